This design comes from an exercise in tuning for small area on the open sky130 flow, not from production work.
Function was checked by simulation only, so behaviour that the tests miss may differ from the original.
The runs stand in the order in which they began. Some may have run side by side, so a run need not build on the results above it, and the first need not be the original design.
The series may have gaps, and a smaller design here may also do less where the tests do not look.
Power and IR drop assume default switching activity.

File: design/flow/config.mk
export PLATFORM = sky130hd
export DESIGN_NAME = vga_game_top
export DESIGN_NICKNAME = vga_game_top
export VERILOG_FILES = /design/flow/design.v
export SDC_FILE = /design/flow/constraint.sdc
export NUM_CORES = 4
export LEC_CHECK = 0
export CAP_MARGIN = 20
export CORE_MARGIN = 2
export CORE_UTILIZATION = 40
export SLEW_MARGIN = 20
File: design/flow/constraint.sdc
create_clock -name core_clock -period 20.0 [get_ports {clk}]
set_input_delay 4.0000 -clock core_clock [delete_from_list [all_inputs] [get_ports {clk}]]
set_output_delay 4.0000 -clock core_clock [all_outputs]
set_load 0.01 [all_outputs]
File: design/flow/design.v
module vga_timing(
    input         clk_50m,     
    input         rst_n,       
    output reg    hsync,       
    output reg    vsync,       
    output reg    valid,       
    output reg [10:0] xpos,    
    output reg [10:0] ypos     
);
parameter H_TOTAL = 1115;   
parameter H_SYNC  = 128;    
parameter H_BACK  = 163;    
parameter H_VALID = 800;    
parameter H_FRONT = 24;     
parameter V_TOTAL = 666;    
parameter V_SYNC  = 6;      
parameter V_BACK  = 23;     
parameter V_VALID = 600;    
parameter V_FRONT = 3;      
reg [10:0] h_cnt;
always @(posedge clk_50m or negedge rst_n) begin
    if(!rst_n) h_cnt <= 11'd0;
    else if(h_cnt == H_TOTAL - 1) h_cnt <= 11'd0;
    else h_cnt <= h_cnt + 11'd1;
end
reg [10:0] v_cnt;
always @(posedge clk_50m or negedge rst_n) begin
    if(!rst_n) v_cnt <= 11'd0;
    else if(h_cnt == H_TOTAL - 1) begin
        if(v_cnt == V_TOTAL - 1) v_cnt <= 11'd0;
        else v_cnt <= v_cnt + 11'd1;
    end
end
always @(posedge clk_50m or negedge rst_n) begin
    if(!rst_n) hsync <= 1'b1;
    else if(h_cnt < H_SYNC) hsync <= 1'b0;
    else hsync <= 1'b1;
end
always @(posedge clk_50m or negedge rst_n) begin
    if(!rst_n) vsync <= 1'b1;
    else if(v_cnt < V_SYNC) vsync <= 1'b0;
    else vsync <= 1'b1;
end
always @(posedge clk_50m or negedge rst_n) begin
    if(!rst_n) begin
        valid <= 1'b0;
        xpos  <= 11'd0;
        ypos  <= 11'd0;
    end
    else if((h_cnt >= H_SYNC + H_BACK) && (h_cnt < H_SYNC + H_BACK + H_VALID) 
         && (v_cnt >= V_SYNC + V_BACK) && (v_cnt < V_SYNC + V_BACK + V_VALID)) begin
        valid <= 1'b1;
        xpos  <= h_cnt - (H_SYNC + H_BACK);   
        ypos  <= v_cnt - (V_SYNC + V_BACK);   
    end
    else begin
        valid <= 1'b0;
        xpos  <= 11'd0;
        ypos  <= 11'd0;
    end
end
endmodule
module game_ctrl(
    input         clk_50m,
    input         rst_n,
    input  [10:0] xpos,     
    input  [10:0] ypos,     
    input         valid,    
    input  [1:0]  key,      
    output reg [11:0] rgb,  
    output reg [7:0] score  
);
parameter BOARD_W = 80;     
parameter BOARD_H = 10;     
parameter BOARD_Y = 580;    
parameter BALL_R  = 5;      
parameter POINT_W = 20;     
parameter POINT_H = 20;     
parameter BORDER_W = 5;     
parameter BORDER_MARGIN = 10;  
parameter BIN_LED_SIZE = 12;  
parameter BIN_LED_GAP = 4;   
parameter SCORE_X = 680;    
parameter SCORE_Y = 20;     
parameter SPEED_CNT_MAX = 250;  
reg [10:0] board_x;   
reg [10:0] ball_x, ball_y;
reg [2:0] ball_vx, ball_vy;
reg ball_dir_x, ball_dir_y;
reg [10:0] point_x[0:2], point_y[0:2];
reg [2:0] point_valid;   
reg [19:0] speed_cnt;
wire move_en;
reg [15:0] lfsr;   
wire feedback;
assign feedback = lfsr[15] ^ lfsr[13] ^ lfsr[12] ^ lfsr[10];   
always @(posedge clk_50m or negedge rst_n) begin
    if(!rst_n) lfsr <= 16'hACE1;   
    else lfsr <= {lfsr[14:0], feedback};   
end
always @(posedge clk_50m or negedge rst_n) begin
    if(!rst_n) speed_cnt <= 20'd0;
    else if(speed_cnt == SPEED_CNT_MAX - 1) speed_cnt <= 20'd0;
    else speed_cnt <= speed_cnt + 1'b1;
end
assign move_en = (speed_cnt == SPEED_CNT_MAX - 1);
always @(posedge clk_50m or negedge rst_n) begin
    if(!rst_n) board_x <= (800 - BOARD_W)/2;
    else if(move_en) begin
        case(key)
            2'b01:   
                if(board_x > 4) board_x <= board_x - 4'd4;  
            2'b10:   
                if(board_x < 800 - BOARD_W - 4) board_x <= board_x + 4'd4;
            default: board_x <= board_x;
        endcase
    end
end
always @(posedge clk_50m or negedge rst_n) begin
    if(!rst_n) begin
        ball_x <= 400; ball_y <= 300;
        ball_dir_x <= 1; ball_dir_y <= 1;
        ball_vx <= 2; ball_vy <= 2;
    end
    else if(move_en) begin
        if(ball_dir_x) ball_x <= ball_x + ball_vx;   
        else ball_x <= ball_x - ball_vx;             
        if(ball_dir_y) ball_y <= ball_y + ball_vy;   
        else ball_y <= ball_y - ball_vy;             
        if(ball_x <= BALL_R + ball_vx)
            ball_dir_x <= 1;  
        else if(ball_x >= 800 - BALL_R - ball_vx)
            ball_dir_x <= 0;  
        if(ball_y <= BALL_R + ball_vy)
            ball_dir_y <= 1;  
        if((ball_y + BALL_R >= BOARD_Y) && (ball_y + BALL_R <= BOARD_Y + BOARD_H + ball_vy)
           && (ball_x >= board_x - BALL_R) && (ball_x <= board_x + BOARD_W + BALL_R))
            ball_dir_y <= 0;   
        if(ball_y >= 600 - BALL_R) begin
            ball_x <= 400; ball_y <= 300;
            ball_dir_x <= 1; ball_dir_y <= 1;
        end
    end
end
integer i;
always @(posedge clk_50m or negedge rst_n) begin
    if(!rst_n) begin
        score <= 8'd0;
        point_valid <= 3'b111;
        point_x[0] <= 200; point_y[0] <= 100;
        point_x[1] <= 400; point_y[1] <= 100;
        point_x[2] <= 600; point_y[2] <= 100;
    end
    else begin
        if(move_en && ball_y >= 600 - BALL_R) begin
             score <= 8'd0;
             point_valid <= 3'b111;
             point_x[0] <= 50 + (lfsr[9:0] % 700);   
             point_y[0] <= 50 + (lfsr[5:0] % 350);   
             point_x[1] <= 50 + ((lfsr[15:6] + 200) % 700);
             point_y[1] <= 50 + ((lfsr[11:6] + 20) % 350);
             point_x[2] <= 50 + ((lfsr[7:0] + 400) % 700);
             point_y[2] <= 50 + ((lfsr[13:8] + 40) % 350);
        end
        else if(point_valid == 3'b000) begin
            point_valid <= 3'b111;   
            point_x[0] <= 50 + (lfsr[9:0] % 700);
            point_y[0] <= 50 + (lfsr[5:0] % 350);
            point_x[1] <= 50 + ((lfsr[15:6] + 200) % 700);
            point_y[1] <= 50 + ((lfsr[11:6] + 20) % 350);
            point_x[2] <= 50 + ((lfsr[7:0] + 400) % 700);
            point_y[2] <= 50 + ((lfsr[13:8] + 40) % 350);
        end
        else begin
            for( i=0; i<3; i=i+1) begin
                if(point_valid[i] && (ball_x >= point_x[i] - BALL_R) && (ball_x <= point_x[i] + POINT_W + BALL_R)
                   && (ball_y >= point_y[i] - BALL_R) && (ball_y <= point_y[i] + POINT_H + BALL_R)) begin
                    point_valid[i] <= 1'b0;   
                    score <= score + 8'd1;    
                end
            end
        end
    end
end
wire [7:0] led_on;   
wire [7:0] in_led;   
genvar j;
generate
    for(j=0; j<8; j=j+1) begin : led_gen
        wire [10:0] led_x = SCORE_X + (7-j) * (BIN_LED_SIZE + BIN_LED_GAP);
        wire [10:0] led_y = SCORE_Y;
        assign in_led[j] = (xpos >= led_x) && (xpos < led_x + BIN_LED_SIZE) &&
                          (ypos >= led_y) && (ypos < led_y + BIN_LED_SIZE);
        assign led_on[j] = score[j]; 
    end
endgenerate
wire in_any_led = |in_led;
wire [11:0] led_color = 
    (in_led[0] && led_on[0]) ? 12'hFFF :
    (in_led[1] && led_on[1]) ? 12'hFFF :
    (in_led[2] && led_on[2]) ? 12'hFFF :
    (in_led[3] && led_on[3]) ? 12'hFFF :
    (in_led[4] && led_on[4]) ? 12'hFFF :
    (in_led[5] && led_on[5]) ? 12'hFFF :
    (in_led[6] && led_on[6]) ? 12'hFFF :
    (in_led[7] && led_on[7]) ? 12'hFFF :
    (in_led[0] && !led_on[0]) ? 12'h333 :
    (in_led[1] && !led_on[1]) ? 12'h333 :
    (in_led[2] && !led_on[2]) ? 12'h333 :
    (in_led[3] && !led_on[3]) ? 12'h333 :
    (in_led[4] && !led_on[4]) ? 12'h333 :
    (in_led[5] && !led_on[5]) ? 12'h333 :
    (in_led[6] && !led_on[6]) ? 12'h333 :
    (in_led[7] && !led_on[7]) ? 12'h333 : 12'h000;
always @(posedge clk_50m or negedge rst_n) begin
    if(!rst_n) rgb <= 12'h000;   
    else if(valid) begin
        if((xpos < BORDER_W) ||                            
           (xpos >= 800 - BORDER_W) ||                     
           (ypos < BORDER_W) ||                            
           (ypos >= 600 - BORDER_W))                       
            rgb <= 12'hFFF;   
        else if(in_any_led)
            rgb <= led_color;
        else if((ypos >= BOARD_Y) && (ypos <= BOARD_Y + BOARD_H)
           && (xpos >= board_x) && (xpos <= board_x + BOARD_W))
            rgb <= 12'h00F;
        else if(((xpos > ball_x ? xpos - ball_x : ball_x - xpos)*(xpos > ball_x ? xpos - ball_x : ball_x - xpos) + 
                 (ypos > ball_y ? ypos - ball_y : ball_y - ypos)*(ypos > ball_y ? ypos - ball_y : ball_y - ypos)) <= BALL_R*BALL_R)
            rgb <= 12'hF00;
        else if((point_valid[0] && (xpos >= point_x[0]) && (xpos <= point_x[0]+POINT_W) 
                && (ypos >= point_y[0]) && (ypos <= point_y[0]+POINT_H))
             || (point_valid[1] && (xpos >= point_x[1]) && (xpos <= point_x[1]+POINT_W) 
                && (ypos >= point_y[1]) && (ypos <= point_y[1]+POINT_H))
             || (point_valid[2] && (xpos >= point_x[2]) && (xpos <= point_x[2]+POINT_W) 
                && (ypos >= point_y[2]) && (ypos <= point_y[2]+POINT_H)))
            rgb <= 12'h0F0;
        else rgb <= 12'h000;
    end
    else rgb <= 12'h000;   
end
endmodule
module vga_game_top(
    input         clk,         
    input         rst_n,       
    input         BTNL,        
    input         BTNR,        
    output        VGA_HS,      
    output        VGA_VS,      
    output [3:0]  VGA_R,       
    output [3:0]  VGA_G,       
    output [3:0]  VGA_B,       
    output [7:0]  LED          
);
wire clk_50m = clk;
wire [1:0] key;
assign key = {BTNR, BTNL};  
wire [11:0] rgb;
assign VGA_R = rgb[11:8];
assign VGA_G = rgb[7:4];
assign VGA_B = rgb[3:0];
wire [10:0] xpos, ypos;
wire        valid;
wire [7:0]  score;
assign LED = score;
vga_timing u_vga_timing(
    .clk_50m(clk_50m),
    .rst_n(rst_n),
    .hsync(VGA_HS),
    .vsync(VGA_VS),
    .valid(valid),
    .xpos(xpos),
    .ypos(ypos)
);
game_ctrl u_game_ctrl(
    .clk_50m(clk_50m),
    .rst_n(rst_n),
    .xpos(xpos),
    .ypos(ypos),
    .valid(valid),
    .key(key),
    .rgb(rgb),
    .score(score)
);
endmodule
File: design/flow/run.sh
#!/bin/bash
# synth_recipe.tcl (not shown) runs the flow's synth.tcl, then flattens the netlist and writes it again
# the make line also repeats each setting of config.mk as NAME=value (left out here)
make -C /OpenROAD-flow-scripts/flow DESIGN_CONFIG=/design/flow/config.mk WORK_HOME=/design/flow/orfs CLKGATE_MAP_FILE= SYNTH_SCRIPT=/design/flow/synth_recipe.tcl finish
==> flow_metrics.py, run 1 <==
metrics = {
    "outcome": {
        "status": "finished clean",
    },
    "timing": {
        "clock_skew_ns": 0.0193,
        "period_share": 0.712,
        "setup_viol": 0,
        "post-route-min-period_ns": 14.24,
        "fmax_ghz": 0.0702,
        "fin_tns_setup_ns": 0,
        "tightest_slew_ns": 1.26,
        "hold_viol": 0,
        "max_slew_margin": 0.160,
        "maxSlewViolCount": 0,
        "rsz0062_at_grt": "no",
    },
    "critical_path": {
        "worstSetupStartpointType": "flop",
        "crit_start": "u_game_ctrl.ball_x[9]",
        "path_common_cell": "fa_1",
        "worst_r2r_endpoint": "u_game_ctrl.rgb[5]",
        "worst_r2r_startpoint": "u_game_ctrl.ball_x[9]",
        "critPathMaxStageDelay_ns": 0.93,
        "cp.required_ns": 20.38,
        "reg2reg_depth": 37,
        "crit_fanout": 18,
        "setup.worst_path.end_class": "flop",
        "cp.arrival_ns": 14.62,
        "r2r_slack_ns": 5.76,
        "slowest_stage": "dfrtp_1",
        "worstSetupPathType": "reg -> reg",
    },
    "final_layout": {
        "final_cell_mix": "inv_1 (847), ha_1 (611), fa_1 (559), nand2_1 (292), nor2_1 (274)",
        "drive_gt1_frac": 0.0406,
        "syn_to_final_growth_pct": 6.08,
        "final_nets": 5666,
        "antenna_cells": 0,
        "fillers": 9917,
        "regArea_um2": 4590,
        "multiInputGateArea_um2": 32200,
        "final_common_cell": "inv_1",
    },
    "floorplanning": {
        "die-area_um2": 104000,
        "io_pins": 26,
        "rows": 116,
        "die_h_um": 322,
        "initial_core_util": 0.404,
        "fp.dieW_um": 322,
        "core-area_um2": 100000,
    },
    "synthesis": {
        "synth-edff-count": 0,
        "yosysWarnings": 4,
        "synthCells": 4505,
        "ys_types": 98,
        "async_flop_share": 1.00,
        "synth_ff_type": "dfrtp_1",
        "ys_seq_elements": 181,
        "syn_area_um2": 40500,
        "avgSynthCellArea_um2": 8.98,
        "ys_seq_area_frac": 0.113,
    },
    "detailed_routing": {
        "wl_per_cell_um": 20.1,
        "vias": 31356,
        "drcViolationCount": 0,
        "drt_pre_antenna_iters": 6,
        "drtAntennaViolNets": 0,
        "routed_via_density": 5.40,
        "drt-total-wl_mm": 117,
        "drtIter0Drc": 2418,
    },
    "cts": {
        "hold_buffers": 0,
        "cts_setup_buffers": 0,
        "insertion_delay_ns": 0.51,
        "clk_pin_slew_worst_paths_ns": 0.09,
        "tritoncts": "done",
        "numCtsBuffers": 17,
        "htree_levels": 4,
        "cts_resized": 0,
        "clkSinkCount": 181,
        "root_buffer": "clkbuf_16",
        "ctsLongestPathBuffers": 2,
    },
    "place": {
        "hpwlAfterDp_mm": 97.6,
        "port_buffers": 25,
        "place.gp.congestion": 0.945,
    },
    "worst_hold_path": {
        "worstHoldPathType": "reg -> reg",
        "min_from": "u_game_ctrl.lfsr[0]",
        "min_to": "u_game_ctrl.lfsr[1]",
        "hold_depth": 0,
    },
    "global_route": {
        "overflow": 0,
        "first_global_vias": 31499,
        "grt_start_max_net_pins": 66,
        "grt_pass1_wl_mm": 185,
        "antenna_found_initial": 2,
        "gr-usage-all-layers": 0.231,
    },
    "run": {
        "maxCapViolCount": 0,
    },
}
-- cells in the mapped netlist (29+ instances only) --
cell type,number,area [um^2]
dfrtp_1,136,3400
o21ai_0,173,866
nand3_1,79,395
inv_1,847,3180
clkbuf_1,86,323
ha_1,611,7640
nor2_1,274,1030
nand2b_1,39,244
nor2b_1,38,238
a21o_1,80,601
dfstp_2,45,1180
a21oi_1,226,1130
nand2_1,293,1100
xnor2_1,250,2190
nand4_1,47,294
fa_1,559,11200
o21a_1,44,330
nor3_1,76,380
xor2_1,83,727
mux2i_1,29,290
-- layout make-up --
| cell class | count | area share |
|---|---|---|
| clock inverters | 15 | 0.00487 |
| well taps | 1298 | 0.0378 |
| clock buffers | 17 | 0.00991 |
| repair buffers | 75 | 0.0147 |
| flip-flops and latches | 181 | 0.107 |
| inverters | 867 | 0.0758 |
| multi-input cells | 3350 | 0.750 |
-- worst max-delay path, delay by kind of cell, from the launching register on --
kind | cells | cell delay, ns
AND/OR/NAND/NOR | 7 | 2.16
buffers and inverters | 8 | 1.13
adder cells (fa/ha/maj) | 12 | 6.65
AO/OA/AOI/OAI | 9 | 2.77
multiplexers | 1 | 0.43
flip-flops | 1 | 0.93
-- sequential cells by signal, summed over array words and instances (netlist names), 11 cells and up --
register	cells
u_game_ctrl.lfsr	16
u_game_ctrl.speed_cnt	20
u_vga_timing.v_cnt	11
u_vga_timing.h_cnt	11
u_game_ctrl.point_y	19
u_vga_timing.ypos	11
u_vga_timing.xpos	11
u_game_ctrl.point_x	31
-- per-layer routing --
layer,routed length [um],GRT usage
met1,56300,0.346
met2,47600,0.326
met3,11000,0.0739
met4,1620,0.0390
met5,0,0
-- stage by stage --
step	cell area (um^2)	setup WS (ns)	util	instances	hold WS [ns]
after floorplan	40500	7.70	-	4509	0.353
after global placement	42300	6.05	0.422	5771	0.414
after detailed placement	42300	5.79	0.422	5771	0.414
after CTS	42900	5.75	0.429	5803	0.425
after global routing	42900	4.92	0.429	5803	0.426
final	42900	5.76	0.429	5803	0.423
-- how the worst max path moves through the flow --
stage                                     to  slack (ns)  cells past startpoint
final                     u_game_ctrl.rgb[5]        5.76                     37
after global routing      u_game_ctrl.rgb[5]        4.92                     37
after CTS                 u_game_ctrl.rgb[5]        5.75                     37
after detailed placement  u_game_ctrl.rgb[7]        5.79                     37
after global placement    u_game_ctrl.rgb[7]        6.05                     37
after floorplan           u_game_ctrl.rgb[5]        7.70                     40
-- logic make-up after synthesis --
kind of cell    share of synthesized area
xor+xnor                           0.0729
simple gates                        0.119
fa+ha+maj                           0.465
compound gates                      0.129
flops                               0.113
mux                               0.00828
buf+inv                            0.0921
other cells                     0.0000927
Power of run 1 is not shown: the default activity estimate is doubtful for this run.
==> run 2: changes to the inputs <==
==> design/flow/design.v (replaced) <==
module vga_timing(
    input             clk_50m,
    input             rst_n,
    output            hsync,
    output            vsync,
    output            valid,
    output reg [10:0] xpos,
    output reg [9:0]  ypos
);
wire x_end = xpos[10] & xpos[6] & xpos[4] & xpos[3] & xpos[1];    
wire y_inc = (xpos == 11'd823);                                    
wire y_end = ypos[9] & ypos[7] & ypos[4] & ypos[3] & ypos[0];     
always @(posedge clk_50m or negedge rst_n) begin
    if(!rst_n) xpos <= 11'd823;
    else if(x_end) xpos <= 11'd0;
    else xpos <= xpos + 11'd1;
end
always @(posedge clk_50m or negedge rst_n) begin
    if(!rst_n) ypos <= 10'd636;
    else if(y_inc) begin
        if(y_end) ypos <= 10'd0;
        else ypos <= ypos + 10'd1;
    end
end
assign hsync = !((xpos >= 11'd824) && (xpos <= 11'd951));
assign vsync = !((ypos >= 10'd637) && (ypos <= 10'd642));
assign valid = (xpos < 11'd800) && (ypos < 10'd600);
endmodule
module game_ctrl(
    input             clk_50m,
    input             rst_n,
    input      [10:0] xpos,
    input      [9:0]  ypos,
    input             valid,
    input      [1:0]  key,      
    output reg [2:0]  hi,       
    output reg        lo,       
    output reg [7:0]  score
);
reg [7:0] spd;
wire move_en = spd[7] & spd[6] & spd[5] & spd[4] & spd[3] & spd[0];
always @(posedge clk_50m or negedge rst_n) begin
    if(!rst_n) spd <= 8'd0;
    else if(move_en) spd <= 8'd0;
    else spd <= spd + 8'd1;
end
reg [15:0] lfsr;
wire feedback = lfsr[15] ^ lfsr[13] ^ lfsr[12] ^ lfsr[10];
always @(posedge clk_50m or negedge rst_n) begin
    if(!rst_n) lfsr <= 16'hACE1;
    else lfsr <= {lfsr[14:0], feedback};
end
reg [7:0] bd;
always @(posedge clk_50m or negedge rst_n) begin
    if(!rst_n) bd <= 8'd90;
    else if(move_en) begin
        if(key == 2'b01) begin
            if(bd != 8'd1) bd <= bd - 8'd1;
        end
        else if(key == 2'b10) begin
            if(bd < 8'd179) bd <= bd + 8'd1;
        end
    end
end
reg [8:0] bx, by;
reg dir_x, dir_y;
wire fall  = by[8] & by[5] & by[3] & by[1];               
wire pad_y = (by >= 9'd288) && (by <= 9'd293);
wire [9:0] bd2 = {1'b0, bd, 1'b0};
wire pad_x = (bd != 8'd1) && ({1'b0, bx} >= bd2 - 10'd2) && ({1'b0, bx} <= bd2 + 10'd42);
always @(posedge clk_50m or negedge rst_n) begin
    if(!rst_n) begin
        bx <= 9'd200; by <= 9'd150;
        dir_x <= 1'b1; dir_y <= 1'b1;
    end
    else if(move_en) begin
        if(fall) begin
            bx <= 9'd200; by <= 9'd150;
            dir_x <= 1'b1; dir_y <= 1'b1;
        end
        else begin
            bx <= dir_x ? bx + 9'd1 : bx - 9'd1;
            by <= dir_y ? by + 9'd1 : by - 9'd1;
            if(bx <= 9'd3) dir_x <= 1'b1;
            else if(bx >= 9'd397) dir_x <= 1'b0;
            if(pad_y && pad_x) dir_y <= 1'b0;
            else if(by <= 9'd3) dir_y <= 1'b1;
        end
    end
end
reg        p_init;      
reg [15:0] pl;          
reg [2:0]  pv;          
wire signed [11:0] BX = {2'b00, bx, 1'b0};
wire signed [11:0] BY = {2'b00, by, 1'b0};
wire signed [11:0] L0 = {2'b00, pl[9:0]};
wire signed [11:0] L1 = {2'b00, pl[15:6]};
wire signed [11:0] L2 = {4'b0000, pl[7:0]};
wire signed [11:0] M0 = {6'b000000, pl[5:0]};
wire signed [11:0] M1 = {6'b000000, pl[11:6]};
wire signed [11:0] M2 = {6'b000000, pl[13:8]};
wire ge0 = pl[9:0] >= 10'd700;      
wire lt1 = pl[15:6] < 10'd500;      
wire signed [11:0] ex0 = BX - L0, ex1 = BX - L1, ex2 = BX - L2;
wire signed [11:0] ey0 = BY - M0, ey1 = BY - M1, ey2 = BY - M2;
wire cx0 = p_init ? (bx >= 9'd98 && bx <= 9'd112) :
           ge0 ? (ex0 >= -12'sd655 && ex0 <= -12'sd625) : (ex0 >= 12'sd45 && ex0 <= 12'sd75);
wire cx1 = p_init ? (bx >= 9'd198 && bx <= 9'd212) :
           lt1 ? (ex1 >= 12'sd245 && ex1 <= 12'sd275) : (ex1 >= -12'sd455 && ex1 <= -12'sd425);
wire cx2 = p_init ? (bx >= 9'd298 && bx <= 9'd312) : (ex2 >= 12'sd445 && ex2 <= 12'sd475);
wire cyi = (by >= 9'd48 && by <= 9'd62);
wire cy0 = p_init ? cyi : (ey0 >= 12'sd45 && ey0 <= 12'sd75);
wire cy1 = p_init ? cyi : (ey1 >= 12'sd65 && ey1 <= 12'sd95);
wire cy2 = p_init ? cyi : (ey2 >= 12'sd85 && ey2 <= 12'sd115);
wire [2:0] hit = pv & {cx2 & cy2, cx1 & cy1, cx0 & cy0};
always @(posedge clk_50m or negedge rst_n) begin
    if(!rst_n) begin
        score <= 8'd0;
        pv <= 3'b111;
        p_init <= 1'b1;
    end
    else if((move_en && fall) || pv == 3'b000) begin
        if(move_en && fall) score <= 8'd0;
        pv <= 3'b111;
        p_init <= 1'b0;
    end
    else begin
        pv <= pv & ~hit;
        if(|hit) score <= score + 8'd1;
    end
end
always @(posedge clk_50m) begin
    if((move_en && fall) || pv == 3'b000) pl <= lfsr;
end
wire signed [11:0] X = {2'b00, xpos[9:0]};    
wire signed [11:0] Y = {2'b00, ypos};
wire border = (X < 12'sd5) || (X >= 12'sd795) || (Y < 12'sd5) || (Y >= 12'sd595);
wire [9:0] u = xpos[9:0] - 10'd680;
wire led_area = (Y >= 12'sd20) && (Y < 12'sd32) && (X >= 12'sd680) && (u[3:2] != 2'b11);
wire led_on = score[~u[6:4]];
wire signed [11:0] dbx = X - {2'b00, bd, 2'b00};
wire in_board = (Y >= 12'sd580) && (Y <= 12'sd590) && (dbx >= 12'sd0) && (dbx <= 12'sd80);
wire signed [11:0] ddx = X - BX, ddy = Y - BY;
wire near_x = (ddx >= -12'sd5) && (ddx <= 12'sd5);
wire near_y = (ddy >= -12'sd5) && (ddy <= 12'sd5);
wire [2:0] ax = ddx[11] ? 3'd0 - ddx[2:0] : ddx[2:0];
wire [2:0] ay = ddy[11] ? 3'd0 - ddy[2:0] : ddy[2:0];
wire [5:0] r2 = ax * ax + ay * ay;
wire in_ball = near_x && near_y && (r2 <= 6'd25);
wire signed [11:0] fx0 = X - L0, fx1 = X - L1, fx2 = X - L2;
wire signed [11:0] fy0 = Y - M0, fy1 = Y - M1, fy2 = Y - M2;
wire qx0 = p_init ? (X >= 12'sd200 && X <= 12'sd220) :
           ge0 ? (fx0 >= -12'sd650 && fx0 <= -12'sd630) : (fx0 >= 12'sd50 && fx0 <= 12'sd70);
wire qx1 = p_init ? (X >= 12'sd400 && X <= 12'sd420) :
           lt1 ? (fx1 >= 12'sd250 && fx1 <= 12'sd270) : (fx1 >= -12'sd450 && fx1 <= -12'sd430);
wire qx2 = p_init ? (X >= 12'sd600 && X <= 12'sd620) : (fx2 >= 12'sd450 && fx2 <= 12'sd470);
wire qyi = (Y >= 12'sd100 && Y <= 12'sd120);
wire qy0 = p_init ? qyi : (fy0 >= 12'sd50 && fy0 <= 12'sd70);
wire qy1 = p_init ? qyi : (fy1 >= 12'sd70 && fy1 <= 12'sd90);
wire qy2 = p_init ? qyi : (fy2 >= 12'sd90 && fy2 <= 12'sd110);
wire in_point = |(pv & {qx2 & qy2, qx1 & qy1, qx0 & qy0});
always @(posedge clk_50m or negedge rst_n) begin
    if(!rst_n) begin
        hi <= 3'b000; lo <= 1'b0;
    end
    else if(!valid) begin
        hi <= 3'b000; lo <= 1'b0;
    end
    else if(border) begin
        hi <= 3'b111; lo <= 1'b0;
    end
    else if(led_area) begin
        hi <= led_on ? 3'b111 : 3'b000; lo <= !led_on;
    end
    else if(in_board) begin
        hi <= 3'b001; lo <= 1'b0;
    end
    else if(in_ball) begin
        hi <= 3'b100; lo <= 1'b0;
    end
    else if(in_point) begin
        hi <= 3'b010; lo <= 1'b0;
    end
    else begin
        hi <= 3'b000; lo <= 1'b0;
    end
end
endmodule
module vga_game_top(
    input         clk,         
    input         rst_n,       
    input         BTNL,        
    input         BTNR,        
    output        VGA_HS,      
    output        VGA_VS,      
    output [3:0]  VGA_R,       
    output [3:0]  VGA_G,       
    output [3:0]  VGA_B,       
    output [7:0]  LED          
);
wire [1:0] key = {BTNR, BTNL};  
wire [10:0] xpos;
wire [9:0]  ypos;
wire        valid;
wire [2:0]  hi;    
wire        lo;    
wire [7:0]  score;
assign VGA_R = {hi[2], hi[2], hi[2] | lo, hi[2] | lo};
assign VGA_G = {hi[1], hi[1], hi[1] | lo, hi[1] | lo};
assign VGA_B = {hi[0], hi[0], hi[0] | lo, hi[0] | lo};
assign LED = score;
vga_timing u_vga_timing(
    .clk_50m(clk),
    .rst_n(rst_n),
    .hsync(VGA_HS),
    .vsync(VGA_VS),
    .valid(valid),
    .xpos(xpos),
    .ypos(ypos)
);
game_ctrl u_game_ctrl(
    .clk_50m(clk),
    .rst_n(rst_n),
    .xpos(xpos),
    .ypos(ypos),
    .valid(valid),
    .key(key),
    .hi(hi),
    .lo(lo),
    .score(score)
);
endmodule
==> flow_metrics.py, run 2 <==
metrics = {
    "cts": {
        "cts_resized": 0,
        "clk_pin_slew_worst_paths_ns": 0.09,
        "htree_levels": 3,
        "hold_buffers": 0,
        "numCtsBuffers": 9,
        "root_buffer": "clkbuf_16",
        "tritoncts": "done",
        "clkSinkCount": 105,
        "ctsLongestPathBuffers": 2,
        "insertion_delay_ns": 0.37,
        "cts_setup_buffers": 0,
    },
    "global_route": {
        "gr-usage-all-layers": 0.229,
        "antenna_found_initial": 0,
        "grt_pass1_wl_mm": 56.2,
        "overflow": 0,
        "first_global_vias": 10157,
        "grt_start_max_net_pins": 54,
    },
    "synthesis": {
        "ys_seq_elements": 105,
        "synthXorXnorAreaFrac": 0.0699,
        "synth_ff_type": "dfrtp_1",
        "synth-edff-count": 16,
        "yosysWarnings": 2,
        "synth_fa_ha_area_frac": 0.179,
        "synth_top_cells_by_count": "ha_1 (153), nor2_1 (124), a21oi_1 (102), inv_1 (93), o21ai_0 (88)",
        "synth.most_common_cell": "ha_1",
        "synth-simple-area-share": 0.202,
        "synth-compound-area-share": 0.252,
        "async_flop_share": 0.848,
        "syn_area_um2": 11900,
        "synth_mux_area_frac": 0.0208,
        "synthCells": 1433,
        "yosys.area.top_type_share": 0.161,
        "avgSynthCellArea_um2": 8.31,
        "yosys.area.top_type": "ha_1",
        "ys_types": 86,
        "synthTopCellsByArea": "ha_1 (16%), dfrtp_1 (11%), dfstp_2 (8.4%)",
        "synth_top_family_by_area": "compound AO/OA/AOI/OAI gates",
        "ys_seq_area_frac": 0.231,
    },
    "timing": {
        "finalWorstSetupSlack_ns": 13.45,
        "fin_tns_setup_ns": 0,
        "hold_viol": 0,
        "setup_viol": 0,
        "rsz0062_at_grt": "no",
        "post-route-min-period_ns": 6.55,
        "fmax_ghz": 0.153,
        "clock_skew_ns": 0.0179,
        "tightest_slew_ns": 1.01,
        "max_slew_margin": 0.324,
        "maxSlewViolCount": 0,
        "period_share": 0.328,
    },
    "final_layout": {
        "final_cell_area_um2": 12900,
        "antenna_cells": 0,
        "regArea_um2": 2760,
        "final_cell_mix": "ha_1 (153), nor2_1 (124), a21oi_1 (102), inv_1 (93), o21ai_0 (87)",
        "syn_to_final_growth_pct": 7.92,
        "drive_gt1_frac": 0.0667,
        "final_common_cell": "ha_1",
        "final_nets": 1602,
        "reg_top3": "u_game_ctrl.lfsr x16, u_game_ctrl.pl x16, u_vga_timing.xpos x11",
        "multiInputGateArea_um2": 8640,
        "fillers": 2967,
    },
    "floorplanning": {
        "fp.dieW_um": 177,
        "rows": 63,
        "io_pins": 26,
        "initial_core_util": 0.404,
        "core-area_um2": 29500,
        "die_h_um": 177,
        "die-area_um2": 31200,
    },
    "detailed_routing": {
        "routed_via_density": 6.00,
        "drt-total-wl_mm": 35.2,
        "wl_per_cell_um": 19.3,
        "drcViolationCount": 0,
        "drt_pre_antenna_iters": 6,
        "vias": 10971,
        "drtAntennaViolNets": 0,
        "drtIter0Drc": 805,
    },
    "outcome": {
        "status": "finished clean",
    },
    "place": {
        "hpwlAfterDp_mm": 27.4,
        "place_area_um2": 12500,
        "place_ws_ns": 13.87,
        "place.gp.congestion": 0.953,
        "port_buffers": 25,
    },
    "critical_path": {
        "cp_top_family": "buffers and inverters",
        "crit_chain": "inv_1 -> ha_1 -> inv_1 -> o21ai_0 -> nor2_1 -> a21oi_1 -> clkdlybuf4s50_1",
        "worstSetupPathType": "reg -> out",
        "critPathMaxStageDelay_ns": 0.57,
        "cp.required_ns": 16.00,
        "cp.arrival_ns": 2.55,
        "worstSetupStartpointType": "flop",
        "crit_fanout": 11,
        "critical_path_buf_inv_count": 3,
        "worst_r2r_endpoint": "u_game_ctrl.hi[2]",
        "worst_r2r_startpoint": "u_game_ctrl.bx[1]",
        "path_common_cell": "inv_1",
        "r2r_slack_ns": 14.65,
        "reg2reg_depth": 19,
        "slowest_stage": "clkdlybuf4s50_1",
        "setup.worst_path.end_class": "output pin",
    },
    "worst_hold_path": {
        "min_from": "u_game_ctrl.lfsr[5]",
        "hold_depth": 0,
        "worstHoldPathType": "reg -> reg",
        "min_to": "u_game_ctrl.lfsr[6]",
    },
    "run": {
        "maxCapViolCount": 0,
    },
}
## run 2: worst max-delay path by stage
stage,depth (start not counted),slack [ns],endpoint,startpoint
2_1_floorplan,6,14.53,VGA_HS,u_vga_timing.xpos[3]
3_3_place_gp,7,13.88,VGA_VS,u_vga_timing.ypos[0]
3_5_place_dp,7,13.87,VGA_VS,u_vga_timing.ypos[0]
4_1_cts,7,13.43,VGA_VS,u_vga_timing.ypos[0]
5_1_grt,7,13.30,VGA_VS,u_vga_timing.ypos[0]
6_report,7,13.45,VGA_VS,u_vga_timing.ypos[0]
## run 2: logic make-up after synthesis
kind of cell | Yosys count
xor+xnor | 95
flops | 105
fa+ha+maj | 164
mux | 22
compound gates | 448
buf+inv | 133
simple gates | 466
## run 2: metal layers
metal / vias up / global-route usage / wire [um]
met5: - / 0 / 0
met4: 0 / 0.0861 / 1190
met3: 53 / 0.0269 / 1870
met2: 340 / 0.361 / 15800
met1: 5219 / 0.322 / 16300
li1: 5359 / - / -
## run 2: stage by stage
| step | hold WS (ns) | cells | utilization |
|---|---|---|---|
| 3_5_place_dp | 0.358 | 1813 | 0.424 |
| 5_1_grt | 0.379 | 1829 | 0.436 |
| 4_1_cts | 0.370 | 1829 | 0.436 |
| 2_1_floorplan | 0.349 | 1433 | - |
| 3_3_place_gp | 0.358 | 1813 | 0.424 |
| 6_report | 0.371 | 1829 | 0.436 |
## run 2: cell type report
cell class | count | share of cell area
clock buffers | 9 | 0.0175
clock inverters | 7 | 0.00925
inverters | 94 | 0.0274
multi-input cells | 1195 | 0.672
flip-flops and latches | 105 | 0.214
well taps | 390 | 0.0380
repair buffers | 29 | 0.0216
Power of run 2 is not shown: the default activity estimate is doubtful for this run.
==> run 3: changes to the inputs <==
--- a/design/flow/design.v
+++ b/design/flow/design.v
@@ -66,8 +66,8 @@
 reg dir_x, dir_y;
 wire fall  = by[8] & by[5] & by[3] & by[1];               
 wire pad_y = (by >= 9'd288) && (by <= 9'd293);
-wire [9:0] bd2 = {1'b0, bd, 1'b0};
-wire pad_x = (bd != 8'd1) && ({1'b0, bx} >= bd2 - 10'd2) && ({1'b0, bx} <= bd2 + 10'd42);
+wire [8:0] rb = bx - {bd, 1'b0};
+wire pad_x = (bd != 8'd1) && (rb >= 9'd510 || rb <= 9'd42);
 always @(posedge clk_50m or negedge rst_n) begin
     if(!rst_n) begin
         bx <= 9'd200; by <= 9'd150;
@@ -91,27 +91,26 @@
 reg        p_init;      
 reg [15:0] pl;          
 reg [2:0]  pv;          
-wire signed [11:0] BX = {2'b00, bx, 1'b0};
-wire signed [11:0] BY = {2'b00, by, 1'b0};
-wire signed [11:0] L0 = {2'b00, pl[9:0]};
-wire signed [11:0] L1 = {2'b00, pl[15:6]};
-wire signed [11:0] L2 = {4'b0000, pl[7:0]};
-wire signed [11:0] M0 = {6'b000000, pl[5:0]};
-wire signed [11:0] M1 = {6'b000000, pl[11:6]};
-wire signed [11:0] M2 = {6'b000000, pl[13:8]};
 wire ge0 = pl[9:0] >= 10'd700;      
 wire lt1 = pl[15:6] < 10'd500;      
-wire signed [11:0] ex0 = BX - L0, ex1 = BX - L1, ex2 = BX - L2;
-wire signed [11:0] ey0 = BY - M0, ey1 = BY - M1, ey2 = BY - M2;
+wire [9:0] BX = {bx, 1'b0};
+wire [9:0] ex0 = BX - pl[9:0];
+wire [9:0] ex1 = BX - pl[15:6];
+wire [9:0] ex2 = BX - {2'b00, pl[7:0]};
+wire [7:0] BY = {by[6:0], 1'b0};
+wire by_lo = (by[8:7] == 2'b00);
+wire [7:0] ey0 = BY - {2'b00, pl[5:0]};
+wire [7:0] ey1 = BY - {2'b00, pl[11:6]};
+wire [7:0] ey2 = BY - {2'b00, pl[13:8]};
 wire cx0 = p_init ? (bx >= 9'd98 && bx <= 9'd112) :
-           ge0 ? (ex0 >= -12'sd655 && ex0 <= -12'sd625) : (ex0 >= 12'sd45 && ex0 <= 12'sd75);
+           ge0 ? (ex0 >= 10'd369 && ex0 <= 10'd399) : (ex0 >= 10'd45 && ex0 <= 10'd75);
 wire cx1 = p_init ? (bx >= 9'd198 && bx <= 9'd212) :
-           lt1 ? (ex1 >= 12'sd245 && ex1 <= 12'sd275) : (ex1 >= -12'sd455 && ex1 <= -12'sd425);
-wire cx2 = p_init ? (bx >= 9'd298 && bx <= 9'd312) : (ex2 >= 12'sd445 && ex2 <= 12'sd475);
+           lt1 ? (ex1 >= 10'd245 && ex1 <= 10'd275) : (ex1 >= 10'd569 && ex1 <= 10'd599);
+wire cx2 = p_init ? (bx >= 9'd298 && bx <= 9'd312) : (ex2 >= 10'd445 && ex2 <= 10'd475);
 wire cyi = (by >= 9'd48 && by <= 9'd62);
-wire cy0 = p_init ? cyi : (ey0 >= 12'sd45 && ey0 <= 12'sd75);
-wire cy1 = p_init ? cyi : (ey1 >= 12'sd65 && ey1 <= 12'sd95);
-wire cy2 = p_init ? cyi : (ey2 >= 12'sd85 && ey2 <= 12'sd115);
+wire cy0 = p_init ? cyi : by_lo && (ey0 >= 8'd45 && ey0 <= 8'd75);
+wire cy1 = p_init ? cyi : by_lo && (ey1 >= 8'd65 && ey1 <= 8'd95);
+wire cy2 = p_init ? cyi : by_lo && (ey2 >= 8'd85 && ey2 <= 8'd115);
 wire [2:0] hit = pv & {cx2 & cy2, cx1 & cy1, cx0 & cy0};
 always @(posedge clk_50m or negedge rst_n) begin
     if(!rst_n) begin
@@ -132,32 +131,50 @@
 always @(posedge clk_50m) begin
     if((move_en && fall) || pv == 3'b000) pl <= lfsr;
 end
-wire signed [11:0] X = {2'b00, xpos[9:0]};    
-wire signed [11:0] Y = {2'b00, ypos};
-wire border = (X < 12'sd5) || (X >= 12'sd795) || (Y < 12'sd5) || (Y >= 12'sd595);
-wire [9:0] u = xpos[9:0] - 10'd680;
-wire led_area = (Y >= 12'sd20) && (Y < 12'sd32) && (X >= 12'sd680) && (u[3:2] != 2'b11);
+wire [9:0] X = xpos[9:0];
+wire [9:0] Y = ypos;
+wire border = (X < 10'd5) || (X >= 10'd795) || (Y < 10'd5) || (Y >= 10'd595);
+wire [9:0] u = X - 10'd680;
+wire led_area = (Y >= 10'd20) && (Y < 10'd32) && (X >= 10'd680) && (u[3:2] != 2'b11);
 wire led_on = score[~u[6:4]];
-wire signed [11:0] dbx = X - {2'b00, bd, 2'b00};
-wire in_board = (Y >= 12'sd580) && (Y <= 12'sd590) && (dbx >= 12'sd0) && (dbx <= 12'sd80);
-wire signed [11:0] ddx = X - BX, ddy = Y - BY;
-wire near_x = (ddx >= -12'sd5) && (ddx <= 12'sd5);
-wire near_y = (ddy >= -12'sd5) && (ddy <= 12'sd5);
-wire [2:0] ax = ddx[11] ? 3'd0 - ddx[2:0] : ddx[2:0];
-wire [2:0] ay = ddy[11] ? 3'd0 - ddy[2:0] : ddy[2:0];
-wire [5:0] r2 = ax * ax + ay * ay;
-wire in_ball = near_x && near_y && (r2 <= 6'd25);
-wire signed [11:0] fx0 = X - L0, fx1 = X - L1, fx2 = X - L2;
-wire signed [11:0] fy0 = Y - M0, fy1 = Y - M1, fy2 = Y - M2;
-wire qx0 = p_init ? (X >= 12'sd200 && X <= 12'sd220) :
-           ge0 ? (fx0 >= -12'sd650 && fx0 <= -12'sd630) : (fx0 >= 12'sd50 && fx0 <= 12'sd70);
-wire qx1 = p_init ? (X >= 12'sd400 && X <= 12'sd420) :
-           lt1 ? (fx1 >= 12'sd250 && fx1 <= 12'sd270) : (fx1 >= -12'sd450 && fx1 <= -12'sd430);
-wire qx2 = p_init ? (X >= 12'sd600 && X <= 12'sd620) : (fx2 >= 12'sd450 && fx2 <= 12'sd470);
-wire qyi = (Y >= 12'sd100 && Y <= 12'sd120);
-wire qy0 = p_init ? qyi : (fy0 >= 12'sd50 && fy0 <= 12'sd70);
-wire qy1 = p_init ? qyi : (fy1 >= 12'sd70 && fy1 <= 12'sd90);
-wire qy2 = p_init ? qyi : (fy2 >= 12'sd90 && fy2 <= 12'sd110);
+wire [7:0] dbx = X[9:2] - bd;
+wire in_board = (Y >= 10'd580) && (Y <= 10'd590) &&
+                ((dbx < 8'd20) || (dbx == 8'd20 && X[1:0] == 2'b00));
+wire [8:0] sx = X[9:1] - bx;       
+wire [8:0] sy = Y[9:1] - by;
+wire near = (sx >= 9'd509 || sx <= 9'd2) && (sy >= 9'd509 || sy <= 9'd2);
+reg round;
+always @(*) begin
+    case({sx[2:0], X[0]})
+        4'b1010: round = 0;                          
+        4'b1011, 4'b0101:                             
+            round = ({sy[2:0], Y[0]} == 4'b0000);
+        4'b1100, 4'b0100:                             
+            round = ({sy[2:0], Y[0]} >= 4'b1101 || {sy[2:0], Y[0]} <= 4'b0011);
+        default:                                      
+            round = ({sy[2:0], Y[0]} >= 4'b1100 || {sy[2:0], Y[0]} <= 4'b0100);
+    endcase
+    if({sy[2:0], Y[0]} == 4'b1010) round = 0;        
+    if({sy[2:0], Y[0]} == 4'b1011 || {sy[2:0], Y[0]} == 4'b0101)    
+        round = ({sx[2:0], X[0]} == 4'b0000);
+end
+wire in_ball = near && round;
+wire [9:0] fx0 = X - pl[9:0];
+wire [9:0] fx1 = X - pl[15:6];
+wire [9:0] fx2 = X - {2'b00, pl[7:0]};
+wire y_lo = (Y[9:8] == 2'b00);
+wire [7:0] fy0 = Y[7:0] - {2'b00, pl[5:0]};
+wire [7:0] fy1 = Y[7:0] - {2'b00, pl[11:6]};
+wire [7:0] fy2 = Y[7:0] - {2'b00, pl[13:8]};
+wire qx0 = p_init ? (X >= 10'd200 && X <= 10'd220) :
+           ge0 ? (fx0 >= 10'd374 && fx0 <= 10'd394) : (fx0 >= 10'd50 && fx0 <= 10'd70);
+wire qx1 = p_init ? (X >= 10'd400 && X <= 10'd420) :
+           lt1 ? (fx1 >= 10'd250 && fx1 <= 10'd270) : (fx1 >= 10'd574 && fx1 <= 10'd594);
+wire qx2 = p_init ? (X >= 10'd600 && X <= 10'd620) : (fx2 >= 10'd450 && fx2 <= 10'd470);
+wire qyi = (Y >= 10'd100 && Y <= 10'd120);
+wire qy0 = p_init ? qyi : y_lo && (fy0 >= 8'd50 && fy0 <= 8'd70);
+wire qy1 = p_init ? qyi : y_lo && (fy1 >= 8'd70 && fy1 <= 8'd90);
+wire qy2 = p_init ? qyi : y_lo && (fy2 >= 8'd90 && fy2 <= 8'd110);
 wire in_point = |(pv & {qx2 & qy2, qx1 & qy1, qx0 & qy0});
 always @(posedge clk_50m or negedge rst_n) begin
     if(!rst_n) begin
==> flow_metrics.py, run 3 <==
metrics = {
    "cts": {
        "numCtsBuffers": 9,
        "clk_pin_slew_worst_paths_ns": 0.07,
        "insertion_delay_ns": 0.37,
        "ctsLongestPathBuffers": 2,
        "clkSinkCount": 105,
        "cts_resized": 0,
        "cts_setup_buffers": 0,
        "tritoncts": "done",
        "htree_levels": 3,
        "root_buffer": "clkbuf_16",
        "hold_buffers": 0,
    },
    "critical_path": {
        "cp_top_family": "buffers and inverters",
        "r2r_slack_ns": 15.85,
        "cp.arrival_ns": 2.74,
        "worstSetupPathDepth": 5,
        "reg2reg_depth": 11,
        "worstSetupStartpointType": "flop",
        "cp-endpoint": "VGA_HS",
        "worst_r2r_startpoint": "u_game_ctrl.pl[1]",
        "crit_start": "u_vga_timing.xpos[2]",
        "setup.worst_path.end_class": "output pin",
        "crit_chain": "inv_1 -> nor3_1 -> a21oi_1 -> o211ai_1 -> clkdlybuf4s50_1",
        "slowest_stage": "dfstp_2",
        "critPathMaxStageDelay_ns": 0.69,
        "cp.required_ns": 16.00,
        "crit_fanout": 11,
        "worstSetupPathType": "reg -> out",
        "worst_r2r_endpoint": "u_game_ctrl.score[4]",
        "critical_path_buf_inv_count": 2,
    },
    "outcome": {
        "status": "finished clean",
    },
    "place": {
        "hpwlAfterDp_mm": 25.6,
        "port_buffers": 25,
        "place.gp.congestion": 0.944,
        "place_ws_ns": 13.67,
    },
    "synthesis": {
        "avgSynthCellArea_um2": 8.33,
        "synth-edff-count": 16,
        "yosysWarnings": 2,
        "ys_seq_elements": 105,
        "ys_seq_area_frac": 0.248,
        "synth-simple-area-share": 0.201,
        "ys_types": 78,
        "synth.most_common_cell": "ha_1",
        "synth_top_family_by_area": "compound AO/OA/AOI/OAI gates",
        "synth_fa_ha_area_frac": 0.161,
        "synth-compound-area-share": 0.227,
        "synth_ff_type": "dfrtp_1",
        "syn_area_um2": 11100,
        "synthXorXnorAreaFrac": 0.0936,
        "synth_mux_area_frac": 0.0196,
        "async_flop_share": 0.848,
        "yosys.area.top_type_share": 0.142,
        "synthCells": 1336,
        "synth_top_cells_by_count": "ha_1 (126), nor2_1 (108), inv_1 (92), o21ai_0 (88), nand2_1 (82)",
        "synthTopCellsByArea": "ha_1 (14%), dfrtp_1 (11%), dfstp_2 (9.0%)",
        "yosys.area.top_type": "ha_1",
    },
    "global_route": {
        "antenna_found_initial": 0,
        "grt_start_max_net_pins": 53,
        "gr-usage-all-layers": 0.236,
        "overflow": 0,
        "grt_pass1_wl_mm": 53.1,
        "first_global_vias": 9456,
    },
    "final_layout": {
        "final_cell_mix": "ha_1 (126), nor2_1 (108), inv_1 (92), o21ai_0 (88), nand2_1 (82)",
        "fin_util": 0.434,
        "fillers": 2723,
        "regArea_um2": 2760,
        "final_common_cell": "ha_1",
        "reg_top3": "u_game_ctrl.lfsr x16, u_game_ctrl.pl x16, u_vga_timing.xpos x11",
        "syn_to_final_growth_pct": 7.52,
        "drive_gt1_frac": 0.0719,
        "multiInputGateArea_um2": 7840,
        "antenna_cells": 0,
        "final_nets": 1472,
    },
    "timing": {
        "period_share": 0.337,
        "fmax_ghz": 0.148,
        "max_slew_margin": 0.238,
        "setup_viol": 0,
        "finalWorstSetupSlack_ns": 13.26,
        "maxSlewViolCount": 0,
        "fin_tns_setup_ns": 0,
        "tightest_slew_ns": 1.11,
        "hold_ws_ns": 0.371,
        "hold_viol": 0,
        "rsz0062_at_grt": "no",
        "clock_skew_ns": 0.0120,
        "post-route-min-period_ns": 6.74,
    },
    "floorplanning": {
        "core-area_um2": 27600,
        "fp.dieW_um": 171,
        "die-area_um2": 29200,
        "initial_core_util": 0.404,
        "rows": 61,
        "io_pins": 26,
        "die_h_um": 171,
    },
    "run": {
        "maxCapViolCount": 0,
    },
    "detailed_routing": {
        "drt_pre_antenna_iters": 5,
        "drcViolationCount": 0,
        "drtAntennaViolNets": 0,
        "wl_per_cell_um": 19.5,
        "routed_via_density": 5.86,
        "vias": 10036,
        "drt-total-wl_mm": 33.4,
        "drtIter0Drc": 943,
    },
    "worst_hold_path": {
        "worstHoldPathType": "reg -> reg",
    },
}
## run 3: changes by cell type in the layout (fill, tap and decap cells not counted), moves of 7 or more
cell	delta
o31ai_1	-13
o21a_1	-25
nand3_1	+11
o41ai_1	+7
xor2_1	+28
a211oi_1	-8
mux2i_1	-9
ha_1	-27
nor2_1	-16
a21oi_1	-22
## run 3: cell families after synthesis
| group | Yosys count |
|---|---|
| AO/OA/AOI/OAI | 378 |
| multiplexers | 18 |
| adder cells (fa/ha/maj) | 137 |
| buffers and inverters | 137 |
| flip-flops | 105 |
| AND/OR/NAND/NOR | 442 |
| XOR/XNOR | 119 |
## run 3: final cells by class
cell class	count	area share
Sequential cell	105	0.230
Timing Repair Buffer	29	0.0232
Multi-Input combinational cell	1094	0.655
Tap cell	378	0.0395
Inverter	92	0.0289
Clock inverter	6	0.00408
Clock buffer	10	0.0191
## run 3: worst min-delay path by stage
stage	cells after the start	to	from
2_1_floorplan	0	u_game_ctrl.lfsr[2]	u_game_ctrl.lfsr[1]
3_3_place_gp	0	u_game_ctrl.lfsr[15]	u_game_ctrl.lfsr[14]
3_5_place_dp	0	u_game_ctrl.lfsr[7]	u_game_ctrl.lfsr[6]
4_1_cts	0	u_game_ctrl.lfsr[6]	u_game_ctrl.lfsr[5]
5_1_grt	0	u_game_ctrl.lfsr[6]	u_game_ctrl.lfsr[5]
6_report	0	u_game_ctrl.lfsr[6]	u_game_ctrl.lfsr[5]
## run 3: through the flow
step | std cells | instance area [um^2]
after floorplan | 1336 | 11100
after global placement | 1698 | 11700
after detailed placement | 1698 | 11700
after CTS | 1714 | 12000
after global routing | 1714 | 12000
final | 1714 | 12000
## run 3: metal layers
metal	track usage	share of wire	vias up
met1	0.329	0.46	4765
met3	0.0271	0.054	64
met5	0	0	-
li1	-	-	4889
met4	0.0977	0.040	0
met2	0.370	0.44	318
Power of run 3 is not shown: the default activity estimate is doubtful for this run.
==> run 4: changes to the inputs <==
==> design/flow/flow/run.sh (new file) <==
#!/bin/bash
set -uo pipefail
W=$PWD
F=$W/flow
R=$W/orfs/results/$FLOW_PLATFORM/vga_game_top/base
log() { echo "[run.sh] $*" | tee -a $W/run_sh.log; }

log "standard synthesis"
bash standard.sh synth > $W/std_synth.log 2>&1 || { log "standard synth failed"; exit 1; }
cp $R/1_2_yosys.v $W/std_1_2_yosys.v

# area synthesis in its own work home
sed 's#log_cmd abc {\*}\$abc_args#log_cmd abc -script $::env(MY_ABC_SCRIPT) {*}[lrange $abc_args 2 end] -dont_use sky130_fd_sc_hd__clkinv_* -dont_use sky130_fd_sc_hd__clkinvlp_*#' \
    $FLOW_HOME/scripts/synth.tcl > $W/area_synth_core.tcl
sed "s#source \$::env(SCRIPTS_DIR)/synth.tcl#source $W/area_synth_core.tcl#" synth_recipe.tcl > $W/area_synth.tcl
sed -e "s#WORK_HOME=[^ ]*#WORK_HOME=$W/orfs_area#" -e "s#SYNTH_SCRIPT=[^ ]*#SYNTH_SCRIPT=$W/area_synth.tcl ADDER_MAP_FILE=#" \
    -e '/^if \[\[/,/^fi/d' standard.sh > $W/area.sh
use_area=0
if grep -q MY_ABC_SCRIPT $W/area_synth_core.tcl && grep -q area_synth_core $W/area_synth.tcl; then
  log "area synthesis"
  if MY_ABC_SCRIPT=$F/area.abc bash $W/area.sh synth > $W/area_synth.log 2>&1; then
    A=$W/orfs_area/results/$FLOW_PLATFORM/vga_game_top/base/1_2_yosys.v
    regs() { grep -E '^\s*sky130_fd_sc_hd__[a-z0-9]+_[0-9]+ ' "$1" | grep -E '__(df|edf|sdf|dl)' | sed -E 's/_[0-9]+ / /' | sort; }
    regs $W/std_1_2_yosys.v > $W/regs_std.txt
    regs $A > $W/regs_area.txt
    if [[ -s $W/regs_std.txt ]] && cmp -s $W/regs_std.txt $W/regs_area.txt; then
      use_area=1
    else
      log "register lists differ; keeping the standard netlist"
    fi
  else
    log "area synthesis failed; keeping the standard netlist"
  fi
fi
if [[ $use_area == 1 ]]; then
  log "using the area netlist"
  cp $A $R/1_2_yosys.v
  rm -f $R/1_synth.odb $R/1_synth.sdc
fi
log "layout"
bash standard.sh > $W/layout.log 2>&1 || { log "layout failed"; exit 1; }
log "done"
==> design/flow/flow/area.abc (new file) <==
strash
dc2
&get -n
&deepsyn -T 60
&dch -f
&nf -R 1000
&put
==> design/flow/standard.sh (new file) <==
#!/bin/bash
# synth_recipe.tcl (not shown) runs the flow's synth.tcl, then flattens the netlist and writes it again
# the make line also repeats each setting of config.mk as NAME=value (left out here)
make -C /OpenROAD-flow-scripts/flow DESIGN_CONFIG=/design/flow/config.mk WORK_HOME=/design/flow/orfs CLKGATE_MAP_FILE= SYNTH_SCRIPT=/design/flow/synth_recipe.tcl "${@:-finish}"
removed: design/flow/run.sh
==> flow_metrics.py, run 4 <==
metrics = {
    "outcome": {
        "status": "finished clean",
    },
    "global_route": {
        "grt_start_max_net_pins": 53,
        "grt_pass1_wl_mm": 42.4,
        "antenna_found_initial": 0,
        "first_global_vias": 7693,
        "overflow": 0,
        "gr-usage-all-layers": 0.246,
    },
    "run": {
        "maxCapViolCount": 0,
    },
    "cts": {
        "cts_setup_buffers": 0,
        "insertion_delay_ns": 0.36,
        "cts_resized": 0,
        "numCtsBuffers": 9,
        "clkSinkCount": 105,
        "clk_pin_slew_worst_paths_ns": 0.07,
        "htree_levels": 3,
        "ctsLongestPathBuffers": 2,
        "root_buffer": "clkbuf_16",
        "hold_buffers": 0,
        "tritoncts": "done",
    },
    "timing": {
        "setup_viol": 0,
        "finalWorstSetupSlack_ns": 13.39,
        "tightest_slew_ns": 0.986,
        "max_slew_margin": 0.326,
        "hold_ws_ns": 0.373,
        "hold_viol": 0,
        "clock_skew_ns": 0.0123,
        "period_share": 0.331,
        "fin_tns_setup_ns": 0,
        "post-route-min-period_ns": 6.61,
        "fmax_ghz": 0.151,
        "rsz0062_at_grt": "no",
        "maxSlewViolCount": 0,
    },
    "final_layout": {
        "final_cell_mix": "nand2_1 (125), nor2_1 (114), a21oi_1 (106), o21ai_0 (88), xnor2_1 (73)",
        "drive_gt1_frac": 0.0529,
        "final_common_cell": "nand2_1",
        "regArea_um2": 2760,
        "final_nets": 1115,
        "antenna_cells": 0,
        "reg_top3": "u_game_ctrl.lfsr x16, u_game_ctrl.pl x16, u_vga_timing.xpos x11",
        "syn_to_final_growth_pct": 10.4,
        "fillers": 2081,
        "multiInputGateArea_um2": 5430,
    },
    "floorplanning": {
        "fp.dieW_um": 149,
        "die-area_um2": 22100,
        "io_pins": 26,
        "die_h_um": 149,
        "core-area_um2": 20400,
        "initial_core_util": 0.411,
        "rows": 52,
    },
    "detailed_routing": {
        "drcViolationCount": 0,
        "wl_per_cell_um": 19.2,
        "vias": 8376,
        "routed_via_density": 6.04,
        "drt_pre_antenna_iters": 9,
        "drtIter0Drc": 791,
        "drt-total-wl_mm": 26.7,
        "drtAntennaViolNets": 0,
    },
    "critical_path": {
        "cp.required_ns": 16.00,
        "worstSetupPathType": "reg -> out",
        "crit_fanout": 22,
        "reg2reg_depth": 20,
        "cp.arrival_ns": 2.61,
        "worstSetupStartpointType": "flop",
        "setup.worst_path.end_class": "output pin",
    },
    "place": {
        "place.gp.congestion": 0.989,
        "place_ws_ns": 13.78,
        "port_buffers": 25,
        "hpwlAfterDp_mm": 19.6,
    },
    "worst_hold_path": {
        "worstHoldPathType": "reg -> reg",
        "hold_depth": 0,
    },
    "synthesis": {
        "syn_area_um2": 8390,
        "avgSynthCellArea_um2": 7.79,
        "synthCells": 1077,
        "yosysWarnings": 2,
    },
}
run 4: final timing paths:
kind                                           start                   end  slack (ns)
worst max-delay path            u_vga_timing.xpos[4]                VGA_HS       13.39
worst min-delay path             u_game_ctrl.lfsr[5]   u_game_ctrl.lfsr[6]        0.37
worst max register to register     u_game_ctrl.bx[2]  u_game_ctrl.score[7]       14.91
worst min register to register   u_game_ctrl.lfsr[5]   u_game_ctrl.lfsr[6]        0.37
max in group asynchronous                      rst_n     u_game_ctrl.bx[1]       15.34
min in group asynchronous                      rst_n  u_vga_timing.ypos[8]        3.60
run 4: area by class of cell:
cell class,count,share of cell area
Multi-Input combinational cell,920,0.586
Sequential cell,105,0.298
Tap cell,270,0.0365
Timing Repair Buffer,29,0.0300
Clock buffer,11,0.0262
Inverter,46,0.0186
Clock inverter,5,0.00473
run 4: through the flow:
stage | util | instance area, um^2 | std cells
floorplan | - | 8390 | 1077
global route | 0.453 | 9260 | 1386
CTS | 0.453 | 9260 | 1386
global placement | 0.439 | 8970 | 1370
finish | 0.453 | 9260 | 1386
detailed placement | 0.439 | 8970 | 1370
run 4: critical path: stages (launching register included):
cell and delay [ns]:
dfstp_2 0.76, and2_0 0.38, a21oi_1 0.16, xnor2_1 0.16
or3_1 0.32, clkdlybuf4s50_1 0.49
run 4: metal layers:
metal | track usage | vias up | share of wire
met5 | 0 | - | 0
met4 | 0.109 | 0 | 0.042
met3 | 0.0343 | 65 | 0.071
met2 | 0.385 | 328 | 0.45
met1 | 0.342 | 3984 | 0.44
li1 | - | 3999 | -
Power of run 4 is not shown: the default activity estimate is doubtful for this run.
==> run 5: changes to the inputs <==
--- a/design/flow/flow/run.sh
+++ b/design/flow/flow/run.sh
@@ -37,6 +37,11 @@
   cp $A $R/1_2_yosys.v
   rm -f $R/1_synth.odb $R/1_synth.sdc
 fi
-log "layout"
-bash standard.sh > $W/layout.log 2>&1 || { log "layout failed"; exit 1; }
+# extra make settings for the layout steps, one per line
+extra=()
+if [[ -f $F/make_args.txt ]]; then
+  while IFS= read -r line; do [[ -n "$line" && "$line" != \#* ]] && extra+=("$line"); done < $F/make_args.txt
+fi
+log "layout ${extra[*]:-}"
+bash standard.sh "${extra[@]}" finish > $W/layout.log 2>&1 || { log "layout failed"; exit 1; }
 log "done"
==> design/flow/flow/make_args.txt (new file) <==
BUFFER_PORTS_ARGS=-buffer_cell sky130_fd_sc_hd__buf_1
CTS_ARGS=-sink_clustering_enable -repair_clock_nets -dont_use_dummy_load -buf_list sky130_fd_sc_hd__clkbuf_4 -root_buf sky130_fd_sc_hd__clkbuf_8
==> flow_metrics.py, run 5 <==
metrics = {
    "cts": {
        "htree_levels": 3,
        "root_buffer": "clkbuf_8",
        "cts_resized": 0,
        "clk_pin_slew_worst_paths_ns": 0.09,
        "cts_setup_buffers": 0,
        "ctsLongestPathBuffers": 2,
        "numCtsBuffers": 9,
        "hold_buffers": 0,
        "insertion_delay_ns": 0.39,
        "clkSinkCount": 105,
        "tritoncts": "done",
    },
    "final_layout": {
        "fillers": 2127,
        "final_nets": 1114,
        "syn_to_final_growth_pct": 6.64,
        "regArea_um2": 2760,
        "antenna_cells": 0,
        "multiInputGateArea_um2": 5440,
        "finalNonFillerCells": 1378,
        "final_cell_mix": "nand2_1 (125), nor2_1 (114), a21oi_1 (106), o21ai_0 (88), xnor2_1 (73)",
        "reg_top3": "u_game_ctrl.lfsr x16, u_game_ctrl.pl x16, u_vga_timing.xpos x11",
        "drive_gt1_frac": 0.0478,
        "final_common_cell": "nand2_1",
    },
    "detailed_routing": {
        "routed_via_density": 5.99,
        "drcViolationCount": 0,
        "drtAntennaViolNets": 0,
        "drt-total-wl_mm": 26.5,
        "drt_pre_antenna_iters": 7,
        "drtIter0Drc": 671,
        "vias": 8258,
        "wl_per_cell_um": 19.2,
    },
    "floorplanning": {
        "die_h_um": 149,
        "die-area_um2": 22100,
        "io_pins": 26,
        "fp.dieW_um": 149,
        "rows": 52,
        "core-area_um2": 20400,
        "initial_core_util": 0.411,
    },
    "global_route": {
        "gr-usage-all-layers": 0.245,
        "overflow": 0,
        "antenna_found_initial": 0,
        "first_global_vias": 7808,
        "grt_pass1_wl_mm": 42.1,
        "grt_start_max_net_pins": 61,
    },
    "worst_hold_path": {
        "min_from": "u_game_ctrl.lfsr[5]",
        "worstHoldPathType": "reg -> reg",
        "hold_depth": 0,
        "min_to": "u_game_ctrl.lfsr[6]",
    },
    "place": {
        "placed_cells": 1369,
        "hpwlAfterDp_mm": 19.4,
        "place.gp.congestion": 0.962,
        "port_buffers": 25,
    },
    "timing": {
        "setup_viol": 0,
        "maxSlewViolCount": 0,
        "tightest_slew_ns": 0.960,
        "fmax_ghz": 0.157,
        "max_slew_margin": 0.358,
        "fin_tns_setup_ns": 0,
        "period_share": 0.318,
        "hold_viol": 0,
        "rsz0062_at_grt": "no",
        "clock_skew_ns": 0.0203,
        "post-route-min-period_ns": 6.35,
    },
    "critical_path": {
        "cp.required_ns": 16.00,
        "reg2reg_depth": 20,
        "worstSetupPathType": "reg -> out",
        "worst_r2r_startpoint": "u_game_ctrl.bx[2]",
        "cp.arrival_ns": 2.35,
        "crit_fanout": 22,
        "worst_r2r_endpoint": "u_game_ctrl.score[7]",
        "worstSetupStartpointType": "flop",
        "r2r_slack_ns": 14.94,
        "crit_start": "u_vga_timing.xpos[4]",
        "setup.worst_path.end_class": "output pin",
    },
    "synthesis": {
        "avgSynthCellArea_um2": 7.79,
        "syn_area_um2": 8390,
        "yosysWarnings": 2,
        "synthCells": 1077,
    },
    "outcome": {
        "status": "finished clean",
    },
    "run": {
        "maxCapViolCount": 0,
    },
}
==> run 5: area by class of cell <==
cell class | count | share of cell area
flip-flops and latches | 105 | 0.308
clock buffers | 9 | 0.0138
multi-input cells | 920 | 0.608
well taps | 270 | 0.0378
repair buffers | 28 | 0.0134
inverters | 46 | 0.0193
==> run 5: critical path, cell delays in order (launching register included) <==
cell and delay, ns:
dfstp_2 0.80, and2_0 0.38, a21oi_1 0.16, xnor2_1 0.16
or3_1 0.33, buf_1 0.14
==> run 5: worst max path at each step <==
| stage | to | slack, ns | depth (start not counted) |
|---|---|---|---|
| after floorplan | VGA_HS | 14.45 | 4 |
| after global placement | VGA_HS | 14.11 | 5 |
| after detailed placement | VGA_HS | 14.10 | 5 |
| after CTS | VGA_HS | 13.65 | 5 |
| after global routing | VGA_HS | 13.49 | 5 |
| final | VGA_HS | 13.65 | 5 |
==> run 5: metal layers <==
metal	vias up	GRT usage	share of wire
met2	326	0.386	0.45
met1	3888	0.331	0.44
met4	0	0.104	0.037
li1	3981	-	-
met5	-	0	0
met3	63	0.0486	0.073
==> run 5: per-stage QoR <==
stage	cell area, um^2	utilization	hold slack [ns]	setup slack, ns
3_3_place_gp	8810	0.431	0.355	14.11
2_1_floorplan	8390	-	0.349	14.45
5_1_grt	8940	0.438	0.379	13.49
4_1_cts	8940	0.438	0.373	13.65
6_report	8940	0.438	0.370	13.65
3_5_place_dp	8820	0.432	0.357	14.10
Power of run 5 is not shown: the default activity estimate is doubtful for this run.
==> run 6: changes to the inputs <==
==> design/flow/flow/make_args.txt (replaced) <==
BUFFER_PORTS_ARGS=-buffer_cell sky130_fd_sc_hd__buf_1
CTS_ARGS=-sink_clustering_enable -repair_clock_nets -dont_use_dummy_load -buf_list sky130_fd_sc_hd__clkbuf_8 -root_buf sky130_fd_sc_hd__clkbuf_8 -sink_clustering_size 30 -sink_clustering_max_diameter 100
==> flow_metrics.py, run 6 <==
metrics = {
    "outcome": {
        "status": "finished clean",
    },
    "timing": {
        "maxSlewViolCount": 0,
        "fin_tns_setup_ns": 0,
        "fmax_ghz": 0.157,
        "max_slew_margin": 0.358,
        "post-route-min-period_ns": 6.35,
        "hold_viol": 0,
        "rsz0062_at_grt": "no",
        "setup_viol": 0,
        "period_share": 0.318,
        "tightest_slew_ns": 0.960,
        "clock_skew_ns": 0.0203,
    },
    "worst_hold_path": {
        "min_to": "u_game_ctrl.lfsr[6]",
        "worstHoldPathType": "reg -> reg",
        "hold_depth": 0,
        "min_from": "u_game_ctrl.lfsr[5]",
    },
    "synthesis": {
        "synthCells": 1077,
        "yosysWarnings": 2,
        "avgSynthCellArea_um2": 7.79,
        "syn_area_um2": 8390,
    },
    "place": {
        "place_area_um2": 8820,
        "port_buffers": 25,
        "place.gp.congestion": 0.962,
        "hpwlAfterDp_mm": 19.4,
    },
    "detailed_routing": {
        "drt_pre_antenna_iters": 7,
        "wl_per_cell_um": 19.2,
        "routed_via_density": 5.99,
        "drt-total-wl_mm": 26.5,
        "drtIter0Drc": 671,
        "drcViolationCount": 0,
        "drtAntennaViolNets": 0,
        "vias": 8258,
    },
    "floorplanning": {
        "rows": 52,
        "die-area_um2": 22100,
        "die_h_um": 149,
        "core-area_um2": 20400,
        "fp.dieW_um": 149,
        "io_pins": 26,
        "initial_core_util": 0.411,
    },
    "final_layout": {
        "fin_util": 0.438,
        "final_cell_mix": "nand2_1 (125), nor2_1 (114), a21oi_1 (106), o21ai_0 (88), xnor2_1 (73)",
        "reg_top3": "u_game_ctrl.lfsr x16, u_game_ctrl.pl x16, u_vga_timing.xpos x11",
        "syn_to_final_growth_pct": 6.64,
        "final_common_cell": "nand2_1",
        "final_nets": 1114,
        "drive_gt1_frac": 0.0478,
        "final_cell_area_um2": 8940,
        "antenna_cells": 0,
        "fillers": 2127,
    },
    "cts": {
        "cts_resized": 0,
        "clkSinkCount": 105,
        "clk_pin_slew_worst_paths_ns": 0.09,
        "hold_buffers": 0,
        "ctsLongestPathBuffers": 2,
        "numCtsBuffers": 9,
        "tritoncts": "done",
        "cts_setup_buffers": 0,
        "insertion_delay_ns": 0.39,
        "htree_levels": 3,
        "root_buffer": "clkbuf_8",
    },
    "critical_path": {
        "worst_r2r_endpoint": "u_game_ctrl.score[7]",
        "crit_fanout": 22,
        "cp.required_ns": 16.00,
        "cp.arrival_ns": 2.35,
        "worst_r2r_startpoint": "u_game_ctrl.bx[2]",
        "worstSetupPathType": "reg -> out",
        "setup.worst_path.end_class": "output pin",
        "worstSetupStartpointType": "flop",
        "r2r_slack_ns": 14.94,
        "reg2reg_depth": 20,
    },
    "global_route": {
        "antenna_found_initial": 0,
        "grt_pass1_wl_mm": 42.1,
        "gr-usage-all-layers": 0.245,
        "grt_start_max_net_pins": 61,
        "first_global_vias": 7808,
        "overflow": 0,
    },
    "run": {
        "maxCapViolCount": 0,
    },
}
-- run 6: cell counts in the layout (fill, tap and decap cells not counted) --
No cell type changed its count.
-- run 6: how the worst max path moves through the flow --
stage                         start  endpoint  slack, ns  cells past startpoint
2_1_floorplan  u_vga_timing.xpos[4]    VGA_HS      14.45                      4
3_3_place_gp   u_vga_timing.xpos[4]    VGA_HS      14.11                      5
3_5_place_dp   u_vga_timing.xpos[4]    VGA_HS      14.10                      5
4_1_cts        u_vga_timing.xpos[4]    VGA_HS      13.65                      5
5_1_grt        u_vga_timing.xpos[4]    VGA_HS      13.49                      5
6_report       u_vga_timing.xpos[4]    VGA_HS      13.65                      5
-- run 6: per-layer routing --
layer	vias up	global-route usage	share of wire
li1	3981	-	-
met1	3888	0.331	0.44
met2	326	0.386	0.45
met3	63	0.0486	0.073
met4	0	0.104	0.037
met5	-	0	0
-- run 6: cell type report --
| class | instances | area [um^2] | share of cell area |
|---|---|---|---|
| multi-input combinational | 920 | 5440 | 0.608 |
| sequential | 105 | 2760 | 0.308 |
| tap | 270 | 338 | 0.0378 |
| inverter | 46 | 173 | 0.0193 |
| clock buffer | 9 | 124 | 0.0138 |
| timing repair buffer | 28 | 120 | 0.0134 |
-- run 6: worst max-delay path, cell delays in order (launching register included) --
cell and delay, ns:
dfstp_2 0.80, and2_0 0.38, a21oi_1 0.16, xnor2_1 0.16
or3_1 0.33, buf_1 0.14
-- run 6: per-stage QoR --
| stage | cells | hold slack [ns] | setup WS, ns |
|---|---|---|---|
| 6_report | 1378 | 0.370 | 13.65 |
| 4_1_cts | 1378 | 0.373 | 13.65 |
| 2_1_floorplan | 1077 | 0.349 | 14.45 |
| 3_5_place_dp | 1369 | 0.357 | 14.10 |
| 3_3_place_gp | 1369 | 0.355 | 14.11 |
| 5_1_grt | 1378 | 0.379 | 13.49 |
Power of run 6 is not shown: the default activity estimate is doubtful for this run.
==> run 7: changes to the inputs <==
==> design/flow/flow/make_args.txt (replaced) <==
BUFFER_PORTS_ARGS=-buffer_cell sky130_fd_sc_hd__buf_1
CTS_ARGS=-sink_clustering_enable -repair_clock_nets -dont_use_dummy_load -buf_list sky130_fd_sc_hd__clkbuf_16 -root_buf sky130_fd_sc_hd__clkbuf_16 -sink_clustering_size 100 -sink_clustering_max_diameter 500
==> flow_metrics.py, run 7 <==
metrics = {
    "outcome": {
        "status": "finished clean",
    },
    "timing": {
        "rsz0062_at_grt": "no",
        "clock_skew_ns": 0.0128,
        "max_slew_margin": 0.224,
        "period_share": 0.316,
        "fmax_ghz": 0.158,
        "maxSlewViolCount": 0,
        "setup_viol": 0,
        "hold_viol": 0,
        "tightest_slew_ns": 1.14,
        "post-route-min-period_ns": 6.32,
        "fin_tns_setup_ns": 0,
    },
    "global_route": {
        "grt_start_max_net_pins": 61,
        "gr-usage-all-layers": 0.245,
        "overflow": 0,
        "first_global_vias": 7827,
        "grt_pass1_wl_mm": 42.1,
        "antenna_found_initial": 1,
    },
    "synthesis": {
        "avgSynthCellArea_um2": 7.79,
        "yosysWarnings": 2,
        "syn_area_um2": 8390,
        "synthCells": 1077,
    },
    "place": {
        "port_buffers": 25,
        "hpwlAfterDp_mm": 19.4,
        "place.gp.congestion": 0.962,
    },
    "detailed_routing": {
        "drt-total-wl_mm": 26.5,
        "routed_via_density": 5.98,
        "drtAntennaViolNets": 0,
        "drcViolationCount": 0,
        "drtIter0Drc": 657,
        "wl_per_cell_um": 19.3,
        "vias": 8247,
        "drt_pre_antenna_iters": 5,
    },
    "critical_path": {
        "setup.worst_path.end_class": "output pin",
        "crit_start": "u_vga_timing.xpos[4]",
        "worst_r2r_startpoint": "u_game_ctrl.bx[2]",
        "worstSetupPathType": "reg -> out",
        "cp.arrival_ns": 2.32,
        "worstSetupStartpointType": "flop",
        "crit_fanout": 22,
        "cp.required_ns": 16.00,
    },
    "cts": {
        "root_buffer": "clkbuf_16",
        "insertion_delay_ns": 0.36,
        "cts_setup_buffers": 0,
        "clkSinkCount": 105,
        "ctsLongestPathBuffers": 2,
        "hold_buffers": 0,
        "tritoncts": "done",
        "numCtsBuffers": 9,
        "htree_levels": 3,
        "clk_pin_slew_worst_paths_ns": 0.06,
        "cts_resized": 0,
    },
    "final_layout": {
        "multiInputGateArea_um2": 5430,
        "final_cell_mix": "nand2_1 (125), nor2_1 (114), a21oi_1 (106), o21ai_0 (88), xnor2_1 (73)",
        "antenna_cells": 0,
        "syn_to_final_growth_pct": 7.83,
        "final_common_cell": "nand2_1",
        "regArea_um2": 2760,
        "reg_top3": "u_game_ctrl.lfsr x16, u_game_ctrl.pl x16, u_vga_timing.xpos x11",
        "fillers": 2110,
        "drive_gt1_frac": 0.0478,
        "final_nets": 1114,
    },
    "floorplanning": {
        "rows": 52,
        "die-area_um2": 22100,
        "die_h_um": 149,
        "io_pins": 26,
        "fp.dieW_um": 149,
        "initial_core_util": 0.411,
        "core-area_um2": 20400,
    },
    "run": {
        "maxCapViolCount": 0,
    },
    "worst_hold_path": {
        "min_from": "u_game_ctrl.lfsr[5]",
        "worstHoldPathType": "reg -> reg",
    },
}
==> run 7: final timing paths <==
check | end | slack [ns] | cells past startpoint
worst max-delay path | VGA_HS | 13.68 | 5
worst min-delay path | u_game_ctrl.lfsr[6] | 0.37 | 0
worst max register to register | u_game_ctrl.score[7] | 14.92 | 20
worst min register to register | u_game_ctrl.lfsr[6] | 0.37 | 0
max in group asynchronous | u_game_ctrl.bx[5] | 15.26 | 2
min in group asynchronous | u_vga_timing.ypos[8] | 3.62 | 1
==> run 7: critical path, stage by stage (launching register included) <==
cell	delay [ns]
dfstp_2	0.80
and2_0	0.38
a21oi_1	0.16
xnor2_1	0.16
or3_1	0.33
buf_1	0.14
==> run 7: stage by stage <==
step | cells | instance area (um^2) | hold slack (ns) | setup WS (ns) | util
after floorplan | 1077 | 8390 | 0.349 | 14.45 | -
after global placement | 1369 | 8810 | 0.355 | 14.11 | 0.431
after detailed placement | 1369 | 8820 | 0.357 | 14.10 | 0.432
after CTS | 1378 | 9040 | 0.369 | 13.70 | 0.443
after global routing | 1378 | 9040 | 0.374 | 13.55 | 0.443
final | 1378 | 9040 | 0.367 | 13.68 | 0.443
==> run 7: layer usage <==
layer / wire, um / global-route usage
met3: 1870 / 0.0508
met4: 1000 / 0.100
met5: 0 / 0
met1: 11700 / 0.328
met2: 11900 / 0.388
==> run 7: cell type report <==
class                      instances  area share
sequential                       105       0.305
tap                              270      0.0373
inverter                          46      0.0191
clock buffer                       9      0.0249
timing repair buffer              28      0.0133
multi-input combinational        920       0.601
Power of run 7 is not shown: the default activity estimate is doubtful for this run.
==> run 8: changes to the inputs <==
--- a/design/flow/design.v
+++ b/design/flow/design.v
@@ -33,8 +33,7 @@
     input      [9:0]  ypos,
     input             valid,
     input      [1:0]  key,      
-    output reg [2:0]  hi,       
-    output reg        lo,       
+    output reg [2:0]  pix,      
     output reg [7:0]  score
 );
 reg [7:0] spd;
@@ -66,8 +65,8 @@
 reg dir_x, dir_y;
 wire fall  = by[8] & by[5] & by[3] & by[1];               
 wire pad_y = (by >= 9'd288) && (by <= 9'd293);
-wire [8:0] rb = bx - {bd, 1'b0};
-wire pad_x = (bd != 8'd1) && (rb >= 9'd510 || rb <= 9'd42);
+wire [7:0] rb = bd - bx[8:1];
+wire pad_x = (bd != 8'd1) && (rb <= 8'd1 || rb >= (bx[0] ? 8'd236 : 8'd235));
 always @(posedge clk_50m or negedge rst_n) begin
     if(!rst_n) begin
         bx <= 9'd200; by <= 9'd150;
@@ -177,30 +176,14 @@
 wire qy2 = p_init ? qyi : y_lo && (fy2 >= 8'd90 && fy2 <= 8'd110);
 wire in_point = |(pv & {qx2 & qy2, qx1 & qy1, qx0 & qy0});
 always @(posedge clk_50m or negedge rst_n) begin
-    if(!rst_n) begin
-        hi <= 3'b000; lo <= 1'b0;
-    end
-    else if(!valid) begin
-        hi <= 3'b000; lo <= 1'b0;
-    end
-    else if(border) begin
-        hi <= 3'b111; lo <= 1'b0;
-    end
-    else if(led_area) begin
-        hi <= led_on ? 3'b111 : 3'b000; lo <= !led_on;
-    end
-    else if(in_board) begin
-        hi <= 3'b001; lo <= 1'b0;
-    end
-    else if(in_ball) begin
-        hi <= 3'b100; lo <= 1'b0;
-    end
-    else if(in_point) begin
-        hi <= 3'b010; lo <= 1'b0;
-    end
-    else begin
-        hi <= 3'b000; lo <= 1'b0;
-    end
+    if(!rst_n) pix <= 3'b000;
+    else if(!valid) pix <= 3'b000;
+    else if(border) pix <= 3'b111;
+    else if(led_area) pix <= led_on ? 3'b111 : 3'b011;
+    else if(in_board) pix <= 3'b001;
+    else if(in_ball) pix <= 3'b100;
+    else if(in_point) pix <= 3'b010;
+    else pix <= 3'b000;
 end
 endmodule
 module vga_game_top(
@@ -219,12 +202,16 @@
 wire [10:0] xpos;
 wire [9:0]  ypos;
 wire        valid;
-wire [2:0]  hi;    
-wire        lo;    
+wire [2:0]  pix;   
 wire [7:0]  score;
-assign VGA_R = {hi[2], hi[2], hi[2] | lo, hi[2] | lo};
-assign VGA_G = {hi[1], hi[1], hi[1] | lo, hi[1] | lo};
-assign VGA_B = {hi[0], hi[0], hi[0] | lo, hi[0] | lo};
+wire grey = ~pix[2] & pix[1] & pix[0];
+wire r_hi = pix[2];
+wire g_hi = pix[1] & ~grey;
+wire b_hi = pix[0] & ~grey;
+wire r_lo = pix[2] | grey;
+assign VGA_R = {r_hi, r_hi, r_lo, r_lo};
+assign VGA_G = {g_hi, g_hi, pix[1], pix[1]};
+assign VGA_B = {b_hi, b_hi, pix[0], pix[0]};
 assign LED = score;
 vga_timing u_vga_timing(
     .clk_50m(clk),
@@ -242,8 +229,7 @@
     .ypos(ypos),
     .valid(valid),
     .key(key),
-    .hi(hi),
-    .lo(lo),
+    .pix(pix),
     .score(score)
 );
 endmodule
==> design/flow/flow/run.sh (replaced) <==
#!/bin/bash
set -uo pipefail
W=$PWD
F=$W/flow
R=$W/orfs/results/$FLOW_PLATFORM/vga_game_top/base
log() { echo "[run.sh] $*" | tee -a $W/run_sh.log; }

log "standard synthesis"
bash standard.sh synth > $W/std_synth.log 2>&1 || { log "standard synth failed"; exit 1; }
cp $R/1_2_yosys.v $W/std_1_2_yosys.v

regs() { grep -E '^\s*sky130_fd_sc_hd__[a-z0-9]+_[0-9]+ ' "$1" | grep -E '__(df|edf|sdf|dl)' | sed -E 's/_[0-9]+ / /' | sort; }
regs $W/std_1_2_yosys.v > $W/regs_std.txt

sed 's#log_cmd abc {\*}\$abc_args#log_cmd abc -script $::env(MY_ABC_SCRIPT) {*}[lrange $abc_args 2 end] -dont_use sky130_fd_sc_hd__clkinv_* -dont_use sky130_fd_sc_hd__clkinvlp_*#' \
    $FLOW_HOME/scripts/synth.tcl > $W/area_synth_core.tcl
sed "s#source \$::env(SCRIPTS_DIR)/synth.tcl#source $W/area_synth_core.tcl#" synth_recipe.tcl > $W/area_synth.tcl
best=""; best_area=""
if grep -q MY_ABC_SCRIPT $W/area_synth_core.tcl && grep -q area_synth_core $W/area_synth.tcl; then
  pids=()
  for s in $F/s*.abc; do
    n=$(basename $s .abc)
    sed -e "s#WORK_HOME=[^ ]*#WORK_HOME=$W/orfs_$n#" -e "s#SYNTH_SCRIPT=[^ ]*#SYNTH_SCRIPT=$W/area_synth.tcl ADDER_MAP_FILE=#" \
        -e '/^if \[\[/,/^fi/d' standard.sh > $W/area_$n.sh
    log "area synthesis $n"
    MY_ABC_SCRIPT=$s bash $W/area_$n.sh synth > $W/area_synth_$n.log 2>&1 &
    pids+=($!)
  done
  for p in "${pids[@]}"; do wait $p; done
  for s in $F/s*.abc; do
    n=$(basename $s .abc)
    A=$W/orfs_$n/results/$FLOW_PLATFORM/vga_game_top/base/1_2_yosys.v
    S=$W/orfs_$n/reports/$FLOW_PLATFORM/vga_game_top/base/synth_stat.txt
    [[ -s $A && -s $S ]] || { log "$n: no netlist"; continue; }
    regs $A > $W/regs_$n.txt
    if [[ -s $W/regs_std.txt ]] && cmp -s $W/regs_std.txt $W/regs_$n.txt; then
      a=$(awk '/Chip area/ {print $NF}' $S)
      log "$n: area $a"
      if [[ -n "$a" ]] && { [[ -z "$best_area" ]] || awk -v a=$a -v b=$best_area 'BEGIN{exit !(a<b)}'; }; then
        best=$A; best_area=$a
      fi
    else
      log "$n: register lists differ; not used"
    fi
  done
fi
if [[ -n "$best" ]]; then
  log "using $best ($best_area)"
  cp $best $R/1_2_yosys.v
  rm -f $R/1_synth.odb $R/1_synth.sdc
else
  log "using the standard netlist"
fi
# extra make settings for the layout steps, one per line
extra=()
if [[ -f $F/make_args.txt ]]; then
  while IFS= read -r line; do [[ -n "$line" && "$line" != \#* ]] && extra+=("$line"); done < $F/make_args.txt
fi
log "layout ${extra[*]:-}"
bash standard.sh "${extra[@]}" finish > $W/layout.log 2>&1 || { log "layout failed"; exit 1; }
log "done"
==> design/flow/flow/make_args.txt (replaced) <==
BUFFER_PORTS_ARGS=-buffer_cell sky130_fd_sc_hd__buf_1
CTS_ARGS=-sink_clustering_enable -repair_clock_nets -dont_use_dummy_load -buf_list sky130_fd_sc_hd__clkbuf_8 -root_buf sky130_fd_sc_hd__clkbuf_16
==> design/flow/flow/s1.abc (new file) <==
strash
dc2
&get -n
&deepsyn -T 60
&put
strash
dch
amap
topo
==> design/flow/flow/s2.abc (new file) <==
strash
dc2
&get -n
&deepsyn -T 60
&put
strash
dch -f
amap -m
topo
==> design/flow/flow/s3.abc (new file) <==
strash
dc2
&get -n
&deepsyn -T 60
&put
strash
dch -f
amap
topo
==> design/flow/flow/s4.abc (new file) <==
strash
dc2
&get -n
&deepsyn -T 60
&dch -f
&nf -R 1000
&put
removed: design/flow/flow/area.abc
==> flow_metrics.py, run 8 <==
metrics = {
    "critical_path": {
        "crit_chain": "inv_1 -> nor2_1 -> inv_1 -> nor2_1 -> nor2_1 -> a21oi_1 -> o21ai_0 -> buf_1",
        "worstSetupStartpointType": "flop",
        "worstSetupPathType": "reg -> out",
        "worstSetupPathDepth": 8,
        "reg2reg_depth": 23,
        "setup.worst_path.end_class": "output pin",
        "slowest_stage": "dfrtp_1",
        "crit_fanout": 11,
        "worst_r2r_startpoint": "u_game_ctrl.bx[0]",
        "cp.required_ns": 16.00,
        "crit_start": "u_vga_timing.xpos[3]",
        "path_common_cell": "nor2_1",
        "critical_path_buf_inv_count": 3,
        "r2r_slack_ns": 15.10,
        "worst_r2r_endpoint": "u_game_ctrl.score[7]",
        "critPathMaxStageDelay_ns": 0.59,
        "cp-endpoint": "VGA_HS",
        "cp.arrival_ns": 2.40,
        "cp_top_family": "buffers and inverters",
    },
    "floorplanning": {
        "core-area_um2": 20100,
        "die_h_um": 146,
        "initial_core_util": 0.404,
        "fp.dieW_um": 146,
        "die-area_um2": 21500,
        "rows": 52,
        "io_pins": 26,
    },
    "detailed_routing": {
        "drt_pre_antenna_iters": 7,
        "drcViolationCount": 0,
        "drt-total-wl_mm": 31.2,
        "vias": 9118,
        "routed_via_density": 6.19,
        "drtAntennaViolNets": 0,
        "drtIter0Drc": 1023,
        "wl_per_cell_um": 21.2,
    },
    "timing": {
        "fin_tns_setup_ns": 0,
        "post-route-min-period_ns": 6.40,
        "hold_viol": 0,
        "rsz0062_at_grt": "no",
        "tightest_slew_ns": 0.927,
        "maxSlewViolCount": 0,
        "period_share": 0.320,
        "clock_skew_ns": 0.0249,
        "fmax_ghz": 0.156,
        "max_slew_margin": 0.377,
        "setup_viol": 0,
    },
    "cts": {
        "clkSinkCount": 104,
        "hold_buffers": 0,
        "root_buffer": "clkbuf_16",
        "cts_resized": 0,
        "tritoncts": "done",
        "numCtsBuffers": 9,
        "clk_pin_slew_worst_paths_ns": 0.06,
        "insertion_delay_ns": 0.36,
        "htree_levels": 3,
        "ctsLongestPathBuffers": 2,
        "cts_setup_buffers": 0,
    },
    "global_route": {
        "gr-usage-all-layers": 0.291,
        "grt_pass1_wl_mm": 48.4,
        "overflow": 0,
        "antenna_found_initial": 0,
        "grt_start_max_net_pins": 50,
        "first_global_vias": 8552,
    },
    "final_layout": {
        "fillers": 2114,
        "final_cell_area_um2": 8760,
        "reg_top3": "u_game_ctrl.lfsr x16, u_game_ctrl.pl x16, u_vga_timing.xpos x11",
        "syn_to_final_growth_pct": 7.84,
        "multiInputGateArea_um2": 4780,
        "drive_gt1_frac": 0.0449,
        "final_cell_mix": "nor2_1 (281), inv_1 (146), o21ai_0 (118), nand2_1 (101), a21oi_1 (79)",
        "final_common_cell": "nor2_1",
        "antenna_cells": 0,
        "regArea_um2": 2730,
        "final_nets": 1209,
    },
    "outcome": {
        "status": "finished clean",
    },
    "worst_hold_path": {
        "worstHoldPathType": "reg -> reg",
    },
    "synthesis": {
        "syn_area_um2": 8120,
        "avgSynthCellArea_um2": 6.92,
        "yosysWarnings": 2,
        "synthCells": 1173,
    },
    "run": {
        "maxCapViolCount": 0,
    },
    "place": {
        "port_buffers": 25,
        "place_area_um2": 8530,
        "hpwlAfterDp_mm": 23.7,
        "place.gp.congestion": 0.963,
    },
}
## run 8: how the worst min path moves through the flow
stage / start / end / slack [ns] / depth (start not counted)
after floorplan: u_game_ctrl.lfsr[1] / u_game_ctrl.lfsr[2] / 0.35 / 0
after global placement: u_game_ctrl.lfsr[5] / u_game_ctrl.lfsr[6] / 0.36 / 0
after detailed placement: u_game_ctrl.lfsr[6] / u_game_ctrl.lfsr[7] / 0.36 / 0
after CTS: u_game_ctrl.lfsr[5] / u_game_ctrl.lfsr[6] / 0.37 / 0
after global routing: u_game_ctrl.lfsr[5] / u_game_ctrl.lfsr[6] / 0.37 / 0
final: u_game_ctrl.lfsr[5] / u_game_ctrl.lfsr[6] / 0.37 / 0
## run 8: per-layer routing
layer  routed length [um]  track usage
met2                13300        0.433
met1                13700        0.409
met4                 1530        0.136
met3                 2780       0.0528
met5                    0            0
## run 8: layout make-up
| type | instances | area share |
|---|---|---|
| multi-input combinational | 914 | 0.546 |
| sequential | 104 | 0.312 |
| inverter | 146 | 0.0626 |
| tap | 270 | 0.0386 |
| clock buffer | 9 | 0.0257 |
| timing repair buffer | 30 | 0.0154 |
## run 8: through the flow
step / instances / setup WS [ns] / hold WS, ns / utilization
after detailed placement: 1464 / 14.02 / 0.357 / 0.424
after floorplan: 1173 / 14.49 / 0.349 / -
after global routing: 1473 / 13.43 / 0.375 / 0.436
final: 1473 / 13.60 / 0.368 / 0.436
after CTS: 1473 / 13.66 / 0.370 / 0.436
after global placement: 1464 / 14.14 / 0.357 / 0.424
## run 8: worst register-to-register path: stages, from the launching register on
cell	delay, ns
dfrtp_1	0.50
inv_1	0.39
a21oi_1	0.13
nor2_1	0.17
nand2_1	0.10
a21oi_1	0.15
nor2_1	0.07
nand2_1	0.08
o21ai_0	0.11
nand2_1	0.11
o21ai_0	0.11
o21ai_0	0.49
a41oi_1	0.20
o41ai_1	0.61
a221oi_1	0.26
nor2_1	0.25
nand2_1	0.11
nor2_1	0.21
nand2_1	0.10
nor2_1	0.16
nand2_1	0.09
nor2_1	0.17
nor2_1	0.06
a211oi_1	0.19
Power of run 8 is not shown: the default activity estimate is doubtful for this run.
==> run 9: changes to the inputs <==
--- a/design/flow/design.v
+++ b/design/flow/design.v
@@ -61,7 +61,9 @@
         end
     end
 end
-reg [8:0] bx, by;
+reg [8:0] bx;
+reg [8:1] by_h;
+wire [8:0] by = {by_h, bx[0]};
 reg dir_x, dir_y;
 wire fall  = by[8] & by[5] & by[3] & by[1];               
 wire pad_y = (by >= 9'd288) && (by <= 9'd293);
@@ -69,17 +71,17 @@
 wire pad_x = (bd != 8'd1) && (rb <= 8'd1 || rb >= (bx[0] ? 8'd236 : 8'd235));
 always @(posedge clk_50m or negedge rst_n) begin
     if(!rst_n) begin
-        bx <= 9'd200; by <= 9'd150;
+        bx <= 9'd200; by_h <= 8'd75;
         dir_x <= 1'b1; dir_y <= 1'b1;
     end
     else if(move_en) begin
         if(fall) begin
-            bx <= 9'd200; by <= 9'd150;
+            bx <= 9'd200; by_h <= 8'd75;
             dir_x <= 1'b1; dir_y <= 1'b1;
         end
         else begin
             bx <= dir_x ? bx + 9'd1 : bx - 9'd1;
-            by <= dir_y ? by + 9'd1 : by - 9'd1;
+            by_h <= dir_y ? by_h + {7'd0, bx[0]} : by_h - {7'd0, ~bx[0]};
             if(bx <= 9'd3) dir_x <= 1'b1;
             else if(bx >= 9'd397) dir_x <= 1'b0;
             if(pad_y && pad_x) dir_y <= 1'b0;
--- a/design/flow/flow/run.sh
+++ b/design/flow/flow/run.sh
@@ -25,6 +25,8 @@
     log "area synthesis $n"
     MY_ABC_SCRIPT=$s bash $W/area_$n.sh synth > $W/area_synth_$n.log 2>&1 &
     pids+=($!)
+    # at most NUM_CORES syntheses at once
+    while (( $(jobs -rp | wc -l) >= ${NUM_CORES:-4} )); do sleep 2; done
   done
   for p in "${pids[@]}"; do wait $p; done
   for s in $F/s*.abc; do
==> design/flow/flow/make_args.txt (replaced) <==
BUFFER_PORTS_ARGS=-buffer_cell sky130_fd_sc_hd__buf_1
CTS_ARGS=-sink_clustering_enable -repair_clock_nets -dont_use_dummy_load -buf_list sky130_fd_sc_hd__clkbuf_8 -root_buf sky130_fd_sc_hd__clkbuf_8
==> design/flow/flow/s0.abc (new file) <==
strash
dc2
&get -n
&deepsyn -T 60
&put
strash
dch -f
amap
topo
==> design/flow/flow/s1.abc (replaced) <==
strash
dc2
&get -n
&deepsyn -T 60 -S 1
&put
strash
dch -f
amap
topo
==> design/flow/flow/s2.abc (replaced) <==
strash
dc2
&get -n
&deepsyn -T 60 -S 2
&put
strash
dch -f
amap
topo
==> design/flow/flow/s3.abc (replaced) <==
strash
dc2
&get -n
&deepsyn -T 60 -S 3
&put
strash
dch -f
amap
topo
==> design/flow/flow/s4.abc (replaced) <==
strash
dc2
&get -n
&deepsyn -T 60 -S 4
&put
strash
dch -f
amap
topo
==> design/flow/flow/s5.abc (new file) <==
strash
dc2
&get -n
&deepsyn -T 60 -S 5
&put
strash
dch -f
amap
topo
==> design/flow/flow/s6.abc (new file) <==
strash
dc2
&get -n
&deepsyn -T 60
&put
strash
dch
amap
topo
==> design/flow/flow/s7.abc (new file) <==
strash
dc2
&get -n
&deepsyn -T 60
&put
strash
dch -f
amap -m
topo
--- a/design/flow/config.mk
+++ b/design/flow/config.mk
@@ -7,5 +7,5 @@
 export LEC_CHECK = 0
 export CAP_MARGIN = 20
 export CORE_MARGIN = 2
-export CORE_UTILIZATION = 40
+export CORE_UTILIZATION = 65
 export SLEW_MARGIN = 20
==> flow_metrics.py, run 9 <==
metrics = {
    "power": {
        "power_frac_seq": 0.559,
        "power.leakage_nw": 3.44,
        "combPwrFrac": 0.182,
        "power_frac_clock": 0.258,
        "p_sw_frac": 0.318,
        "switching_power_mw": 0.134,
        "power-per-cell-area_nw_per_um2": 50.7,
        "p_total_mw": 0.423,
        "intPower_mw": 0.289,
        "ir_worst_vdd_mv": 0.0543,
    },
    "synthesis": {
        "synthCells": 1153,
        "avgSynthCellArea_um2": 6.93,
        "syn_area_um2": 7990,
        "yosysWarnings": 2,
    },
    "timing": {
        "fin_tns_setup_ns": 0,
        "maxSlewViolCount": 0,
        "post-route-min-period_ns": 6.51,
        "period_share": 0.325,
        "fmax_ghz": 0.154,
        "tightest_slew_ns": 0.873,
        "rsz0062_at_grt": "no",
        "clock_skew_ns": 0.0177,
        "hold_viol": 0,
        "max_slew_margin": 0.411,
        "setup_viol": 0,
    },
    "final_layout": {
        "fillers": 1025,
        "syn_to_final_growth_pct": 4.42,
        "final_nets": 1186,
        "final_common_cell": "nor2_1",
        "antenna_cells": 0,
        "final_cell_mix": "nor2_1 (257), inv_1 (145), o21ai_0 (123), nand2_1 (98), a21oi_1 (74)",
        "drive_gt1_frac": 0.0424,
        "reg_top3": "u_game_ctrl.lfsr x16, u_game_ctrl.pl x16, u_vga_timing.xpos x11",
    },
    "cts": {
        "root_buffer": "clkbuf_8",
        "clk_pin_slew_worst_paths_ns": 0.09,
        "insertion_delay_ns": 0.40,
        "ctsLongestPathBuffers": 2,
        "tritoncts": "done",
        "hold_buffers": 0,
        "clkSinkCount": 103,
        "htree_levels": 3,
        "cts_setup_buffers": 0,
        "cts_resized": 0,
        "numCtsBuffers": 9,
    },
    "place": {
        "place.gp.congestion": 1.01,
        "hpwlAfterDp_mm": 20.8,
        "port_buffers": 25,
    },
    "worst_hold_path": {
        "min_to": "u_game_ctrl.lfsr[6]",
        "min_from": "u_game_ctrl.lfsr[5]",
        "worstHoldPathType": "reg -> reg",
        "hold_depth": 0,
    },
    "global_route": {
        "overflow": 0,
        "first_global_vias": 8288,
        "grt_start_max_net_pins": 67,
        "grt_pass1_wl_mm": 44.5,
        "gr-usage-all-layers": 0.442,
        "antenna_found_initial": 0,
    },
    "detailed_routing": {
        "routed_via_density": 7.09,
        "wl_per_cell_um": 21.6,
        "drt-total-wl_mm": 28.6,
        "drtAntennaViolNets": 0,
        "vias": 9402,
        "drcViolationCount": 0,
        "drt_pre_antenna_iters": 9,
        "drtIter0Drc": 1551,
    },
    "floorplanning": {
        "die_h_um": 115,
        "rows": 40,
        "initial_core_util": 0.665,
        "core-area_um2": 12000,
        "io_pins": 26,
        "fp.dieW_um": 115,
        "die-area_um2": 13200,
    },
    "run": {
        "maxCapViolCount": 0,
    },
    "critical_path": {
        "worstSetupStartpointType": "flop",
        "r2r_slack_ns": 14.45,
        "crit_start": "u_vga_timing.xpos[3]",
        "worst_r2r_startpoint": "u_game_ctrl.bx[0]",
        "worstSetupPathType": "reg -> out",
        "worst_r2r_endpoint": "u_game_ctrl.score[7]",
        "cp.arrival_ns": 2.51,
        "crit_fanout": 13,
        "cp.required_ns": 16.00,
        "reg2reg_depth": 29,
        "setup.worst_path.end_class": "output pin",
    },
    "outcome": {
        "status": "finished clean",
    },
}
==> run 9: power by group through the flow <==
stage | logic, mW | clock network (mW) | registers [mW]
after floorplan | 0.0560 | 0 | 0.234
after global placement | 0.0721 | 0 | 0.239
after detailed placement | 0.0745 | 0 | 0.239
after CTS | 0.0748 | 0.109 | 0.235
after global routing | 0.0864 | 0.114 | 0.237
final | 0.0771 | 0.109 | 0.237
==> run 9: area by class of cell <==
| cell class | instances | area, um^2 | share of cell area |
|---|---|---|---|
| tap | 147 | 184 | 0.0221 |
| inverter | 145 | 544 | 0.0653 |
| clock buffer | 9 | 124 | 0.0149 |
| sequential | 103 | 2710 | 0.324 |
| timing repair buffer | 27 | 113 | 0.0135 |
| multi-input combinational | 896 | 4670 | 0.560 |
==> run 9: worst max path at each step <==
stage / cells past startpoint / slack (ns) / end
floorplan: 11 / 14.35 / u_game_ctrl.bd[7]
global placement: 12 / 14.06 / u_game_ctrl.bd[7]
detailed placement: 12 / 13.94 / u_game_ctrl.bd[7]
CTS: 8 / 13.58 / VGA_HS
global route: 8 / 13.19 / VGA_HS
finish: 8 / 13.49 / VGA_HS
==> run 9: critical path: stages (launching register included) <==
cell and delay [ns]:
dfrtp_1 0.63, inv_1 0.27, nor2_1 0.38, inv_1 0.17, nor2_1 0.17, nor2_1 0.08, a21oi_1 0.16, o21ai_0 0.10
buf_1 0.15
==> run 9: stage by stage <==
step	setup WS, ns	instance area (um^2)	hold slack [ns]	util	std cells
after detailed placement	13.94	8210	0.361	0.684	1318
final	13.49	8340	0.373	0.694	1327
after global placement	14.06	8210	0.353	0.684	1318
after floorplan	14.35	7990	0.349	-	1153
after CTS	13.58	8340	0.375	0.694	1327
after global routing	13.19	8340	0.377	0.694	1327
==> run 9: layer usage <==
metal	global-route usage	part of all wire	up-vias	wire (um)
met5	0	0	-	0
met4	0.206	0.054	0	1560
met3	0.0912	0.14	154	4010
met2	0.653	0.42	773	12100
met1	0.626	0.38	4228	10900
li1	-	-	4247	-
==> run 10: changes to the inputs <==
--- a/design/flow/config.mk
+++ b/design/flow/config.mk
@@ -7,5 +7,5 @@
 export LEC_CHECK = 0
 export CAP_MARGIN = 20
 export CORE_MARGIN = 2
-export CORE_UTILIZATION = 65
+export CORE_UTILIZATION = 50
 export SLEW_MARGIN = 20
==> flow_metrics.py, run 10 <==
metrics = {
    "outcome": {
        "status": "finished clean",
    },
    "timing": {
        "fmax_ghz": 0.155,
        "period_share": 0.323,
        "tightest_slew_ns": 0.912,
        "post-route-min-period_ns": 6.45,
        "hold_viol": 0,
        "max_slew_margin": 0.384,
        "hold_ws_ns": 0.375,
        "rsz0062_at_grt": "no",
        "maxSlewViolCount": 0,
        "clock_skew_ns": 0.0338,
        "setup_viol": 0,
        "fin_tns_setup_ns": 0,
        "finalWorstSetupSlack_ns": 13.55,
    },
    "cts": {
        "cts_setup_buffers": 0,
        "insertion_delay_ns": 0.41,
        "clk_pin_slew_worst_paths_ns": 0.12,
        "ctsLongestPathBuffers": 2,
        "hold_buffers": 0,
        "root_buffer": "clkbuf_8",
        "numCtsBuffers": 9,
        "tritoncts": "done",
        "htree_levels": 3,
        "cts_resized": 0,
        "clkSinkCount": 103,
    },
    "detailed_routing": {
        "drt-total-wl_mm": 28.7,
        "drt_pre_antenna_iters": 6,
        "routed_via_density": 6.43,
        "drtIter0Drc": 1336,
        "vias": 8974,
        "wl_per_cell_um": 20.6,
        "drcViolationCount": 0,
        "drtAntennaViolNets": 0,
    },
    "floorplanning": {
        "initial_core_util": 0.506,
        "rows": 46,
        "die-area_um2": 17000,
        "die_h_um": 130,
        "core-area_um2": 15800,
        "fp.dieW_um": 130,
        "io_pins": 26,
    },
    "final_layout": {
        "antenna_cells": 0,
        "drive_gt1_frac": 0.0424,
        "multiInputGateArea_um2": 4670,
        "final_cell_mix": "nor2_1 (257), inv_1 (145), o21ai_0 (123), nand2_1 (98), a21oi_1 (74)",
        "final_common_cell": "nor2_1",
        "final_nets": 1186,
        "regArea_um2": 2710,
        "syn_to_final_growth_pct": 5.50,
        "reg_top3": "u_game_ctrl.lfsr x16, u_game_ctrl.pl x16, u_vga_timing.xpos x11",
        "fillers": 1586,
    },
    "worst_hold_path": {
        "min_from": "u_game_ctrl.lfsr[5]",
        "worstHoldPathType": "reg -> reg",
    },
    "critical_path": {
        "path_common_cell": "nor2_1",
        "setup.worst_path.end_class": "output pin",
        "cp_top_family": "simple AND/OR/NAND/NOR gates",
        "critPathMaxStageDelay_ns": 0.62,
        "worstSetupPathType": "reg -> out",
        "worstSetupStartpointType": "flop",
        "cp.arrival_ns": 2.45,
        "crit_fanout": 13,
        "critical_path_buf_inv_count": 3,
        "crit_chain": "inv_1 -> nor2_1 -> inv_1 -> nor2_1 -> nor2_1 -> a21oi_1 -> o21ai_0 -> buf_1",
        "worst_r2r_startpoint": "u_game_ctrl.bx[0]",
        "cp.required_ns": 16.00,
        "crit_start": "u_vga_timing.xpos[3]",
        "slowest_stage": "dfrtp_1",
    },
    "global_route": {
        "first_global_vias": 7843,
        "grt_start_max_net_pins": 47,
        "antenna_found_initial": 0,
        "grt_pass1_wl_mm": 44.7,
        "gr-usage-all-layers": 0.346,
        "overflow": 0,
    },
    "synthesis": {
        "synthCells": 1153,
        "yosysWarnings": 2,
        "syn_area_um2": 7990,
        "avgSynthCellArea_um2": 6.93,
    },
    "place": {
        "place_ws_ns": 13.89,
        "place.gp.congestion": 0.958,
        "hpwlAfterDp_mm": 21.2,
        "port_buffers": 25,
    },
    "run": {
        "maxCapViolCount": 0,
    },
    "power": {
        "power.leakage_nw": 3.44,
        "ir_worst_vdd_mv": 0.0354,
        "power-per-cell-area_nw_per_um2": 50.7,
    },
}
[run 10: layout make-up]
type,instances,share of cell area
Timing Repair Buffer,27,0.0134
Tap cell,216,0.0321
Multi-Input combinational cell,896,0.554
Clock buffer,9,0.0147
Inverter,145,0.0646
Sequential cell,103,0.321
[run 10: report_power, final]
part           internal [mW]  switching, mW  leakage [nW]  total [mW]
logic                 0.0258         0.0515          2.23      0.0773
clock network         0.0407         0.0727        0.0647       0.113
registers              0.222         0.0138          1.15       0.236
[run 10: metrics by stage]
stage	area, um^2	utilization	instances	total power [mW]
CTS	8420	0.534	1396	0.427
detailed placement	8300	0.526	1387	0.315
finish	8420	0.534	1396	0.427
floorplan	7990	-	1153	0.290
global route	8420	0.534	1396	0.447
global placement	8300	0.526	1387	0.315
[run 10: worst paths after layout]
path                       depth (start not counted)              endpoint  slack, ns
min                                                0   u_game_ctrl.lfsr[6]       0.38
min in group asynchronous                          1   u_game_ctrl.lfsr[2]       3.61
max                                                8                VGA_HS      13.55
min reg2reg                                        0   u_game_ctrl.lfsr[6]       0.38
max reg2reg                                       25  u_game_ctrl.score[7]      14.32
max in group asynchronous                          2     u_game_ctrl.bx[8]      15.32
[run 10: per-layer routing]
layer	wire length [um]	up-vias	share of wire	global-route usage
li1	-	4254	-	-
met1	12300	4110	0.43	0.508
met3	3020	84	0.11	0.0737
met4	1180	0	0.041	0.141
met2	12200	526	0.42	0.498
met5	0	-	0	0
[run 10: worst reg2reg max path, delay by kind of cell, from the launching register on]
kind	cells	cell delay [ns]
simple gates	14	2.00
compound gates	9	2.23
flops	1	0.73
buf+inv	2	0.59

afterwards: timing with drivers on the ports:
The flow's constraints put no driver on any port. The routed layouts listed below were extracted and timed again, unchanged, in two steps.
Step 1 assumes that a clkbuf_16 drives the clock port and a buf_2 every other input.
Step 2, shift: input delay + t, output delay - t, t = (earliest + latest rising clock arrival at the registers) / 2. This alone moves slack from input paths to output paths.
Three values: ideal, step 1, step 2; two values: the first two.
run | t, ns | setup slack, ns | worst setup path at the end | worst register clock-pin slew, ns | pins driven straight from the clock port
run 1 | 0.559 | 5.760 / 5.760 / 5.760 | register to register | 0.09 / 0.09 | 1
run 2 | 0.416 | 13.450 / 13.399 / 13.815 | register to output | 0.09 / 0.09 | 1
run 3 | 0.410 | 13.262 / 13.212 / 13.622 | register to output | 0.08 / 0.08 | 1
run 4 | 0.394 | 13.388 / 13.344 / 13.737 | register to output | 0.08 / 0.08 | 1
run 5 | 0.421 | 13.647 / 13.608 / 14.029 | register to output | 0.10 / 0.10 | 1
run 6 | 0.421 | 13.647 / 13.608 / 14.029 | register to output | 0.10 / 0.10 | 1
run 7 | 0.392 | 13.679 / 13.635 / 14.026 | register to output | 0.07 / 0.07 | 1
run 8 | 0.399 | 13.601 / 13.553 / 13.953 | register to output | 0.08 / 0.08 | 1
run 9 | 0.432 | 13.491 / 13.449 / 13.881 | register to output | 0.10 / 0.10 | 1
run 10 | 0.434 | 13.550 / 13.509 / 13.861 | input to register | 0.12 / 0.12 | 1
After both steps every run listed still meets setup and hold.
